Background: an optimization exercise with open tools, aiming at small area. Do not read the settings as production practice. Only simulation tests tie the RTL to the original design; equivalence was not proved. Order is by start time. A run may have started before the one above it ended, and the first run may already hold edits. The series may have gaps, and a smaller design here may also do less where the tests do not look. The clock port is modelled as an ideal driver; clocking choices that lean on that would not hold on a real chip. Power and IR drop assume default switching activity.

<file path="flow/config.mk">
export PLATFORM = sky130hd
export DESIGN_NAME = L2C010
export DESIGN_NICKNAME = L2C010
export VERILOG_FILES = /design/flow/design.v
export SDC_FILE = /design/flow/constraint.sdc
export NUM_CORES = 4
export LEC_CHECK = 0
export CAP_MARGIN = 20
export CORE_MARGIN = 2
export CORE_UTILIZATION = 40
export SLEW_MARGIN = 20
</file>
<file path="flow/constraint.sdc">
create_clock -name core_clock -period 5.0 [get_ports {clock}]
set_input_delay 1.0000 -clock core_clock [delete_from_list [all_inputs] [get_ports {clock}]]
set_output_delay 1.0000 -clock core_clock [all_outputs]
set_load 0.01 [all_outputs]
</file>
<file path="flow/design.v">
module L2C010(
	input [9:0]sw,
	input [3:0]key,
	input clock,
	input rst,
	output [9:0]ledr,
	output [7:0]ledg,
	output reg[6:0]hex3, hex2, hex1, hex0);
	reg[24:0] delay;
	reg[24:0] delay2;
	reg[24:0] delay3;
	reg[24:0] delay4;
	reg signed [5:0]keyCount;
	reg tact;
	reg toggle;
	reg start;
	reg [3:0]last;
	reg first;
	reg fistScroll;
	reg increment;
	reg[1:0] count;
	reg[1:0] count2;
	reg[1:0] count3;
	reg[1:0] count4;			
	reg[24:0] counter_24M;
	reg clk_1Hz;	
	reg initialStart;
	parameter COUNT_24M = 12000;
	assign ledg[0] = tact;
	assign ledg[7:1] = 7'b0000000;
	integer numSel;
	integer LED_Select;
	reg firstTime;
	reg mylatch;
	reg [9:0]LED_reg;
	assign ledr[0] = LED_reg[0];
	assign ledr[1] = LED_reg[1];
	assign ledr[2] = LED_reg[2];
	assign ledr[3] = LED_reg[3];
	assign ledr[4] = LED_reg[4];
	assign ledr[5] = LED_reg[5];
	assign ledr[6] = LED_reg[6];
	assign ledr[7] = LED_reg[7];
	assign ledr[8] = LED_reg[8];
	assign ledr[9] = LED_reg[9];
	parameter COUNT_LEDBLIP = 1335;
	reg[24:0] counter_LEDBLIP;
always @(posedge clock) begin
	if (rst) begin
		counter_LEDBLIP <= 0;
		LED_Select <= 0;
		counter_24M <= 0;
		clk_1Hz <= 1'b0;
		tact <= 1'b0;
	end
	else begin
		if(sw[9:5] == 5'b10000 && start == 1'b1)begin
			if(counter_LEDBLIP == COUNT_LEDBLIP)begin
				counter_LEDBLIP <= 0;
				LED_Select <= LED_Select + 1;
			end
			else begin 
				counter_LEDBLIP <= counter_LEDBLIP + 1;
			end
			if(LED_Select == 18) begin
				LED_Select <= 0;
			end
		end
		else begin
			LED_Select <= 0;
		end 
		if(counter_24M == COUNT_24M) begin
			counter_24M <= 0;
			clk_1Hz <= !clk_1Hz;
		end
		else begin
			counter_24M <= counter_24M + 1;	
		end
		if(sw[8] && !sw[0])begin		
			tact <= !clk_1Hz;
		end 
		else begin
			tact <= 1'b0;
		end
	end
end
wire tick_1Hz = (counter_24M == COUNT_24M) && !clk_1Hz;
always @(posedge clock)begin
	if (rst) begin
		start <= 1'b1;
		numSel <= 0;
		count <= 2'b00;
		count2 <= 2'b00;
		count3 <= 2'b00;
		count4 <= 2'b00;
	end
	else if (tick_1Hz) begin
	if(sw[9:5] == 5'b10000) begin
		start <= 1'b1;
		if(numSel < 19 && !sw[0]) begin
			numSel <= numSel + 1;
		end
		else if(numSel == 19) begin
			numSel <= 0;
		end
	end
	else begin
		start <= 1'b0;
		numSel <= 0;
	end
	if(initialStart != 1'b1 || sw[0])begin
		count <= 2'b00;
		count2 <= 2'b00;
		count3 <= 2'b00;
		count4 <= 2'b00; 
	end
		else if(count == 2'b10)begin
			count <= 2'b00;
			if(count2 == 2'b10)begin
				count2 <= 2'b00;
					if(count3 == 2'b10) begin
						count3 <= 2'b00;
							if(count4 == 2'b10)begin
								count4 <= 2'b00;
							end
							else begin
								count4 <= count4 + 1;
							end
					end
					else begin
						count3 <= count3 + 1;
					end
			end
			else begin
				count2 <= count2 + 1;			
			end
		end
		else
			count <= count + 1;
	end
end
always @ (posedge clock) begin
	if (rst) begin
		keyCount = 6'b000000;
		firstTime = 1'b1;
		fistScroll = 1'b1;
		mylatch <= 1'b0;
		delay <= 0;
		delay2 <= 0;
		initialStart <= 1'b0;
		LED_reg[9:0] <= 0;
		hex3 = 7'b1111111; hex2 = 7'b1111111;
		hex1 = 7'b1111111; hex0 = 7'b1111111;
	end
	else begin
	if (sw[9:5] == 5'b00000)begin
		keyCount = 4'b0000;
		firstTime = 1'b1;
		fistScroll = 1'b1;
		LED_reg[9:0] <= 0;
		display(16, hex3[6:0]); display(0, hex2[6:0]); 
		display(1, hex1[6:0]);  display(0, hex0[6:0]); 				
	end
	else if(sw[9:5] == 5'b00001)begin
		keyCount = 4'b0000;
		firstTime = 1'b1;
		LED_reg[9:0] <= 0;
		case (sw[3:0])
			4'b0000: begin display(0, hex3[6:0]);display(0, hex2[6:0]);
						display(16, hex1[6:0]);display(0, hex0[6:0]);end
			4'b0001: begin display(0, hex3[6:0]);display(1, hex2[6:0]); 
		 				display(16, hex1[6:0]);display(1, hex0[6:0]);end
			4'b0010: begin display(0, hex3[6:0]);display(2, hex2[6:0]); 
		 				display(16, hex1[6:0]);display(2, hex0[6:0]);end
		  4'b0011: begin display(0, hex3[6:0]);display(3, hex2[6:0]); 
		 				display(16, hex1[6:0]);display(3, hex0[6:0]);end
		  4'b0100: begin display(0, hex3[6:0]);display(4, hex2[6:0]); 
		 				display(16, hex1[6:0]);display(4, hex0[6:0]);end
		  4'b0101: begin display(0, hex3[6:0]);display(5, hex2[6:0]); 
		 				display(16, hex1[6:0]);display(5, hex0[6:0]);end
		  4'b0110: begin display(0, hex3[6:0]);display(6, hex2[6:0]); 
		 				display(16, hex1[6:0]);display(6, hex0[6:0]);end
		  4'b0111: begin display(0, hex3[6:0]);display(7, hex2[6:0]); 
		 				display(16, hex1[6:0]);display(7, hex0[6:0]);end
		  4'b1000: begin display(0, hex3[6:0]);display(8, hex2[6:0]); 
		 				display(16, hex1[6:0]);display(8, hex0[6:0]);end
		  4'b1001: begin display(0, hex3[6:0]);display(9, hex2[6:0]); 
		 				display(16, hex1[6:0]);display(9, hex0[6:0]);end
		  4'b1010: begin display(1, hex3[6:0]);display(0, hex2[6:0]); 
		 				display(16, hex1[6:0]);display(10, hex0[6:0]);end
		  4'b1011: begin display(1, hex3[6:0]);display(1, hex2[6:0]); 
		 				display(16, hex1[6:0]);display(11, hex0[6:0]);end
		  4'b1100: begin display(1, hex3[6:0]);display(2, hex2[6:0]); 
		 				display(16, hex1[6:0]);display(12, hex0[6:0]);end
		  4'b1101: begin display(1, hex3[6:0]);display(3, hex2[6:0]); 
		 				display(16, hex1[6:0]);display(13, hex0[6:0]);end
		  4'b1110: begin display(1, hex3[6:0]);display(4, hex2[6:0]); 
		 				display(16, hex1[6:0]);display(14, hex0[6:0]);end
		  4'b1111: begin display(1, hex3[6:0]);display(5, hex2[6:0]); 
		 				display(16, hex1[6:0]);display(15, hex0[6:0]);end
			default:;  
		endcase
	end
	else if(sw[9:5] == 5'b00010)begin
     keyCount = 4'b0000;
     firstTime = 1'b1;
     fistScroll = 1'b1;
     LED_reg[9:0] <= 0;
     if(sw[0] == 1'b0)begin
				display(sw[4:3], hex3[6:0]);
				display(sw[2:1], hex2[6:0]);
				display(16, hex1[6:0]);
				display(sw[4:3] + sw[2:1], hex0[6:0]);
     end
     else if(sw[0] == 1'b1)begin
				display(sw[4:3], hex3[6:0]);
				display(sw[2:1], hex2[6:0]);
				display(16, hex1[6:0]);
				display(sw[4:3] * sw[2:1], hex0[6:0]);
     end    
	end
	if(sw[9:5] == 5'b00100) begin
		fistScroll = 1'b1;
		LED_reg[9:0] <= 0;
		display(16, hex0[6:0]);
		display(16, hex1[6:0]);
		display(16, hex3[6:0]);
	if(firstTime == 1'b1 || sw[0]) begin
		keyCount = 4'b0000;
		firstTime = 1'b0;
		display(keyCount, hex2[6:0]);	
	end
	if(!key[2] && (mylatch == 1'b0)) begin
		if(delay2 >= 20) begin
			mylatch <= 1'b1;
			if(!sw[1]) begin
				keyCount = keyCount + 1;
			end
			else  begin
				keyCount = keyCount - 1;
			end
			display(keyCount, hex2[6:0]);
			delay2 <= 0;
		end
		else begin
			delay2 <= delay2 +1;
		end
	end
	else if(key[2] && (mylatch == 1'b1)) begin
		display(keyCount, hex2[6:0]);
		if(delay >= 20)begin 
			mylatch <= 1'b0;
			delay <= 0;
		end
		else begin
			delay <= delay + 1;
		end
	end
	if(keyCount > 15)begin
		keyCount = 0;
		display(keyCount, hex2[6:0]);
	end
	if(keyCount < 0)begin
		keyCount = 15;
		display(keyCount, hex2[6:0]);
	end
end
	if(sw[9:5] == 5'b01000)begin
		keyCount = 4'b0000;
		firstTime = 1'b1;
		fistScroll = 1'b1;
		LED_reg[9:0] <= 0;
			if(initialStart != 1'b1)begin
				initialStart <= 1'b1;
			end
		display(count4, hex3[6:0]);
		display(count3, hex2[6:0]);
		display(count2, hex1[6:0]);
		display(count, hex0[6:0]);
	end
		else if(!sw[8] || sw[0])begin
			initialStart <= 1'b0;
		end
	if(sw[9:5] == 5'b10000)begin
		if(!sw[0]) begin
			case (numSel)					
			0:  begin display(16, hex3[6:0]);display(16, hex2[6:0]);
								display(16, hex1[6:0]);display(16, hex0[6:0]);end
			1:  begin display(16, hex3[6:0]);display(16, hex2[6:0]);
								display(16, hex1[6:0]);display(17, hex0[6:0]);end
			2:  begin display(16, hex3[6:0]);display(16, hex2[6:0]); 
								display(17, hex1[6:0]);display(18, hex0[6:0]);end
			3:  begin display(16, hex3[6:0]);display(17, hex2[6:0]); 
								display(18, hex1[6:0]);display(19, hex0[6:0]);end
			4:  begin display(17, hex3[6:0]);display(18, hex2[6:0]); 
								display(19, hex1[6:0]);display(19, hex0[6:0]);end
			5:  begin display(18, hex3[6:0]);display(19, hex2[6:0]); 
								display(19, hex1[6:0]);display(20, hex0[6:0]);end
			6:  begin display(19, hex3[6:0]);display(19, hex2[6:0]); 
								display(20, hex1[6:0]);display(16, hex0[6:0]);end
			7:  begin display(19, hex3[6:0]);display(20, hex2[6:0]); 
								display(16, hex1[6:0]);display(16, hex0[6:0]);end
			8:  begin display(20, hex3[6:0]);display(16, hex2[6:0]);
								display(16, hex1[6:0]);display(21, hex0[6:0]);end
			9:  begin display(16, hex3[6:0]);display(16, hex2[6:0]);
								display(21, hex1[6:0]);display(1, hex0[6:0]);	end
			10:  begin display(16, hex3[6:0]);display(21, hex2[6:0]); 
								display(1, hex1[6:0]);display(13, hex0[6:0]);	end
			11:  begin display(21, hex3[6:0]);display(1, hex2[6:0]);
								display(13, hex1[6:0]);display(16, hex0[6:0]);end	
			12:  begin display(1, hex3[6:0]);display(13, hex2[6:0]); 
								display(16, hex1[6:0]);display(0, hex0[6:0]);end
			13:  begin display(13, hex3[6:0]);display(16, hex2[6:0]); 
								display(0, hex1[6:0]);display(1, hex0[6:0]);end	
			14:  begin display(16, hex3[6:0]);display(0, hex2[6:0]); 
								display(1, hex1[6:0]);display(0, hex0[6:0]);end
			15:  begin display(0, hex3[6:0]);display(1, hex2[6:0]);
								display(0, hex1[6:0]);display(16, hex0[6:0]);end
			16:  begin display(1, hex3[6:0]);display(0, hex2[6:0]); 
								display(16, hex1[6:0]);display(16, hex0[6:0]);end
			17:  begin display(0, hex3[6:0]);display(16, hex2[6:0]); 
								display(16, hex1[6:0]);display(16, hex0[6:0]);end
			18:  begin display(16, hex3[6:0]);display(16, hex2[6:0]); 
								display(16, hex1[6:0]);display(16, hex0[6:0]);end
					 default: 			                               ; 
		endcase
		case (LED_Select)					
			0:  begin LED_reg[0] <= 1'b1; LED_reg[9:1] <= 1'b0;end
			1:  begin LED_reg[1] <= 1'b1;	LED_reg[9:2] <= 1'b0; LED_reg[0] <= 1'b0;end
			2:  begin LED_reg[2] <= 1'b1;	LED_reg[9:3] <= 1'b0; LED_reg[1:0] <= 1'b0;end
			3:  begin LED_reg[3] <= 1'b1;	LED_reg[9:4] <= 1'b0; LED_reg[2:0] <= 1'b0;end
			4:  begin LED_reg[4] <= 1'b1;	LED_reg[9:5] <= 1'b0; LED_reg[3:0] <= 1'b0;end
			5:  begin LED_reg[5] <= 1'b1;	LED_reg[9:6] <= 1'b0; LED_reg[4:0] <= 1'b0;end
			6:  begin LED_reg[6] <= 1'b1;	LED_reg[9:7] <= 1'b0; LED_reg[5:0] <= 1'b0;end
			7:  begin LED_reg[7] <= 1'b1;	LED_reg[9:8] <= 1'b0; LED_reg[6:0] <= 1'b0;end
			8:  begin LED_reg[8] <= 1'b1;	LED_reg[9:9] <= 1'b0; LED_reg[7:0] <= 1'b0;end
			9:  begin LED_reg[9] <= 1'b1;	LED_reg[8:0] <= 1'b0;end
			10: begin LED_reg[8] <= 1'b1;	LED_reg[9:9] <= 1'b0; LED_reg[7:0] <= 1'b0;end
			11: begin LED_reg[7] <= 1'b1;	LED_reg[9:8] <= 1'b0; LED_reg[6:0] <= 1'b0;end
			12: begin LED_reg[6] <= 1'b1;	LED_reg[9:7] <= 1'b0; LED_reg[5:0] <= 1'b0;end
			13: begin LED_reg[5] <= 1'b1;	LED_reg[9:6] <= 1'b0; LED_reg[4:0] <= 1'b0;end	
			14: begin LED_reg[4] <= 1'b1;	LED_reg[9:5] <= 1'b0; LED_reg[3:0] <= 1'b0;end
			15: begin LED_reg[3] <= 1'b1;	LED_reg[9:4] <= 1'b0; LED_reg[2:0] <= 1'b0;end
			16: begin LED_reg[2] <= 1'b1;	LED_reg[9:3] <= 1'b0; LED_reg[1:0] <= 1'b0;end
			17: begin LED_reg[1] <= 1'b1;	LED_reg[9:2] <= 1'b0; LED_reg[0] <= 1'b0;end
					default:  ;	
		endcase
		end
		else if(sw[0]) begin
		end
		else if (sw[9:5] != 5'b10000) begin 
			LED_reg[9:0] <= 0;
		end
	end
	end
end
	task display;
		input integer num;
		output reg[6:0]HEX;
		case (num)
			0:  begin HEX[6:0] = 7'b1000000; end
			1:  begin HEX[6:0] = 7'b1111001; end
			2:  begin HEX[6:0] = 7'b0100100; end
			3:  begin HEX[6:0] = 7'b0110000; end
			4:  begin HEX[6:0] = 7'b0011001; end
			5:  begin HEX[6:0] = 7'b0010010; end
			6:  begin HEX[6:0] = 7'b0000010; end
			7:  begin HEX[6:0] = 7'b1111000; end
			8:  begin HEX[6:0] = 7'b0000000; end
			9:  begin HEX[6:0] = 7'b0010000; end
			10: begin HEX[6:0] = 7'b0001000; end
			11: begin HEX[6:0] = 7'b0000011; end
			12: begin HEX[6:0] = 7'b1000110; end
			13: begin HEX[6:0] = 7'b0100001; end
			14: begin HEX[6:0] = 7'b0000110; end
			15: begin HEX[6:0] = 7'b0001110; end
			16: begin HEX[6:0] = 7'b1111111; end
			17: begin HEX[6:0] = 7'b0001001; end 
			18: begin HEX[6:0] = 7'b0000110; end 
			19: begin HEX[6:0] = 7'b1000111; end 
			20: begin HEX[6:0] = 7'b1000000; end 
			21: begin HEX[6:0] = 7'b1000110; end 
			default: begin HEX[6:0] = 7'b1111111; end
		endcase
	endtask 
endmodule 
</file>
<file path="flow/run.sh">
#!/bin/bash
# synth_recipe.tcl (not shown) runs the flow's synth.tcl, then flattens the netlist and writes it again
# the make line also repeats each setting of config.mk as NAME=value (left out here)
make -C /OpenROAD-flow-scripts/flow DESIGN_CONFIG=/design/flow/config.mk WORK_HOME=/design/flow/orfs CLKGATE_MAP_FILE= SYNTH_SCRIPT=/design/flow/synth_recipe.tcl finish
</file>
==> results of run 1 <==
[cells by family (layout without fill, tap and decap cells)]
family,Yosys count,count (layout),share of synthesized area [%]
compound gates,420,420,19.92
xor+xnor,108,108,6.876
simple gates,825,825,30.15
mux,21,21,1.655
buf+inv,161,195,4.675
other cells,1,7,0.02726
fa+ha+maj,47,47,4.384
flops,222,222,32.31
[layout make-up]
type | count | area, um^2
fill | 3371 | 18030
multi-input combinational | 1428 | 8691
sequential | 222 | 4444
timing repair buffer | 92 | 813.3
clock buffer | 35 | 764.5
tap | 448 | 560.5
inverter | 55 | 206.4
clock inverter | 13 | 188.9
[path summary, 6_finish.rpt]
kind | end | slack, ns | depth (start not counted)
setup reg to reg | hex0[6] | 1.27 | 9
setup / recovery | hex2[5] | 0.72 | 13
hold / removal | start | 0.47 | 1
hold reg to reg | start | 0.47 | 1
[critical path, stage by stage]
cell and delay (ns):
clkdlybuf4s50_1 0.42, buf_4 0.21, a2111o_1 0.54, nand3_1 0.15, inv_1 0.19, fa_1 0.47, xor2_1 0.20, and3_1 0.25
or2_2 0.39, a31oi_1 0.23, a221oi_1 0.13, or3_1 0.42, a21oi_1 0.15
[through the flow]
| step | setup slack [ns] | instances |
|---|---|---|
| after CTS | 0.7772 | 2293 |
| after detailed placement | 0.2146 | 2245 |
| after global placement | 0.2413 | 2245 |
| after global routing | 0.4311 | 2293 |
| after floorplan | 0.5930 | 1811 |
| final | 0.7245 | 2293 |
[layer usage]
layer / global-route usage [%] / vias up / routed length [um]
li1: - / 6580 / -
met1: 30.18 / 6325 / 18510
met2: 33.02 / 409 / 17190
met3: 3.781 / 62 / 2558
met4: 5.784 / 0 / 1101
met5: 0 / - / 0
[synthesized netlist by cell type, types with 6 or more instances]
cell type and number:
nor2_1 263, dfxtp_1 222, nand2_1 144, a21oi_1 120, clkbuf_1 88, o21ai_0 78, nand3_1 75, inv_1 55
xnor2_1 55, nor3_1 54, xor2_1 53, nor4_1 50, and3_1 45, ha_1 45, nand4_1 42, a31oi_1 30
or3_1 30, a211oi_1 21, and2_1 18, o211ai_1 17, mux2i_1 16, nor3b_1 16, nor2b_1 15, a21o_1 13
nand2b_1 13, and4_1 11, nand3b_1 11, a211o_1 10, o22ai_1 10, a2111oi_0 9, a221oi_1 9, or2_2 9
buf_1 8, buf_4 8, o21ai_1 8, nor4b_1 7, o21a_1 7, o21bai_1 7, o31ai_1 7, a221o_1 6
[power groups by stage]
stage / Combinational, W / Clock [W] / Sequential [W]
global placement: 0.000298 / 0 / 0.00184
finish: 0.000305 / 0.00206 / 0.00180
detailed placement: 0.000301 / 0 / 0.00184
global route: 0.000334 / 0.00218 / 0.00180
floorplan: 0.000190 / 0 / 0.00184
CTS: 0.000303 / 0.00211 / 0.00180
==> summary.txt, run 1 <==
Global routing
  • First-pass GRT wire length: around 64000 um
  • Largest net degree at the start of global routing: 41
  • Initial antenna violation count: 0
  • GRT overflow: 0
  • Vias in the first global route: between 10k and 15k
  • GRT Total Usage: 21.24%

Setup path
  • Startpoint Class: input pin
  • Critical R2R Launch: numSel[0]
  • Crit path DAT: roughly 4.7 ns
  • Worst setup EP type: flop
  • Critical Path RT: about 5.5 ns
  • Worst setup path start: sw[5]
  • WS Path Type: input pin to flop
  • Crit Path Max Fanout: 14

Clocking
  • Worst-Skew Late Latency: ~0.54 ns
  • Worst-case clock buffer depth: 3
  • CTS tree: built
  • Cells resized by post-CTS repair: 0
  • CTS H-tree lvls: 1
  • Clk slew on worst S/H paths: 0.06 ns
  • TritonCTS buffer count: 26
  • Buffer count from post-CTS setup fixing: 0
  • CTS Sinks: 222
  • Clk root buf: clkbuf_16
  • Number of hold buffers added after cts: 0

Floorplanning
  • Die X: 189.4 um
  • Io pins: between 60 and 70
  • Die H: ~190 um
  • Die Area: 35890 um^2
  • Starting Density: 40.82%
  • Site row count: 67
  • Core area: 33700 um^2

Timing
  • Hold Slack: 0.4666 ns
  • Final hold violations: 0
  • Final Skew: 0.01945 ns
  • Setup TNS: 0 ns
  • Pins Over Slew Limit: 0
  • RSZ-0062 raised after global routing: false
  • Final setup fails: 0
  • Period Utilization, post-route: 85.51%
  • Slew headroom: 32.73%
  • FMAX: between 200 and 250 MHz
  • Worst slew pin tran: around 1.0 ns
  • Fin crit period: 4.276 ns

Routing
  • Routed vias/inst: approximately 5.8
  • Routed vias: 13.38k
  • Post-DRT Antenna Nets: 0
  • DRT iter0 DRCs: between 1k and 1.5k
  • DRC: 0
  • DRT Wirelength: about 40000 um
  • First-pass DRT Iterations: 5
  • Average wire per standard cell: 17.17 um

Power
  • Leakage Power: between 5 and 6 nW
  • Maximum VDD drop: 0.0003207 V
  • Sw Share: a little under a quarter
  • Cell Pwr Density: approximately 270 nW/um^2
  • Tot Pwr: ~0.0042 W
  • Seq pwr share: a little over two fifths
  • Cell Int Power: about 0.0032 W
  • Clock network power share: slightly below 50%
  • Sw Pwr: around 0.00098 W
  • Logic pwr share: approximately 7.3%

Yosys
  • Dominant cells by area after synthesis: dfxtp_1 (32%), nor2_1 (7.2%), a21oi_1 (4.4%)
  • Async SR Flop Fraction: 0%
  • Sequential share of the synthesized area: 32.31%
  • Synth Warn #: 1
  • Synth top area share: between 30% and 40%
  • Synth area leader: dfxtp_1
  • Mapped cell area: ~14000 um^2
  • Number of synthesized flops with an enable pin: 0
  • Syn Inst Count: between 1.5k and 2k
  • Synth cell types: 83
  • Yosys reg bits: between 200 and 250
  • Syn_area_per_cell: between 7 and 8 um^2
  • Post-synth top flop: dfxtp_1

Hold path
  • HP Class: flop to flop
  • Start point of the worst hold path: start

Final layout
  • Biggest regs: LED_Select x32, numSel x32
  • Area growth syn-to-layout: 13.91%
  • Fin area: around 16000 um^2
  • Fin util: 46.50%
  • Commonest non-fill, non-tap cell in the layout: nor2_1
  • Most frequent cells in the layout: nor2_1 (263), dfxtp_1 (222), nand2_1 (144)
  • Final nets: ~1.9k
  • Layout cells sized above 1: under 10%
  • Antenna diodes: 0

Placed design
  • Area post-placement: 14720 um^2
  • IO buf count: a little over 50
  • DPL Wire Length: 28630 um
  • RePlAce Congestion: around 0.94

Run status
  • Status: timing/DRC/antenna clean

Job
  • Max cap viols: 0
==> run 2, diff against run 1 <==
==> flow/design.v (replaced) <==
module L2C010(
	input [9:0] sw,
	input [3:0] key,
	input clock,
	input rst,
	output [9:0] ledr,
	output [7:0] ledg,
	output [6:0] hex3, hex2, hex1, hex0);
	localparam [4:0] S_BL = 5'd16, S_H = 5'd17, S_E = 5'd14, S_L = 5'd19,
	                 S_O = 5'd0, S_C = 5'd12, S_D = 5'd13;
	wire [4:0] mode = sw[9:5];
	wire m0  = mode == 5'b00000;
	wire m1  = mode == 5'b00001;
	wire m2  = mode == 5'b00010;
	wire m4  = mode == 5'b00100;
	wire m8  = mode == 5'b01000;
	wire m16 = mode == 5'b10000;
	reg [13:0] c24;
	reg clk1;
	reg tact;
	wire wrap24 = c24[0] & ~c24[1] & ~c24[3] & c24[4] & c24[6] & ~c24[7] & ~c24[8] & ~c24[9] & ~c24[10] & ~c24[11] & ~c24[12];
	wire fb24 = c24[2] ^ c24[9] ^ c24[10] ^ c24[13];
	wire tick = wrap24 & ~clk1;
	reg [10:0] blip;
	reg [4:0] sel;
	reg start;
	wire bwrap = blip[0] & blip[1] & blip[3] & ~blip[4] & ~blip[5] & ~blip[6] & ~blip[7] & blip[8] & blip[9];  
	wire fbb = blip[9] ^ blip[10];
	always @(posedge clock) begin
		if (rst) begin
			c24 <= 0; clk1 <= 0; tact <= 0; blip <= 0; sel <= 0;
		end else begin
			if (wrap24) begin
				c24 <= 0; clk1 <= ~clk1;
			end else
				c24 <= ~{c24[12:0], fb24};
			tact <= sw[8] & ~sw[0] & ~clk1;
			if (m16 & start) begin
				if (bwrap) blip <= 0; else blip <= ~{blip[9:0], fbb};
				if (sel == 5'd18) sel <= 0;
				else if (bwrap) sel <= sel + 1'b1;
			end else
				sel <= 0;
		end
	end
	reg [4:0] numSel;
	reg [1:0] cnt0, cnt1, cnt2, cnt3;
	reg initialStart;
	always @(posedge clock) begin
		if (rst) begin
			start <= 1; numSel <= 0; cnt0 <= 0; cnt1 <= 0; cnt2 <= 0; cnt3 <= 0;
		end else if (tick) begin
			if (m16) begin
				start <= 1;
				if (numSel == 5'd19) numSel <= 0;
				else if (~sw[0]) numSel <= numSel + 1'b1;
			end else begin
				start <= 0; numSel <= 0;
			end
			if (~initialStart | sw[0]) begin
				cnt0 <= 0; cnt1 <= 0; cnt2 <= 0; cnt3 <= 0;
			end else if (cnt0 == 2'd2) begin
				cnt0 <= 0;
				if (cnt1 == 2'd2) begin
					cnt1 <= 0;
					if (cnt2 == 2'd2) begin
						cnt2 <= 0;
						cnt3 <= (cnt3 == 2'd2) ? 2'd0 : cnt3 + 1'b1;
					end else cnt2 <= cnt2 + 1'b1;
				end else cnt1 <= cnt1 + 1'b1;
			end else cnt0 <= cnt0 + 1'b1;
		end
	end
	wire [31:0] f3_b0 = 32'h000130d0;
	wire [31:0] f3_b1 = 32'h000000e0;
	wire [31:0] f3_b2 = 32'h00002820;
	wire [31:0] f3_b3 = 32'h00002820;
	wire [31:0] f3_b4 = 32'hfffc46df;
	wire [4:0] f3 = {f3_b4[numSel], f3_b3[numSel], f3_b2[numSel], f3_b1[numSel], f3_b0[numSel]};
	wire [31:0] f2_b0 = 32'h00009868;
	wire [31:0] f2_b1 = 32'h00000070;
	wire [31:0] f2_b2 = 32'h00001410;
	wire [31:0] f2_b3 = 32'h00001410;
	wire [31:0] f2_b4 = 32'hfffe236f;
	wire [4:0] f2 = {f2_b4[numSel], f2_b3[numSel], f2_b2[numSel], f2_b1[numSel], f2_b0[numSel]};
	wire [31:0] f1_b0 = 32'h00004c34;
	wire [31:0] f1_b1 = 32'h00000038;
	wire [31:0] f1_b2 = 32'h00000a08;
	wire [31:0] f1_b3 = 32'h00000a08;
	wire [31:0] f1_b4 = 32'hffff11b7;
	wire [4:0] f1 = {f1_b4[numSel], f1_b3[numSel], f1_b2[numSel], f1_b1[numSel], f1_b0[numSel]};
	wire [31:0] f0_b0 = 32'h0000261a;
	wire [31:0] f0_b1 = 32'h0000001c;
	wire [31:0] f0_b2 = 32'h00000504;
	wire [31:0] f0_b3 = 32'h00000504;
	wire [31:0] f0_b4 = 32'hffff88db;
	wire [4:0] f0 = {f0_b4[numSel], f0_b3[numSel], f0_b2[numSel], f0_b1[numSel], f0_b0[numSel]};
	reg [4:0] h3, h2, h1, h0;
	reg [3:0] led;       
	reg [3:0] kc;
	reg firstTime, mylatch;
	reg [4:0] deb;
	wire debDone = deb[4] & deb[2];  
	wire [3:0] ones = sw[3:0] > 4'd9 ? sw[3:0] - 4'd10 : sw[3:0];
	wire [3:0] res2 = sw[0] ? sw[4:3] * sw[2:1] : sw[4:3] + sw[2:1];
	wire [3:0] ledPos = sel > 5'd9 ? 5'd18 - sel : sel;
	reg [3:0] kcA, kcB;
	reg dispK;
	always @(*) begin
		kcA = (firstTime | sw[0]) ? 4'd0 : kc;
		dispK = firstTime | sw[0];
		kcB = kcA;
		if (~key[2] & ~mylatch) begin
			if (debDone) begin
				kcB = sw[1] ? kcA - 1'b1 : kcA + 1'b1;
				dispK = 1;
			end
		end else if (key[2] & mylatch)
			dispK = 1;
	end
	always @(posedge clock) begin
		if (rst) begin
			h3 <= S_BL; h2 <= S_BL; h1 <= S_BL; h0 <= S_BL;
			led <= 4'd15; kc <= 0; firstTime <= 1; mylatch <= 0; deb <= 0;
			initialStart <= 0;
		end else begin
			if (m0 | m1 | m2 | m8) begin
				kc <= 0; firstTime <= 1;
			end
			if (m0 | m1 | m2 | m4 | m8) led <= 4'd15;
			if (m0) begin
				h3 <= S_BL; h2 <= 5'd0; h1 <= 5'd1; h0 <= 5'd0;
			end
			if (m1) begin
				h3 <= {4'd0, sw[3:0] > 4'd9}; h2 <= {1'b0, ones}; h1 <= S_BL; h0 <= {1'b0, sw[3:0]};
			end
			if (m2) begin
				h3 <= {3'd0, sw[4:3]}; h2 <= {3'd0, sw[2:1]}; h1 <= S_BL; h0 <= {1'b0, res2};
			end
			if (m8) begin
				h3 <= {3'd0, cnt3}; h2 <= {3'd0, cnt2}; h1 <= {3'd0, cnt1}; h0 <= {3'd0, cnt0};
			end
			if (m8) initialStart <= 1;
			else if (~sw[8] | sw[0]) initialStart <= 0;
			if (m4) begin
				h3 <= S_BL; h1 <= S_BL; h0 <= S_BL;
				firstTime <= 0;
				kc <= kcB;
				if (dispK) h2 <= {1'b0, kcB};
				if (~key[2] & ~mylatch) begin
					if (debDone) begin mylatch <= 1; deb <= 0; end
					else deb <= deb + 1'b1;
				end else if (key[2] & mylatch) begin
					if (debDone) begin mylatch <= 0; deb <= 0; end
					else deb <= deb + 1'b1;
				end
			end
			if (m16 & ~sw[0]) begin
				if (numSel != 5'd19) begin
					h3 <= f3; h2 <= f2; h1 <= f1; h0 <= f0;
				end
				if (sel != 5'd18) led <= ledPos;
			end
		end
	end
	localparam [31:0] SEG0 = 32'hffff2812;
	localparam [31:0] SEG1 = 32'hfffdd860;
	localparam [31:0] SEG2 = 32'hfffdd004;
	localparam [31:0] SEG3 = 32'hfff78492;
	localparam [31:0] SEG4 = 32'hfff502ba;
	localparam [31:0] SEG5 = 32'hfff5208e;
	localparam [31:0] SEG6 = 32'hfffd1083;
	assign hex3 = {SEG6[h3], SEG5[h3], SEG4[h3], SEG3[h3], SEG2[h3], SEG1[h3], SEG0[h3]};
	assign hex2 = {SEG6[h2], SEG5[h2], SEG4[h2], SEG3[h2], SEG2[h2], SEG1[h2], SEG0[h2]};
	assign hex1 = {SEG6[h1], SEG5[h1], SEG4[h1], SEG3[h1], SEG2[h1], SEG1[h1], SEG0[h1]};
	assign hex0 = {SEG6[h0], SEG5[h0], SEG4[h0], SEG3[h0], SEG2[h0], SEG1[h0], SEG0[h0]};
	genvar gi;
	generate for (gi = 0; gi < 10; gi = gi + 1) begin : g_led
		assign ledr[gi] = led == gi;
	end endgenerate
	assign ledg = {7'b0, tact};
endmodule
--- a/flow/config.mk
+++ b/flow/config.mk
@@ -6,4 +6,5 @@
 export NUM_CORES = 4
 export LEC_CHECK = 0
+export ABC_AREA = 1
 export CAP_MARGIN = 20
 export CORE_MARGIN = 2
==> summary.txt, run 2 <==
Timing
  • Setup TNS: 0 ns
  • Slew headroom: ~45%
  • Final Skew: ~0.007 ns
  • Final setup fails: 0
  • Final hold violations: 0
  • Worst slew pin tran: between 0.8 and 0.9 ns
  • Period Utilization, post-route: 64.98%
  • Fin crit period: ~3.2 ns
  • Pins Over Slew Limit: 0
  • RSZ-0062 raised after global routing: false
  • FMAX: around 300 MHz

Job
  • Max cap viols: 0

Final layout
  • Area growth syn-to-layout: 15.51%
  • Commonest non-fill, non-tap cell in the layout: nand2_1
  • Max reg flops: 14
  • Most frequent cells in the layout: nand2_1 (153), inv_1 (113), a21oi_1 (85)
  • Multi-input gate area: between 3000 and 4000 um^2
  • Layout cells sized above 1: approximately 7.1%
  • Filler cell count in the final layout: around 1.5k
  • Biggest regs: c24 x14, blip x11
  • Final nets: 963
  • Post-route non-filler standard cell count: around 1.1k
  • Storage cell area: ~1600 um^2
  • Top reg by flops: c24
  • Antenna diodes: 0

Yosys
  • Dominant cells by area after synthesis: dfxtp_1 (28%), ha_1 (11%), nand2_1 (9.6%)
  • Async SR Flop Fraction: 0%
  • Count leader, synth: nand2_1
  • Syn Inst Count: roughly 860
  • Syn_area_per_cell: 6.932 um^2
  • Mapped cell area: ~6000 um^2
  • Sequential share of the synthesized area: 27.51%
  • Synth cell count leaders: nand2_1 (153), inv_1 (113), a21oi_1 (85)
  • Synth top area share: about 28%
  • Synth area leader: dfxtp_1
  • Number of synthesized flops with an enable pin: 0
  • Synth Warn #: 1
  • Synth cell types: 52
  • Yosys reg bits: 82
  • Post-synth top flop: dfxtp_1

Power
  • Maximum VDD drop: roughly 0.00014 V
  • Seq pwr share: 41.6%
  • Clock network power share: 46.8%
  • Tot Pwr: around 0.0017 W
  • Cell Int Power: 0.001271 W
  • Leakage Power: a little under 3 nW
  • Logic pwr share: between 10% and 20%
  • Sw Pwr: around 0.00038 W
  • Sw Share: a little under a quarter
  • Cell Pwr Density: 240.1 nW/um^2

Routing
  • DRT iter0 DRCs: between 300 and 400
  • DRC: 0
  • Routed vias: 5554
  • Routed vias/inst: just over 5
  • Average wire per standard cell: around 13 um
  • First-pass DRT Iterations: 5
  • DRT Wirelength: around 14000 um
  • Post-DRT Antenna Nets: 0

Clocking
  • TritonCTS buffer count: 9
  • Worst-case clock buffer depth: 2
  • CTS H-tree lvls: 3
  • CTS tree: built
  • Clk slew on worst S/H paths: around 0.060 ns
  • Clk root buf: clkbuf_16
  • Buffer count from post-CTS setup fixing: 0
  • Number of hold buffers added after cts: 0
  • Cells resized by post-CTS repair: 0
  • Worst-Skew Late Latency: 0.33 ns
  • CTS Sinks: 82

Setup path
  • Crit path DAT: 2.25 ns
  • Critical Path RT: ~4.0 ns
  • CP cell instances: inv_1, ha_1, o211ai_1, a21oi_1, a31oi_1, clkdlybuf4s50_1
  • CP max stage delay: approximately 0.56 ns
  • Startpoint Class: flop
  • Largest delay share family, worst path: buffers and inverters
  • Crit Path Max Fanout: 7
  • Worst setup EP type: primary output
  • WS Path Type: flop to primary output
  • Critical-path top delay cell: clkdlybuf4s50_1
  • CP Buf/Inv Count: 2

Floorplanning
  • Starting Density: between 40 and 50%
  • Io pins: 62
  • Die H: approximately 130 um
  • Site row count: between 40 and 50
  • Core area: approximately 15000 um^2
  • Die X: ~130 um
  • Die Area: roughly 16000 um^2

Global routing
  • Largest net degree at the start of global routing: 40
  • First-pass GRT wire length: around 24000 um
  • Initial antenna violation count: 0
  • Vias in the first global route: 5079
  • GRT Total Usage: between 15 and 20%
  • GRT overflow: 0

Placed design
  • IO buf count: 51
  • RePlAce Congestion: about 0.87
  • DPL Wire Length: 10580 um
  • Placed Cells: roughly 1.1k

Hold path
  • HP Class: flop to flop

Run status
  • Status: timing/DRC/antenna clean
run 2: changes by cell type in the layout (fill, tap and decap cells not counted), moves of 30 or more:
| cell | delta |
|---|---|
| dfxtp_1 | -140 |
| a21oi_1 | -35 |
| or3_1 | -30 |
| and3_1 | -45 |
| nand4_1 | -33 |
| inv_1 | +58 |
| buf_4 | -40 |
| nor3_1 | -37 |
| xnor2_1 | -52 |
| nor4_1 | -49 |
| xor2_1 | -47 |
| nor2_1 | -198 |
run 2: final cells by class:
type	count	area share [%]
clock inverter	4	1.416
tap	184	3.339
multi-input combinational	626	53.39
timing repair buffer	52	7.514
clock buffer	12	3.721
sequential	82	23.81
inverter	123	6.806
run 2: worst paths after layout:
kind / endpoint / slack (ns) / cells after the start / from
max reg2reg: h0[4] / 2.75 / 6 / numSel[2]
min: c24[6] / 0.39 / 1 / c24[5]
min reg2reg: c24[6] / 0.39 / 1 / c24[5]
max: hex3[3] / 1.75 / 6 / h3[0]
run 2: power by group through the flow:
stage	sequential, W	clock, W	combinational (W)
final	0.000688	0.000775	0.000193
after global routing	0.000691	0.000816	0.000217
after CTS	0.000688	0.000792	0.000194
after detailed placement	0.000703	0	0.000194
after global placement	0.000703	0	0.000193
after floorplan	0.000694	0	0.000126
run 2: metal layers:
metal	routed length, um	up-vias	global-route usage [%]
met5	0	-	0
li1	-	2922	-
met2	6386	124	29.48
met4	186	0	4.008
met1	6651	2487	24.46
met3	555	21	2.761
run 2: cell families after synthesis:
logic type,synth area share [%]
compound gates,21.34
xor+xnor,1.321
fa+ha+maj,11.36
buf+inv,11.19
flops,27.51
other cells,0.06283
simple gates,27.21
run 2: metrics by stage:
step                      worst slack (ns)  hold slack, ns  area, um^2  utilization (%)
after floorplan                      2.587          0.3682        5991                -
after global placement               1.660          0.3798        6540            45.00
final                                1.751          0.3876        6894            47.43
after global routing                 1.609          0.4090        6894            47.43
after detailed placement             1.647          0.3810        6540            45.00
after CTS                            1.736          0.3887        6894            47.43
==> run 3, diff against run 2 <==
==> flow/flow/run.sh (new file) <==
#!/bin/bash
# Layout flow: the standard ORFS flow (standard.sh) with three changes:
#  - the final ABC mapping in synthesis uses an area-oriented script (area.abc),
#  - half/full adders are not extracted (ADDER_MAP_FILE empty), so ABC maps
#    that logic too,
#  - ports are buffered with the smallest buffer cell.
# Everything before the ABC mapping (register inference, naming, flattening,
# renaming) is the standard synthesis; the registers are checked against a
# standard synthesis run, and on any difference the standard flow is used.
set -uo pipefail
W=$(pwd)
F=$W/flow

sed "/synth_preamble.tcl/a set abc_args [lreplace \$abc_args 1 1 $F/area.abc]" \
  "$FLOW_HOME/scripts/synth.tcl" > "$W/custom_synth_body.tcl"
sed "s#\$::env(SCRIPTS_DIR)/synth.tcl#$W/custom_synth_body.tcl#" \
  "$W/synth_recipe.tcl" > "$W/custom_synth.tcl"

regs() {
  grep -E '^\s*sky130_fd_sc_hd__[a-z0-9_]+ .*\$_[A-Z0-9_]*DFF' "$1" \
    | awk '{print $2, $1}' | sed -E 's/_[0-9]+$//' | sort
}

# reference: the standard synthesis
bash standard.sh WORK_HOME="$W/std" synth > "$W/std_synth.log" 2>&1
STD_NET="$W/std/results/$FLOW_PLATFORM/L2C010/base/1_2_yosys.v"

CUSTOM=(SYNTH_SCRIPT="$W/custom_synth.tcl" ADDER_MAP_FILE=
        "BUFFER_PORTS_ARGS=-buffer_cell sky130_fd_sc_hd__buf_1")
bash standard.sh "${CUSTOM[@]}" synth > "$W/custom_synth.log" 2>&1
NET="$W/orfs/results/$FLOW_PLATFORM/L2C010/base/1_2_yosys.v"

regs "$STD_NET" > "$W/regs_std.txt"
regs "$NET" > "$W/regs_custom.txt"
if [[ -s "$W/regs_std.txt" ]] && cmp -s "$W/regs_std.txt" "$W/regs_custom.txt"; then
  echo "registers match the standard synthesis; custom flow" > "$W/flow_choice.log"
  bash standard.sh "${CUSTOM[@]}" finish > "$W/custom_finish.log" 2>&1
else
  echo "registers differ from the standard synthesis; standard flow" > "$W/flow_choice.log"
  rm -rf "$W/orfs"
  bash standard.sh finish > "$W/standard_finish.log" 2>&1
fi
==> flow/flow/area.abc (new file) <==
strash
&get -n
&deepsyn -I 1 -J 200 -T 600
&put
strash
dch -f
map -a
topo
==> flow/standard.sh (new file) <==
#!/bin/bash
# synth_recipe.tcl (not shown) runs the flow's synth.tcl, then flattens the netlist and writes it again
# the make line also repeats each setting of config.mk as NAME=value (left out here)
make -C /OpenROAD-flow-scripts/flow DESIGN_CONFIG=/design/flow/config.mk WORK_HOME=/design/flow/orfs CLKGATE_MAP_FILE= SYNTH_SCRIPT=/design/flow/synth_recipe.tcl "${@:-finish}"
removed: flow/run.sh
==> summary.txt, run 3 <==
Setup path
  • WS Path Type: input pin to flop
  • Startpoint Class: input pin
  • Crit Path Max Fanout: 6
  • Worst setup path endpoint: h1[2]
  • Worst setup EP type: flop
  • Critical R2R Launch: numSel[0]
  • Crit path DAT: approximately 3.9 ns
  • Worst setup path start: sw[8]
  • FF-to-FF setup slack: 2.17 ns
  • R2R depth: 11
  • Reg-to-reg endpoint: h2[2]
  • Critical Path RT: ~5.3 ns

Global routing
  • GRT Total Usage: between 20 and 25%
  • Largest net degree at the start of global routing: 19
  • GRT overflow: 0
  • Initial antenna violation count: 0
  • First-pass GRT wire length: approximately 20000 um
  • Vias in the first global route: approximately 4.2k

Yosys
  • Syn Inst Count: 680
  • Async SR Flop Fraction: 0%
  • Syn_area_per_cell: 6.563 um^2
  • Count leader, synth: clkinv_1
  • Simple-Gate Fraction of Synth Area: 27.14%
  • Mapped cell area: around 4500 um^2
  • Number of synthesized flops with an enable pin: 0
  • Post-synthesis mux area share: 0%
  • Post-Synth Adder-Cell Area: 0%
  • Dominant cells by area after synthesis: dfxtp_1 (37%), clkinv_1 (11%), nor2_1 (10%)
  • Synth Warn #: 1
  • Synth cell types: 36
  • Synth area leader: dfxtp_1
  • Sequential share of the synthesized area: 36.78%
  • Synth Area in XOR/XNOR: less than 1%
  • Post-synth top flop: dfxtp_1
  • Compound-Gate Fraction of Synth Area: about 23%
  • Synth top area share: between 30% and 40%
  • Yosys reg bits: just over 80
  • Synth cell count leaders: clkinv_1 (130), nor2_1 (121), dfxtp_1 (82)
  • Largest family of logic cells by synthesized area: simple AND/OR/NAND/NOR gates

Power
  • Maximum VDD drop: between 0.00015 and 0.0002 V
  • Cell Pwr Density: 258.5 nW/um^2
  • Leakage Power: 1.658 nW

Floorplanning
  • Die Area: around 12000 um^2
  • Die X: approximately 110 um
  • Starting Density: between 40 and 50%
  • Die H: 109.6 um
  • Io pins: between 60 and 70
  • Site row count: 38
  • Core area: approximately 11000 um^2

Timing
  • Fin crit period: about 3.6 ns
  • Final setup fails: 0
  • Slew headroom: roughly 55%
  • Worst slew pin tran: 0.6705 ns
  • Final Skew: about 0.011 ns
  • Final hold violations: 0
  • RSZ-0062 raised after global routing: false
  • Setup TNS: 0 ns
  • FMAX: 278.9 MHz
  • Period Utilization, post-route: 71.71%
  • Pins Over Slew Limit: 0

Clocking
  • CTS Sinks: 82
  • CTS tree: built
  • Worst-Skew Late Latency: 0.36 ns
  • Number of hold buffers added after cts: 0
  • Clk root buf: clkbuf_8
  • Cells resized by post-CTS repair: 0
  • CTS H-tree lvls: 3
  • Clk slew on worst S/H paths: about 0.08 ns
  • Worst-case clock buffer depth: 2
  • Buffer count from post-CTS setup fixing: 0
  • TritonCTS buffer count: 9

Job
  • Max cap viols: 0

Final layout
  • Filler cell count in the final layout: ~1.2k
  • Storage cell area: roughly 1600 um^2
  • Multi-input gate area: between 2000 and 2500 um^2
  • Final nets: between 700 and 800
  • Layout cells sized above 1: approximately 3.1%
  • Top reg by flops: c24
  • Post-route non-filler standard cell count: approximately 890
  • Max reg flops: 14
  • Area growth syn-to-layout: 11.89%
  • Biggest regs: c24 x14, blip x11
  • Antenna diodes: 0
  • Commonest non-fill, non-tap cell in the layout: clkinv_1
  • Most frequent cells in the layout: clkinv_1 (130), nor2_1 (121), dfxtp_1 (82)

Routing
  • DRT iter0 DRCs: 362
  • DRT Wirelength: roughly 12000 um
  • Routed vias/inst: 5.312
  • Routed vias: between 4k and 5k
  • Post-DRT Antenna Nets: 0
  • First-pass DRT Iterations: 5
  • Average wire per standard cell: roughly 13 um
  • DRC: 0

Run status
  • Status: timing/DRC/antenna clean

Placed design
  • RePlAce Congestion: ~0.94
  • Placed Cells: between 800 and 900
  • IO buf count: a little over 50
  • DPL Wire Length: 9245 um

Hold path
  • HP Class: flop to flop
-- run 3: changes by cell type in the layout (fill, tap and decap cells not counted), moves of 39 or more --
cell	previous run	this run
clkinv_1	1	130
inv_1	113	0
nand2_1	153	76
nor2_1	65	121
buf_1	0	51
clkdlybuf4s50_1	51	0
ha_1	51	0
a21oi_1	85	46
-- run 3: through the flow --
stage               hold WS (ns)  setup slack, ns  util, %  cell area [um^2]  power (W)
global placement          0.3738            1.166    44.34              4807  0.0008491
CTS                       0.3934            1.497    46.06              4994   0.001304
finish                    0.3907            1.414    46.06              4994   0.001291
detailed placement        0.3802            1.121    44.34              4807  0.0008519
floorplan                 0.3682            1.936        -              4486  0.0008046
global route              0.4014            1.072    46.06              4994   0.001353
-- run 3: worst min path at each step --
stage                     startpoint      to  slack (ns)  cells after the start
after floorplan               c24[5]  c24[6]        0.37                      1
after global placement        c24[5]  c24[6]        0.37                      1
after detailed placement      c24[5]  c24[6]        0.38                      1
after CTS                     c24[5]  c24[6]        0.39                      1
after global routing          c24[5]  c24[6]        0.40                      1
final                         c24[5]  c24[6]        0.39                      1
-- run 3: report_power, final --
part | internal, W | switching (W)
Combinational | 0.0000489 | 0.000102
Sequential | 0.000671 | 0.0000160
Clock | 0.000209 | 0.000243
-- run 3: logic make-up after synthesis --
group                  after synthesis
AND/OR/NAND/NOR                    285
AO/OA/AOI/OAI                      169
flip-flops                          82
buffers and inverters              138
XOR/XNOR                             5
other                                1
-- run 3: per-layer routing --
| metal | up-vias | track usage, % | share of wire [%] | wire length [um] |
|---|---|---|---|---|
| li1 | 2444 | - | - | - |
| met1 | 2103 | 26.74 | 47 | 5542 |
| met2 | 150 | 34.26 | 46 | 5448 |
| met3 | 15 | 3.497 | 5.8 | 682 |
| met4 | 0 | 6.329 | 1.3 | 151 |
| met5 | - | 0 | 0 | 0 |
-- run 3: layout make-up --
type / instances / area share, %
multi-input combinational: 466 / 45.98
sequential: 82 / 32.87
inverter: 130 / 9.772
timing repair buffer: 53 / 4.134
tap: 140 / 3.508
clock buffer: 11 / 3.032
clock inverter: 5 / 0.7016
-- run 3: critical path, cell delays in order --
cell and delay [ns]:
buf_1 0.13, nor2_1 0.15, nand2_1 0.07, nor2_1 0.11, clkinv_1 0.12, nor2_1 0.19, clkinv_1 0.26, nor2_1 0.38
clkinv_1 0.25, nor2_1 0.19, clkinv_1 0.17, nor2_1 0.16, o21ai_0 0.10, a211oi_1 0.33, nand4_1 0.16, o21ai_0 0.11
==> run 4, diff against run 3 <==
==> flow/design.v (replaced) <==
module L2C010(
	input [9:0] sw,
	input [3:0] key,
	input clock,
	input rst,
	output [9:0] ledr,
	output [7:0] ledg,
	output [6:0] hex3, hex2, hex1, hex0);
	wire [4:0] mode = sw[9:5];
	wire m0  = mode == 5'b00000;
	wire m1  = mode == 5'b00001;
	wire m2  = mode == 5'b00010;
	wire m4  = mode == 5'b00100;
	wire m8  = mode == 5'b01000;
	wire m16 = mode == 5'b10000;
	reg [13:0] c24;
	reg clk1;
	reg tact;
	wire wrap24 = c24[0] & ~c24[1] & ~c24[3] & c24[4] & c24[6] & ~c24[7] & ~c24[8] & ~c24[9] & ~c24[10] & ~c24[11] & ~c24[12];
	wire fb24 = c24[2] ^ c24[9] ^ c24[10] ^ c24[13];
	wire tick = wrap24 & ~clk1;
	reg [10:0] blip;
	reg [4:0] sel;
	reg start;
	wire bwrap = blip[0] & blip[1] & blip[3] & ~blip[4] & ~blip[5] & ~blip[6] & ~blip[7] & blip[8] & blip[9];
	wire fbb = blip[9] ^ blip[10];
	always @(posedge clock) begin
		if (rst) begin
			c24 <= 0; clk1 <= 0; tact <= 0; blip <= 0; sel <= 0;
		end else begin
			if (wrap24) begin
				c24 <= 0; clk1 <= ~clk1;
			end else
				c24 <= ~{c24[12:0], fb24};
			tact <= sw[8] & ~sw[0] & ~clk1;
			if (m16 & start) begin
				if (bwrap) blip <= 0; else blip <= ~{blip[9:0], fbb};
				if (sel[4] & sel[1]) sel <= 0;     
				else if (bwrap) sel <= sel + 1'b1;
			end else
				sel <= 0;
		end
	end
	reg [4:0] numSel;
	reg [1:0] cnt0, cnt1, cnt2, cnt3;
	reg initialStart;
	always @(posedge clock) begin
		if (rst) begin
			start <= 1; numSel <= 0; cnt0 <= 0; cnt1 <= 0; cnt2 <= 0; cnt3 <= 0;
		end else if (tick) begin
			if (m16) begin
				start <= 1;
				if (numSel[4] & numSel[1] & numSel[0]) numSel <= 0;     
				else if (~sw[0]) numSel <= numSel + 1'b1;
			end else begin
				start <= 0; numSel <= 0;
			end
			if (~initialStart | sw[0]) begin
				cnt0 <= 0; cnt1 <= 0; cnt2 <= 0; cnt3 <= 0;
			end else if (cnt0[1]) begin     
				cnt0 <= 0;
				if (cnt1[1]) begin
					cnt1 <= 0;
					if (cnt2[1]) begin
						cnt2 <= 0;
						cnt3 <= {cnt3[0], ~cnt3[1] & ~cnt3[0]};
					end else cnt2 <= {cnt2[0], ~cnt2[0]};
				end else cnt1 <= {cnt1[0], ~cnt1[0]};
			end else cnt0 <= {cnt0[0], ~cnt0[0]};
		end
	end
	wire [31:0] f3_t0 = 32'h7615761f;
	wire [31:0] f3_t1 = 32'h20202020;
	wire [31:0] f3_t2 = 32'h44e44eef;
	wire [31:0] f3_t3 = 32'h20d020d0;
	wire [3:0] f3 = {f3_t3[numSel], f3_t2[numSel], f3_t1[numSel], f3_t0[numSel]};
	wire [31:0] f2_t0 = 32'haa06bb07;
	wire [31:0] f2_t1 = 32'h00180018;
	wire [31:0] f2_t2 = 32'h14101410;
	wire [31:0] f2_t3 = 32'h14181418;
	wire [31:0] f2_t4 = 32'h226e236f;
	wire [4:0] f2 = {f2_t4[numSel], f2_t3[numSel], f2_t2[numSel], f2_t1[numSel], f2_t0[numSel]};
	wire [31:0] f1_t0 = 32'h55875587;
	wire [31:0] f1_t1 = 32'h0808080c;
	wire [31:0] f1_t2 = 32'hffff13bb;
	wire [31:0] f1_t3 = 32'h08300834;
	wire [3:0] f1 = {f1_t3[numSel], f1_t2[numSel], f1_t1[numSel], f1_t0[numSel]};
	wire [31:0] f0_t0 = 32'hffffaec1;
	wire [31:0] f0_t1 = 32'h00000006;
	wire [31:0] f0_t2 = 32'h05000504;
	wire [31:0] f0_t3 = 32'h00000506;
	wire [31:0] f0_t4 = 32'hffff88db;
	wire [4:0] f0 = {f0_t4[numSel], f0_t3[numSel], f0_t2[numSel], f0_t1[numSel], f0_t0[numSel]};
	reg [3:0] h3, h1;
	reg [4:0] h2, h0;
	reg [3:0] led;       
	reg [3:0] kc;
	reg firstTime, mylatch;
	reg [4:0] deb;       
	wire debDone = deb[4] & deb[2];  
	wire [3:0] ones = sw[3:0] > 4'd9 ? sw[3:0] - 4'd10 : sw[3:0];
	wire [3:0] res2 = sw[0] ? sw[4:3] * sw[2:1] : sw[4:3] + sw[2:1];
	wire [3:0] ledPos;
	wire [31:0] ledPos_t0 = 32'haaaaaaaa;
	wire [31:0] ledPos_t1 = 32'hdddd98cc;
	wire [31:0] ledPos_t2 = 32'h78f078f0;
	wire [31:0] ledPos_t3 = 32'h7000700;
	assign ledPos = {ledPos_t3[sel], ledPos_t2[sel], ledPos_t1[sel], ledPos_t0[sel]};
	reg [3:0] kcA, kcB;
	reg dispK;
	always @(*) begin
		kcA = (firstTime | sw[0]) ? 4'd0 : kc;
		dispK = firstTime | sw[0];
		kcB = kcA;
		if (~key[2] & ~mylatch) begin
			if (debDone) begin
				kcB = sw[1] ? kcA - 1'b1 : kcA + 1'b1;
				dispK = 1;
			end
		end else if (key[2] & mylatch)
			dispK = 1;
	end
	always @(posedge clock) begin
		if (rst) begin
			h3 <= 4'd5; h2 <= 5'd17; h1 <= 4'd5; h0 <= 5'd17;
			led <= 4'd15; kc <= 0; firstTime <= 1; mylatch <= 0; deb <= 0;
			initialStart <= 0;
		end else begin
			if (m0 | m1 | m2 | m8) begin
				kc <= 0; firstTime <= 1;
			end
			if (m0 | m1 | m2 | m4 | m8) led <= 4'd15;
			if (m0) begin
				h3 <= 4'd5; h2 <= 5'd0; h1 <= 4'd1; h0 <= 5'd0;
			end
			if (m1) begin
				h3 <= {3'd0, sw[3:0] > 4'd9}; h2 <= {1'b0, ones}; h1 <= 4'd5; h0 <= {1'b0, sw[3:0]};
			end
			if (m2) begin
				h3 <= {2'd0, sw[4:3]}; h2 <= {3'd0, sw[2:1]}; h1 <= 4'd5; h0 <= {1'b0, res2};
			end
			if (m8) begin
				h3 <= {2'd0, cnt3}; h2 <= {3'd0, cnt2}; h1 <= {2'd0, cnt1}; h0 <= {3'd0, cnt0};
			end
			if (m8) initialStart <= 1;
			else if (~sw[8] | sw[0]) initialStart <= 0;
			if (m4) begin
				h3 <= 4'd5; h1 <= 4'd5; h0 <= 5'd17;
				firstTime <= 0;
				kc <= kcB;
				if (dispK) h2 <= {1'b0, kcB};
				if (~key[2] & ~mylatch) begin
					if (debDone) begin mylatch <= 1; deb <= 0; end
					else deb <= deb + 1'b1;
				end else if (key[2] & mylatch) begin
					if (debDone) begin mylatch <= 0; deb <= 0; end
					else deb <= deb + 1'b1;
				end
			end
			if (m16 & ~sw[0]) begin
				if (~(numSel[4] & numSel[1] & numSel[0])) begin
					h3 <= f3; h2 <= f2; h1 <= f1; h0 <= f0;
				end
				if (~(sel[4] & sel[1])) led <= ledPos;
			end
		end
	end
	localparam [15:0] HEX3_S0 = 16'hff22;
	localparam [15:0] HEX3_S1 = 16'hf0f0;
	localparam [15:0] HEX3_S2 = 16'hf4f4;
	localparam [15:0] HEX3_S3 = 16'h2222;
	localparam [15:0] HEX3_S4 = 16'haa;
	localparam [15:0] HEX3_S5 = 16'hcae;
	localparam [15:0] HEX3_S6 = 16'h1133;
	assign hex3 = {HEX3_S6[h3], HEX3_S5[h3], HEX3_S4[h3], HEX3_S3[h3], HEX3_S2[h3], HEX3_S1[h3], HEX3_S0[h3]};
	localparam [31:0] HEX2_S0 = 32'hffff2812;
	localparam [31:0] HEX2_S1 = 32'hfb73d860;
	localparam [31:0] HEX2_S2 = 32'hf337d004;
	localparam [31:0] HEX2_S3 = 32'h84928492;
	localparam [31:0] HEX2_S4 = 32'h2ba02ba;
	localparam [31:0] HEX2_S5 = 32'h208e208e;
	localparam [31:0] HEX2_S6 = 32'h10831083;
	assign hex2 = {HEX2_S6[h2], HEX2_S5[h2], HEX2_S4[h2], HEX2_S3[h2], HEX2_S2[h2], HEX2_S1[h2], HEX2_S0[h2]};
	localparam [15:0] HEX1_S0 = 16'hffaa;
	localparam [15:0] HEX1_S1 = 16'hf0f0;
	localparam [15:0] HEX1_S2 = 16'hf0fc;
	localparam [15:0] HEX1_S3 = 16'haaaa;
	localparam [15:0] HEX1_S4 = 16'h2222;
	localparam [15:0] HEX1_S5 = 16'h2626;
	localparam [15:0] HEX1_S6 = 16'h3333;
	assign hex1 = {HEX1_S6[h1], HEX1_S5[h1], HEX1_S4[h1], HEX1_S3[h1], HEX1_S2[h1], HEX1_S1[h1], HEX1_S0[h1]};
	localparam [31:0] HEX0_S0 = 32'hffff2812;
	localparam [31:0] HEX0_S1 = 32'hfb73d860;
	localparam [31:0] HEX0_S2 = 32'hf337d004;
	localparam [31:0] HEX0_S3 = 32'h84928492;
	localparam [31:0] HEX0_S4 = 32'h2ba02ba;
	localparam [31:0] HEX0_S5 = 32'h208e208e;
	localparam [31:0] HEX0_S6 = 32'h10831083;
	assign hex0 = {HEX0_S6[h0], HEX0_S5[h0], HEX0_S4[h0], HEX0_S3[h0], HEX0_S2[h0], HEX0_S1[h0], HEX0_S0[h0]};
	wire [15:0] ledr_t0 = 16'h1;
	wire [15:0] ledr_t1 = 16'h2;
	wire [15:0] ledr_t2 = 16'h404;
	wire [15:0] ledr_t3 = 16'h808;
	wire [15:0] ledr_t4 = 16'h1010;
	wire [15:0] ledr_t5 = 16'h2020;
	wire [15:0] ledr_t6 = 16'h4040;
	wire [15:0] ledr_t7 = 16'h80;
	wire [15:0] ledr_t8 = 16'h5500;
	wire [15:0] ledr_t9 = 16'h2200;
	assign ledr = {ledr_t9[led], ledr_t8[led], ledr_t7[led], ledr_t6[led], ledr_t5[led], ledr_t4[led], ledr_t3[led], ledr_t2[led], ledr_t1[led], ledr_t0[led]};
	assign ledg = {7'b0, tact};
endmodule
==> flow/flow/area.abc (replaced) <==
strash
&get -n
&deepsyn -I 1 -J 30 -T 600
&put
strash
dch -f
amap
topo
--- a/flow/config.mk
+++ b/flow/config.mk
@@ -6,5 +6,4 @@
 export NUM_CORES = 4
 export LEC_CHECK = 0
-export ABC_AREA = 1
 export CAP_MARGIN = 20
 export CORE_MARGIN = 2
==> summary.txt, run 4 <==
Setup path
  • Crit path DAT: about 4 ns
  • Reg-to-reg endpoint: cnt3[0]
  • WS Path Type: input pin to flop
  • Startpoint Class: input pin
  • FF-to-FF setup slack: about 2.4 ns
  • Worst setup path start: sw[6]
  • Worst setup EP type: flop
  • Crit Path Max Fanout: 9
  • R2R depth: 14
  • Critical R2R Launch: c24[7]
  • Critical Path RT: ~5.3 ns

Yosys
  • Async SR Flop Fraction: 0%
  • Synth top area share: 40.00%
  • Yosys reg bits: 80
  • Synth area leader: dfxtp_1
  • Number of synthesized flops with an enable pin: 0
  • Synth cell types: 48
  • Dominant cells by area after synthesis: dfxtp_1 (40%), nor2_1 (12%), clkinv_1 (8.3%)
  • Mapped cell area: approximately 4000 um^2
  • Sequential share of the synthesized area: between 40% and 50%
  • Synth cell count leaders: nor2_1 (124), clkinv_1 (88), dfxtp_1 (80)
  • Synth Warn #: 1
  • Syn Inst Count: approximately 570
  • Count leader, synth: nor2_1
  • Syn_area_per_cell: 7.074 um^2
  • Post-synth top flop: dfxtp_1

Clocking
  • Number of hold buffers added after cts: 0
  • CTS tree: built
  • Buffer count from post-CTS setup fixing: 0
  • Clk slew on worst S/H paths: approximately 0.080 ns
  • CTS Sinks: 80
  • CTS H-tree lvls: 3
  • Worst-case clock buffer depth: 2
  • Worst-Skew Late Latency: between 0.3 and 0.4 ns
  • Clk root buf: clkbuf_8
  • TritonCTS buffer count: 9
  • Cells resized by post-CTS repair: 0

Hold path
  • Start point of the worst hold path: c24[5]
  • Hold Crit Depth: 1
  • WHS Endpoint: c24[6]
  • HP Class: flop to flop

Timing
  • Final hold violations: 0
  • Fin crit period: between 3 and 4 ns
  • Pins Over Slew Limit: 0
  • Final Skew: around 0.013 ns
  • Final setup fails: 0
  • RSZ-0062 raised after global routing: false
  • Slew headroom: around 50%
  • FMAX: 277.9 MHz
  • Period Utilization, post-route: 71.96%
  • Worst slew pin tran: between 0.7 and 0.8 ns
  • Setup TNS: 0 ns

Routing
  • DRT iter0 DRCs: slightly below 300
  • Routed vias/inst: ~5.4
  • Average wire per standard cell: between 10 and 15 um
  • Uppermost routed layer: met4
  • Met3 WL: between 600 and 700 um
  • Met2 wire length: between 4000 and 5000 um
  • WL met1: 4783 um
  • DRT Wirelength: around 10000 um
  • Post-DRT Antenna Nets: 0
  • DRC: 0
  • Routed vias: slightly above 4k
  • First-pass DRT Iterations: 6

Power
  • Logic pwr share: roughly 8.6%
  • Cell Pwr Density: just under 300 nW/um^2
  • Leakage Power: 1.503 nW
  • Cell Int Power: 0.0009747 W
  • Sw Pwr: roughly 0.00033 W
  • Seq pwr share: between 50% and 60%
  • Clock network power share: around 41%
  • Maximum VDD drop: 0.0001891 V
  • Sw Share: between 20% and 30%

Run status
  • Status: timing/DRC/antenna clean

Final layout
  • Fin area: 4537 um^2
  • Max reg flops: 14
  • Most frequent cells in the layout: nor2_1 (124), clkinv_1 (88), dfxtp_1 (80)
  • Biggest regs: c24 x14, blip x11
  • Antenna diodes: 0
  • Filler cell count in the final layout: around 1.0k
  • Final nets: ~640
  • Area growth syn-to-layout: 13.31%
  • Top reg by flops: c24
  • Fin util: a little under half
  • Commonest non-fill, non-tap cell in the layout: nor2_1
  • Layout cells sized above 1: under 10%

Floorplanning
  • Starting Density: 41.15%
  • Die X: roughly 100 um
  • Die H: between 100 and 150 um
  • Die Area: around 11000 um^2
  • Core area: about 9700 um^2
  • Io pins: just over 60
  • Site row count: 36

Placed design
  • RePlAce Congestion: around 0.96
  • DPL Wire Length: 7910 um
  • Area post-placement: 4317 um^2
  • IO buf count: 51

Global routing
  • First-pass GRT wire length: approximately 17000 um
  • GRT Total Usage: between 10% and 20%
  • Initial antenna violation count: 0
  • Vias in the first global route: 3626
  • GRT overflow: 0
  • Largest net degree at the start of global routing: 17

Job
  • Max cap viols: 0
-- run 4: critical path, cell delays in order --
cell,delay [ns]
buf_1,0.11
or3_1,0.42
nor3_1,0.58
clkinv_1,0.42
nand2_1,0.26
clkinv_1,0.29
nand3_1,0.29
or2_0,0.27
a31o_1,0.13
o21a_1,0.11
-- run 4: power groups by stage --
stage | registers (W) | logic [W] | clock network (W)
2_1_floorplan | 0.000678 | 0.0000811 | 0
3_3_place_gp | 0.000680 | 0.000110 | 0
3_5_place_dp | 0.000681 | 0.000112 | 0
4_1_cts | 0.000666 | 0.000113 | 0.000542
5_1_grt | 0.000668 | 0.000127 | 0.000568
6_report | 0.000666 | 0.000113 | 0.000530
-- run 4: how the worst max path moves through the flow --
stage | depth (start not counted) | slack, ns | to
after floorplan | 9 | 1.99 | led[3]
after global placement | 10 | 1.22 | led[3]
after detailed placement | 10 | 1.12 | led[3]
after CTS | 10 | 1.49 | led[3]
after global routing | 10 | 1.29 | led[3]
final | 10 | 1.40 | led[3]
-- run 4: logic make-up after synthesis --
family	after synthesis	synth area share, %
buf+inv	99	10.31
flops	80	40.00
other cells	1	0.09366
compound gates	146	23.81
simple gates	240	25.78
-- run 4: per-layer routing --
metal	vias to the layer above	global-route usage (%)
li1	2089	-
met1	1861	25.47
met2	130	30.22
met3	16	3.070
met4	0	7.819
met5	-	0
-- run 4: layout make-up --
class / instances / area (um^2) / area share (%)
clock inverters: 6 / 92.59 / 2.041
clock buffers: 10 / 127.6 / 2.813
repair buffers: 53 / 206.4 / 4.550
inverters: 88 / 330.3 / 7.281
well taps: 133 / 166.4 / 3.668
multi-input cells: 393 / 2012 / 44.35
flip-flops and latches: 80 / 1602 / 35.30
-- run 4: per-stage QoR --
stage / total power (W) / hold WS [ns] / setup WS (ns) / cells
final: 0.001308 / 0.4002 / 1.402 / 763
after global placement: 0.0007905 / 0.3720 / 1.218 / 747
after global routing: 0.001363 / 0.4236 / 1.286 / 763
after detailed placement: 0.0007930 / 0.3745 / 1.120 / 747
after CTS: 0.001320 / 0.3996 / 1.489 / 763
after floorplan: 0.0007587 / 0.3682 / 1.986 / 572
==> run 5, diff against run 4 <==
--- a/flow/flow/run.sh
+++ b/flow/flow/run.sh
@@ -28,4 +28,10 @@
 CUSTOM=(SYNTH_SCRIPT="$W/custom_synth.tcl" ADDER_MAP_FILE=
         "BUFFER_PORTS_ARGS=-buffer_cell sky130_fd_sc_hd__buf_1")
+# further ORFS make variables, one assignment per line
+if [[ -f "$F/make_args.txt" ]]; then
+  while IFS= read -r line; do
+    [[ -n "$line" && "$line" != \#* ]] && CUSTOM+=("$line")
+  done < "$F/make_args.txt"
+fi
 bash standard.sh "${CUSTOM[@]}" synth > "$W/custom_synth.log" 2>&1
 NET="$W/orfs/results/$FLOW_PLATFORM/L2C010/base/1_2_yosys.v"
==> flow/flow/make_args.txt (new file) <==
CTS_ARGS=-sink_clustering_enable -repair_clock_nets -dont_use_dummy_load -sink_clustering_size 90 -sink_clustering_max_diameter 400 -buf_list sky130_fd_sc_hd__clkbuf_16
==> summary.txt, run 5 <==
Final layout
  • Commonest non-fill, non-tap cell in the layout: nor2_1
  • Top reg by flops: c24
  • Fin util: between 40% and 50%
  • Antenna diodes: 0
  • Final nets: ~640
  • Area growth syn-to-layout: 13.44%
  • Biggest regs: c24 x14, blip x11
  • Layout cells sized above 1: between 1.5 and 2%
  • Filler cell count in the final layout: about 1k
  • Most frequent cells in the layout: nor2_1 (124), clkinv_1 (88), dfxtp_1 (80)
  • Max reg flops: 14
  • Fin area: 4542 um^2

Placed design
  • Area post-placement: around 4300 um^2
  • IO buf count: 51
  • DPL Wire Length: just under 8000 um
  • RePlAce Congestion: approximately 0.96

Yosys
  • Async SR Flop Fraction: 0%
  • Syn_area_per_cell: roughly 7.1 um^2
  • Yosys reg bits: 80
  • Synth area leader: dfxtp_1
  • Mapped cell area: 4004 um^2
  • Number of synthesized flops with an enable pin: 0
  • Dominant cells by area after synthesis: dfxtp_1 (40%), nor2_1 (12%), clkinv_1 (8.3%)
  • Synth cell count leaders: nor2_1 (124), clkinv_1 (88), dfxtp_1 (80)
  • Synth top area share: 40.00%
  • Synth cell types: 48
  • Syn Inst Count: 566
  • Count leader, synth: nor2_1
  • Sequential share of the synthesized area: approximately 40%
  • Synth Warn #: 1
  • Post-synth top flop: dfxtp_1

Clocking
  • Worst-case clock buffer depth: 2
  • Worst-Skew Late Latency: around 0.33 ns
  • TritonCTS buffer count: 9
  • CTS H-tree lvls: 3
  • Number of hold buffers added after cts: 0
  • CTS tree: built
  • Clk slew on worst S/H paths: 0.06 ns
  • Clk root buf: clkbuf_16
  • Buffer count from post-CTS setup fixing: 0
  • CTS Sinks: 80
  • Cells resized by post-CTS repair: 0

Hold path
  • Hold Crit Depth: 1
  • HP Class: flop to flop
  • WHS Endpoint: c24[6]
  • Start point of the worst hold path: c24[5]

Routing
  • Routed vias: about 4.1k
  • Average wire per standard cell: around 13 um
  • Post-DRT Antenna Nets: 0
  • DRT iter0 DRCs: between 200 and 300
  • DRC: 0
  • DRT Wirelength: just over 10000 um
  • First-pass DRT Iterations: 5
  • Routed vias/inst: 5.409

Setup path
  • FF-to-FF setup slack: about 2.4 ns
  • Crit path top cell by count: clkinv_1
  • Critical Path Stages: 10
  • CP cell instances: buf_1, or3_1, nor3_1, clkinv_1, nand2_1, clkinv_1, nand3_1, or2_0, a31o_1, o21a_1
  • R2R depth: 14
  • Largest delay share family, worst path: simple AND/OR/NAND/NOR gates
  • Startpoint Class: input pin
  • Worst setup EP type: flop
  • WS Path Type: input pin to flop
  • Crit path DAT: roughly 3.9 ns
  • Critical R2R Launch: c24[7]
  • CP max stage delay: 0.57 ns
  • CP Buf/Inv Count: 3
  • Reg-to-reg endpoint: cnt3[0]
  • Critical Path RT: ~5.3 ns
  • Critical-path top delay cell: nor3_1
  • Crit Path Max Fanout: 9

Timing
  • Period Utilization, post-route: between 70% and 80%
  • Worst slew pin tran: 0.7340 ns
  • Setup TNS: 0 ns
  • Final setup fails: 0
  • Pins Over Slew Limit: 0
  • Fin crit period: between 3 and 4 ns
  • Final hold violations: 0
  • Final Skew: roughly 0.015 ns
  • Slew headroom: between 50 and 60%
  • RSZ-0062 raised after global routing: false
  • FMAX: 275.6 MHz

Power
  • Maximum VDD drop: about 0.00019 V
  • Leakage Power: ~1.5 nW
  • Cell Int Power: 0.001008 W
  • Clock network power share: between 40% and 50%
  • Logic pwr share: 8.6%
  • Seq pwr share: about half
  • Cell Pwr Density: between 200 and 300 nW/um^2
  • Sw Share: between 20% and 30%
  • Sw Pwr: roughly 0.0003 W

Floorplanning
  • Die X: about 100 um
  • Starting Density: 41.15%
  • Core area: 9729 um^2
  • Io pins: slightly above 60
  • Die Area: ~11000 um^2
  • Site row count: 36
  • Die H: ~100 um

Global routing
  • GRT overflow: 0
  • First-pass GRT wire length: ~17000 um
  • Vias in the first global route: ~3.6k
  • GRT Total Usage: 18.91%
  • Initial antenna violation count: 0
  • Largest net degree at the start of global routing: 17

Job
  • Max cap viols: 0

Run status
  • Status: timing/DRC/antenna clean
run 5: cell counts after synthesis:
No cell type changed its count.
run 5: kinds of logic (layout without fill, tap and decap cells):
kind of cell,after synthesis,after routing,synth area share (%)
compound gates,146,146,23.81
other cells,1,7,0.09366
simple gates,240,240,25.78
flops,80,80,40.00
buf+inv,99,150,10.31
run 5: area by class of cell:
| class | count | area [um^2] | share of cell area, % |
|---|---|---|---|
| inverter | 88 | 330.3 | 7.273 |
| sequential | 80 | 1602 | 35.26 |
| tap | 133 | 166.4 | 3.664 |
| multi-input combinational | 393 | 2012 | 44.30 |
| clock buffer | 9 | 225.2 | 4.959 |
| timing repair buffer | 53 | 206.4 | 4.545 |
run 5: how the worst max path moves through the flow:
stage	startpoint	to	slack (ns)
after global routing	sw[6]	led[3]	1.26
final	sw[6]	led[3]	1.37
after detailed placement	sw[6]	led[3]	1.12
after CTS	sw[6]	led[3]	1.47
after global placement	sw[6]	led[3]	1.22
after floorplan	sw[6]	led[3]	1.99
run 5: power groups by stage:
stage	logic (W)	clock network, W	registers [W]
4_1_cts	0.000113	0.000554	0.000667
2_1_floorplan	0.0000811	0	0.000678
3_5_place_dp	0.000112	0	0.000681
5_1_grt	0.000127	0.000577	0.000669
6_report	0.000113	0.000537	0.000667
3_3_place_gp	0.000110	0	0.000680
run 5: stage by stage:
step | hold WS, ns | instances | power (W) | setup slack, ns
floorplan | 0.3682 | 572 | 0.0007587 | 1.986
global placement | 0.3720 | 747 | 0.0007905 | 1.218
detailed placement | 0.3745 | 747 | 0.0007930 | 1.120
CTS | 0.3957 | 756 | 0.001334 | 1.466
global route | 0.4192 | 756 | 0.001373 | 1.258
finish | 0.3970 | 756 | 0.001317 | 1.372
run 5: per-layer routing:
| layer | global-route usage (%) | wire (um) | vias up |
|---|---|---|---|
| met5 | 0 | 0 | - |
| met4 | 8.784 | 218 | 0 |
| met3 | 2.882 | 540 | 18 |
| met2 | 30.26 | 4579 | 128 |
| met1 | 25.08 | 4820 | 1852 |
| li1 | - | - | 2091 |
==> run 6, diff against run 5 <==
==> flow/flow/make_args.txt (replaced) <==
CTS_ARGS=-sink_clustering_enable -repair_clock_nets -dont_use_dummy_load -buf_list {sky130_fd_sc_hd__clkbuf_4 sky130_fd_sc_hd__clkbuf_8}
==> summary.txt, run 6 <==
Floorplanning
  • Die X: roughly 100 um
  • Die Area: approximately 11000 um^2
  • Core area: slightly below 10000 um^2
  • Io pins: between 60 and 70
  • Starting Density: about two fifths
  • Site row count: 36
  • Die H: 104.0 um

Timing
  • Final setup fails: 0
  • Period Utilization, post-route: 71.80%
  • Slew headroom: about half
  • Pins Over Slew Limit: 0
  • Setup TNS: 0 ns
  • Final hold violations: 0
  • Worst slew pin tran: around 0.74 ns
  • Final WS setup: approximately 1.4 ns
  • FMAX: approximately 280 MHz
  • Fin crit period: 3.590 ns
  • Final Skew: 0.02173 ns
  • RSZ-0062 raised after global routing: false

Power
  • Clock network power share: about 32%
  • Cell Int Power: about 0.00085 W
  • Sw Pwr: between 0.0002 and 0.0003 W
  • Logic pwr share: around 10%
  • Maximum VDD drop: 0.0001599 V
  • Cell Pwr Density: 257.9 nW/um^2
  • Seq pwr share: 58.2%
  • Sw Share: between 20% and 30%
  • Leakage Power: between 1 and 1.5 nW

Yosys
  • Synth area leader: dfxtp_1
  • Synth top area share: between 40% and 50%
  • Dominant cells by area after synthesis: dfxtp_1 (40%), nor2_1 (12%), clkinv_1 (8.3%)
  • Synth cell types: between 40 and 50
  • Number of synthesized flops with an enable pin: 0
  • Syn Inst Count: 566
  • Sequential share of the synthesized area: roughly 40%
  • Yosys reg bits: 80
  • Syn_area_per_cell: 7.074 um^2
  • Synth cell count leaders: nor2_1 (124), clkinv_1 (88), dfxtp_1 (80)
  • Synth Warn #: 1
  • Post-synth top flop: dfxtp_1
  • Async SR Flop Fraction: 0%
  • Mapped cell area: between 4000 and 5000 um^2
  • Count leader, synth: nor2_1

Routing
  • Routed vias/inst: ~5.4
  • DRT Wirelength: approximately 10000 um
  • DRT iter0 DRCs: 330
  • DRC: 0
  • Average wire per standard cell: approximately 13 um
  • First-pass DRT Iterations: 4
  • Routed vias: 4068
  • Post-DRT Antenna Nets: 0

Clocking
  • Buffer count from post-CTS setup fixing: 0
  • Clk slew on worst S/H paths: 0.08 ns
  • Clk root buf: clkbuf_8
  • CTS tree: built
  • CTS H-tree lvls: 3
  • Worst-case clock buffer depth: 2
  • Cells resized by post-CTS repair: 0
  • CTS Sinks: 80
  • TritonCTS buffer count: 9
  • Worst-Skew Late Latency: roughly 0.35 ns
  • Number of hold buffers added after cts: 0

Final layout
  • Area growth syn-to-layout: 10.91%
  • Most frequent cells in the layout: nor2_1 (124), clkinv_1 (88), dfxtp_1 (80)
  • Antenna diodes: 0
  • Biggest regs: c24 x14, blip x11
  • Final nets: around 640
  • Max reg flops: 14
  • Commonest non-fill, non-tap cell in the layout: nor2_1
  • Filler cell count in the final layout: ~1.0k
  • Fin area: roughly 4400 um^2
  • Layout cells sized above 1: 1.766%
  • Top reg by flops: c24

Placed design
  • Pre-CTS setup slack: 1.120 ns
  • Area post-placement: around 4300 um^2
  • RePlAce Congestion: 0.9599
  • DPL Wire Length: between 7000 and 8000 um
  • IO buf count: 51

Setup path
  • FF-to-FF setup slack: 2.37 ns
  • Worst setup path endpoint: led[3]
  • Critical R2R Launch: c24[7]
  • R2R depth: 14
  • WS Path Type: input pin to flop
  • Worst setup path start: sw[6]
  • Crit Path Max Fanout: 9
  • Startpoint Class: input pin
  • Worst setup EP type: flop
  • Critical Path RT: roughly 5.3 ns
  • Reg-to-reg endpoint: cnt3[0]
  • Crit path DAT: ~3.9 ns

Global routing
  • Largest net degree at the start of global routing: 17
  • First-pass GRT wire length: ~17000 um
  • Initial antenna violation count: 0
  • GRT Total Usage: a little under a fifth
  • GRT overflow: 0
  • Vias in the first global route: 3629

Job
  • Max cap viols: 0

Run status
  • Status: timing/DRC/antenna clean

Hold path
  • HP Class: flop to flop
## run 6: changes by cell type in the layout (fill, tap and decap cells not counted)
cell       change
clkbuf_16      -9
clkbuf_8       +9
## run 6: cell type report
type                            count  area [um^2]  area share (%)
Multi-Input combinational cell    393         2012           45.31
Sequential cell                    80         1602           36.07
Inverter                           88        330.3           7.439
Timing Repair Buffer               53        206.4           4.649
Tap cell                          133        166.4           3.748
Clock buffer                        9        123.9           2.790
## run 6: worst max-delay path, stage by stage
cell and delay [ns]:
buf_1 0.11, or3_1 0.42, nor3_1 0.58, clkinv_1 0.42, nand2_1 0.26, clkinv_1 0.29, nand3_1 0.29, or2_0 0.27
a31o_1 0.13, o21a_1 0.11
## run 6: cell families after synthesis
kind of cell | Yosys count | share of synthesized area [%]
flops | 80 | 40.00
simple gates | 240 | 25.78
other cells | 1 | 0.09366
compound gates | 146 | 23.81
buf+inv | 99 | 10.31
## run 6: worst min-delay path by stage
stage / end / start / cells after the start / slack (ns)
after global placement: c24[6] / c24[5] / 1 / 0.37
final: c24[6] / c24[5] / 1 / 0.40
after floorplan: c24[6] / c24[5] / 1 / 0.37
after detailed placement: c24[6] / c24[5] / 1 / 0.37
after global routing: c24[6] / c24[5] / 1 / 0.42
after CTS: c24[6] / c24[5] / 1 / 0.40
## run 6: layer usage
metal,GRT usage (%),wire (um),vias to the layer above
met5,0,0,-
met4,7.819,202,0
met2,30.26,4538,126
met1,25.27,4820,1839
li1,-,-,2086
met3,2.882,577,17
## run 6: power groups by stage
stage,clock network (W),logic (W),registers [W]
6_report,0.000366,0.000113,0.000666
3_5_place_dp,0,0.000112,0.000681
2_1_floorplan,0,0.0000811,0.000678
5_1_grt,0.000402,0.000127,0.000668
4_1_cts,0.000377,0.000113,0.000666
3_3_place_gp,0,0.000110,0.000680
## run 6: per-stage QoR
step / util [%] / hold WS (ns) / instances / power, W
after floorplan: - / 0.3682 / 572 / 0.0007587
after detailed placement: 44.37 / 0.3745 / 747 / 0.0007930
after global placement: 44.37 / 0.3720 / 747 / 0.0007905
after CTS: 45.64 / 0.3996 / 756 / 0.001156
after global routing: 45.64 / 0.4236 / 756 / 0.001197
final: 45.64 / 0.4002 / 756 / 0.001145
==> run 7, diff against run 6 <==
==> flow/flow/make_args.txt (replaced) <==
CTS_ARGS=-sink_clustering_enable -repair_clock_nets -dont_use_dummy_load
==> summary.txt, run 7 <==
Clocking
  • Cells resized by post-CTS repair: 0
  • Clk root buf: clkbuf_8
  • Worst-case clock buffer depth: 2
  • Clk slew on worst S/H paths: around 0.080 ns
  • CTS tree: built
  • Worst-Skew Late Latency: ~0.35 ns
  • CTS H-tree lvls: 3
  • Number of hold buffers added after cts: 0
  • Buffer count from post-CTS setup fixing: 0
  • TritonCTS buffer count: 9
  • CTS Sinks: 80

Global routing
  • Largest net degree at the start of global routing: 17
  • GRT overflow: 0
  • Vias in the first global route: ~3.6k
  • First-pass GRT wire length: between 15000 and 20000 um
  • Initial antenna violation count: 0
  • GRT Total Usage: approximately a fifth

Timing
  • Final Skew: around 0.022 ns
  • Fin crit period: about 3.6 ns
  • Hold Slack: between 0.4 and 0.5 ns
  • Final setup fails: 0
  • Final hold violations: 0
  • RSZ-0062 raised after global routing: false
  • Period Utilization, post-route: slightly above 70%
  • Worst slew pin tran: about 0.74 ns
  • Pins Over Slew Limit: 0
  • Setup TNS: 0 ns
  • FMAX: approximately 280 MHz
  • Slew headroom: roughly 51%

Power
  • Leakage Power: 1.464 nW
  • Maximum VDD drop: 0.0001599 V
  • Sw Pwr: between 0.0002 and 0.0003 W
  • Tot Pwr: about 0.0011 W
  • Sw Share: between 20% and 30%
  • Cell Pwr Density: 257.9 nW/um^2
  • Cell Int Power: ~0.00085 W
  • Logic pwr share: between 9 and 10%
  • Clock network power share: 32.0%
  • Seq pwr share: between 50% and 60%

Yosys
  • Synth Warn #: 1
  • Simple-Gate Fraction of Synth Area: around a quarter
  • Mapped cell area: 4004 um^2
  • Post-synth top flop: dfxtp_1
  • Largest family of logic cells by synthesized area: simple AND/OR/NAND/NOR gates
  • Post-Synth Adder-Cell Area: 0%
  • Synth area leader: dfxtp_1
  • Sequential share of the synthesized area: ~40%
  • Synth cell count leaders: nor2_1 (124), clkinv_1 (88), dfxtp_1 (80)
  • Post-synthesis mux area share: 0%
  • Count leader, synth: nor2_1
  • Dominant cells by area after synthesis: dfxtp_1 (40%), nor2_1 (12%), clkinv_1 (8.3%)
  • Syn_area_per_cell: roughly 7 um^2
  • Synth cell types: 48
  • Synth top area share: roughly 40%
  • Syn Inst Count: 566
  • Synth Area in XOR/XNOR: 0%
  • Async SR Flop Fraction: 0%
  • Number of synthesized flops with an enable pin: 0
  • Compound-Gate Fraction of Synth Area: a little under a quarter
  • Yosys reg bits: 80

Routing
  • Average wire per standard cell: around 13 um
  • DRC: 0
  • Routed vias/inst: ~5.4
  • WL met1: about 4800 um
  • Met2 wire length: about 4500 um
  • First-pass DRT Iterations: 4
  • DRT Wirelength: around 10000 um
  • Met3 WL: between 500 and 600 um
  • Post-DRT Antenna Nets: 0
  • DRT iter0 DRCs: 330
  • Uppermost routed layer: met4
  • Routed vias: 4068

Final layout
  • Max reg flops: 14
  • Layout cells sized above 1: under 10%
  • Biggest regs: c24 x14, blip x11
  • Final nets: 641
  • Commonest non-fill, non-tap cell in the layout: nor2_1
  • Most frequent cells in the layout: nor2_1 (124), clkinv_1 (88), dfxtp_1 (80)
  • Area growth syn-to-layout: 10.91%
  • Fin area: between 4000 and 5000 um^2
  • Antenna diodes: 0
  • Top reg by flops: c24

Floorplanning
  • Core area: around 10000 um^2
  • Die H: 104.0 um
  • Site row count: 36
  • Io pins: 62
  • Die Area: 10830 um^2
  • Starting Density: between 40% and 50%
  • Die X: ~100 um

Setup path
  • Critical Path RT: roughly 5.3 ns
  • Crit Path Max Fanout: 9
  • Worst setup EP type: flop
  • Startpoint Class: input pin
  • Crit path DAT: 3.89 ns
  • WS Path Type: input pin to flop

Job
  • Max cap viols: 0

Run status
  • Status: timing/DRC/antenna clean

Hold path
  • HP Class: flop to flop

Placed design
  • IO buf count: 51
  • RePlAce Congestion: ~0.96
  • DPL Wire Length: a little under 8000 um
  • Area post-placement: approximately 4300 um^2
==> run 7: cell counts after synthesis <==
No cell type changed its count.
==> run 7: worst paths after layout <==
check / startpoint / end / slack (ns) / cells after the start
worst max-delay path: sw[6] / led[3] / 1.41 / 10
worst min-delay path: c24[5] / c24[6] / 0.40 / 1
worst max register to register: c24[7] / cnt3[0] / 2.37 / 14
worst min register to register: c24[5] / c24[6] / 0.40 / 1
==> run 7: layout make-up <==
type / count / area, um^2
inverters: 88 / 330.3
well taps: 133 / 166.4
clock buffers: 9 / 123.9
multi-input cells: 393 / 2012
flip-flops and latches: 80 / 1602
repair buffers: 53 / 206.4
fillers: 1045 / 5289
==> run 7: power by group through the flow <==
stage	Sequential [W]	Combinational [W]	Clock [W]
6_report	0.000666	0.000113	0.000366
5_1_grt	0.000668	0.000127	0.000402
4_1_cts	0.000666	0.000113	0.000377
3_5_place_dp	0.000681	0.000112	0
3_3_place_gp	0.000680	0.000110	0
2_1_floorplan	0.000678	0.0000811	0
==> run 7: metrics by stage <==
| stage | utilization [%] | setup slack, ns | cells |
|---|---|---|---|
| 2_1_floorplan | - | 1.986 | 572 |
| 3_3_place_gp | 44.37 | 1.218 | 747 |
| 3_5_place_dp | 44.37 | 1.120 | 747 |
| 4_1_cts | 45.64 | 1.486 | 756 |
| 5_1_grt | 45.64 | 1.280 | 756 |
| 6_report | 45.64 | 1.410 | 756 |
==> run 7: routing by layer <==
| metal | up-vias | GRT usage [%] |
|---|---|---|
| met5 | - | 0 |
| met4 | 0 | 7.819 |
| met3 | 17 | 2.882 |
| met2 | 126 | 30.26 |
| met1 | 1839 | 25.27 |
| li1 | 2086 | - |
==> run 7: kinds of logic after synthesis <==
logic type,count (synthesis)
other,1
AND/OR/NAND/NOR,240
AO/OA/AOI/OAI,146
buffers and inverters,99
flip-flops,80
==> run 7: worst max-delay path, stage by stage <==
cell      delay [ns]
buf_1           0.11
or3_1           0.42
nor3_1          0.58
clkinv_1        0.42
nand2_1         0.26
clkinv_1        0.29
nand3_1         0.29
or2_0           0.27
a31o_1          0.13
o21a_1          0.11
==> run 8, diff against run 7 <==
--- a/flow/design.v
+++ b/flow/design.v
@@ -22,4 +22,6 @@
 	reg [10:0] blip;
 	reg [4:0] sel;
+	wire [4:0] selSucc;
+	wire selLast;
 	reg start;
 	wire bwrap = blip[0] & blip[1] & blip[3] & ~blip[4] & ~blip[5] & ~blip[6] & ~blip[7] & blip[8] & blip[9];
@@ -36,6 +38,6 @@
 			if (m16 & start) begin
 				if (bwrap) blip <= 0; else blip <= ~{blip[9:0], fbb};
-				if (sel[4] & sel[1]) sel <= 0;     
-				else if (bwrap) sel <= sel + 1'b1;
+				if (selLast) sel <= 0;
+				else if (bwrap) sel <= selSucc;
 			end else
 				sel <= 0;
@@ -43,4 +45,14 @@
 	end
 	reg [4:0] numSel;
+	wire [4:0] nsSucc;
+	wire nsLast;
+	wire [31:0] nsSucc_t0 = 32'h55555555;
+	wire [31:0] nsSucc_t1 = 32'h66666666;
+	wire [31:0] nsSucc_t2 = 32'h78787878;
+	wire [31:0] nsSucc_t3 = 32'h7f807f80;
+	wire [31:0] nsSucc_t4 = 32'hffff8000;
+	assign nsSucc = {nsSucc_t4[numSel], nsSucc_t3[numSel], nsSucc_t2[numSel], nsSucc_t1[numSel], nsSucc_t0[numSel]};
+	wire [31:0] nsLast_t0 = 32'h88880000;
+	assign nsLast = {nsLast_t0[numSel]};
 	reg [1:0] cnt0, cnt1, cnt2, cnt3;
 	reg initialStart;
@@ -51,6 +63,6 @@
 			if (m16) begin
 				start <= 1;
-				if (numSel[4] & numSel[1] & numSel[0]) numSel <= 0;     
-				else if (~sw[0]) numSel <= numSel + 1'b1;
+				if (nsLast) numSel <= 0;
+				else if (~sw[0]) numSel <= nsSucc;
 			end else begin
 				start <= 0; numSel <= 0;
@@ -98,5 +110,14 @@
 	reg firstTime, mylatch;
 	reg [4:0] deb;       
-	wire debDone = deb[4] & deb[2];  
+	wire [4:0] debSucc;
+	wire debLast;
+	wire [31:0] debSucc_t0 = 32'h55555555;
+	wire [31:0] debSucc_t1 = 32'h66666666;
+	wire [31:0] debSucc_t2 = 32'h78787878;
+	wire [31:0] debSucc_t3 = 32'h7f807f80;
+	wire [31:0] debSucc_t4 = 32'hffff8000;
+	assign debSucc = {debSucc_t4[deb], debSucc_t3[deb], debSucc_t2[deb], debSucc_t1[deb], debSucc_t0[deb]};
+	wire [31:0] debLast_t0 = 32'hf0f00000;
+	assign debLast = {debLast_t0[deb]};
 	wire [3:0] ones = sw[3:0] > 4'd9 ? sw[3:0] - 4'd10 : sw[3:0];
 	wire [3:0] res2 = sw[0] ? sw[4:3] * sw[2:1] : sw[4:3] + sw[2:1];
@@ -107,4 +128,12 @@
 	wire [31:0] ledPos_t3 = 32'h7000700;
 	assign ledPos = {ledPos_t3[sel], ledPos_t2[sel], ledPos_t1[sel], ledPos_t0[sel]};
+	wire [31:0] selSucc_t0 = 32'h55555555;
+	wire [31:0] selSucc_t1 = 32'h66666666;
+	wire [31:0] selSucc_t2 = 32'h78787878;
+	wire [31:0] selSucc_t3 = 32'h7f807f80;
+	wire [31:0] selSucc_t4 = 32'hffff8000;
+	assign selSucc = {selSucc_t4[sel], selSucc_t3[sel], selSucc_t2[sel], selSucc_t1[sel], selSucc_t0[sel]};
+	wire [31:0] selLast_t0 = 32'hcccc0000;
+	assign selLast = {selLast_t0[sel]};
 	reg [3:0] kcA, kcB;
 	reg dispK;
@@ -114,5 +143,5 @@
 		kcB = kcA;
 		if (~key[2] & ~mylatch) begin
-			if (debDone) begin
+			if (debLast) begin
 				kcB = sw[1] ? kcA - 1'b1 : kcA + 1'b1;
 				dispK = 1;
@@ -151,16 +180,16 @@
 				if (dispK) h2 <= {1'b0, kcB};
 				if (~key[2] & ~mylatch) begin
-					if (debDone) begin mylatch <= 1; deb <= 0; end
-					else deb <= deb + 1'b1;
+					if (debLast) begin mylatch <= 1; deb <= 0; end
+					else deb <= debSucc;
 				end else if (key[2] & mylatch) begin
-					if (debDone) begin mylatch <= 0; deb <= 0; end
-					else deb <= deb + 1'b1;
+					if (debLast) begin mylatch <= 0; deb <= 0; end
+					else deb <= debSucc;
 				end
 			end
 			if (m16 & ~sw[0]) begin
-				if (~(numSel[4] & numSel[1] & numSel[0])) begin
+				if (~nsLast) begin
 					h3 <= f3; h2 <= f2; h1 <= f1; h0 <= f0;
 				end
-				if (~(sel[4] & sel[1])) led <= ledPos;
+				if (~selLast) led <= ledPos;
 			end
 		end
==> flow/flow/run.sh (replaced) <==
#!/bin/bash
# Layout flow: the standard ORFS flow (standard.sh) with these changes:
#  - synthesis: the final ABC mapping uses area-oriented scripts; several
#    candidate scripts (flow/abc_*.abc) are tried and the one giving the
#    smallest synthesized area is kept,
#  - half/full adders are not extracted (ADDER_MAP_FILE empty), so ABC maps
#    that logic too,
#  - ports are buffered with the smallest buffer cell,
#  - further ORFS make variables from flow/make_args.txt (one per line).
# Everything before the ABC mapping (register inference, naming, flattening,
# renaming) is the standard synthesis; the registers are checked against a
# standard synthesis run, and on any difference the standard flow is used.
# Each tool's output goes to a log file in this folder (and ORFS's own logs).
set -uo pipefail
W=$(pwd)
F=$W/flow
PLAT_DIR=results/$FLOW_PLATFORM/L2C010/base

EXTRA=()
if [[ -f "$F/make_args.txt" ]]; then
  while IFS= read -r line; do
    [[ -n "$line" && "$line" != \#* ]] && EXTRA+=("$line")
  done < "$F/make_args.txt"
fi

mk_synth_script() {  # $1 abc script, $2 name
  sed "/synth_preamble.tcl/a set abc_args [lreplace \$abc_args 1 1 $1]" \
    "$FLOW_HOME/scripts/synth.tcl" > "$W/synth_body_$2.tcl"
  sed "s#\$::env(SCRIPTS_DIR)/synth.tcl#$W/synth_body_$2.tcl#" \
    "$W/synth_recipe.tcl" > "$W/synth_$2.tcl"
}

regs() {
  grep -E '^\s*sky130_fd_sc_hd__[a-z0-9_]+ .*\$_[A-Z0-9_]*DFF' "$1" \
    | awk '{print $2, $1}' | sed -E 's/_[0-9]+$//' | sort
}

area_of() {
  grep -i "chip area" "$1/reports/$FLOW_PLATFORM/L2C010/base/synth_stat.txt" 2>/dev/null \
    | tail -n 1 | awk '{print $NF}'
}

# reference: the standard synthesis
bash standard.sh WORK_HOME="$W/std" synth > "$W/std_synth.log" 2>&1

# candidate syntheses, up to NUM_CORES at a time
names=()
for a in "$F"/abc_*.abc; do
  n=$(basename "$a" .abc)
  names+=("$n")
  mk_synth_script "$a" "$n"
done
running=0
for n in "${names[@]}"; do
  bash standard.sh WORK_HOME="$W/cand_$n" SYNTH_SCRIPT="$W/synth_$n.tcl" ADDER_MAP_FILE= \
    > "$W/cand_${n}_synth.log" 2>&1 synth &
  running=$((running + 1))
  if (( running >= ${NUM_CORES:-4} )); then wait -n; running=$((running - 1)); fi
done
wait

best=""; best_area=""
regs "$W/std/$PLAT_DIR/1_2_yosys.v" > "$W/regs_std.txt"
: > "$W/candidates.log"
for n in "${names[@]}"; do
  a=$(area_of "$W/cand_$n")
  regs "$W/cand_$n/$PLAT_DIR/1_2_yosys.v" > "$W/regs_$n.txt"
  same=no
  if [[ -s "$W/regs_std.txt" ]] && cmp -s "$W/regs_std.txt" "$W/regs_$n.txt"; then same=yes; fi
  echo "$n area=${a:-none} registers_match=$same" >> "$W/candidates.log"
  if [[ $same == yes && -n "$a" ]]; then
    if [[ -z "$best" ]] || awk -v x="$a" -v y="$best_area" 'BEGIN{exit !(x < y)}'; then
      best=$n; best_area=$a
    fi
  fi
done

if [[ -n "$best" ]]; then
  echo "custom flow with $best (synthesized area $best_area)" > "$W/flow_choice.log"
  CUSTOM=(SYNTH_SCRIPT="$W/synth_$best.tcl" ADDER_MAP_FILE=
          "BUFFER_PORTS_ARGS=-buffer_cell sky130_fd_sc_hd__buf_1" "${EXTRA[@]}")
  bash standard.sh "${CUSTOM[@]}" synth > "$W/custom_synth.log" 2>&1
  regs "$W/orfs/$PLAT_DIR/1_2_yosys.v" > "$W/regs_custom.txt"
  if cmp -s "$W/regs_std.txt" "$W/regs_custom.txt"; then
    bash standard.sh "${CUSTOM[@]}" finish > "$W/custom_finish.log" 2>&1
    exit 0
  fi
  echo "final synthesis registers differ; standard flow" >> "$W/flow_choice.log"
else
  echo "no candidate matches the standard registers; standard flow" > "$W/flow_choice.log"
fi
rm -rf "$W/orfs"
bash standard.sh finish > "$W/standard_finish.log" 2>&1
==> flow/flow/abc_amap_s0.abc (new file) <==
strash
&get -n
&deepsyn -S 0 -I 1 -J 50 -T 600
&put
strash
dch -f
amap
topo
==> flow/flow/abc_amap_s1.abc (new file) <==
strash
&get -n
&deepsyn -S 1 -I 1 -J 50 -T 600
&put
strash
dch -f
amap
topo
==> flow/flow/abc_amap_s2.abc (new file) <==
strash
&get -n
&deepsyn -S 2 -I 1 -J 50 -T 600
&put
strash
dch -f
amap
topo
==> flow/flow/abc_amap_s3.abc (new file) <==
strash
&get -n
&deepsyn -S 3 -I 1 -J 50 -T 600
&put
strash
dch -f
amap
topo
==> flow/flow/abc_nf_s0.abc (new file) <==
strash
&get -n
&deepsyn -S 0 -I 1 -J 50 -T 600
&put
strash
&get -n
&dch -f
&nf -R 1000
&put
topo
==> flow/flow/abc_nf_s1.abc (new file) <==
strash
&get -n
&deepsyn -S 1 -I 1 -J 50 -T 600
&put
strash
&get -n
&dch -f
&nf -R 1000
&put
topo
==> flow/flow/abc_nf_s2.abc (new file) <==
strash
&get -n
&deepsyn -S 2 -I 1 -J 50 -T 600
&put
strash
&get -n
&dch -f
&nf -R 1000
&put
topo
==> flow/flow/abc_nf_s3.abc (new file) <==
strash
&get -n
&deepsyn -S 3 -I 1 -J 50 -T 600
&put
strash
&get -n
&dch -f
&nf -R 1000
&put
topo
removed: flow/flow/area.abc
==> summary.txt, run 8 <==
Yosys
  • Post-synth top flop: dfxtp_1
  • Syn Inst Count: 510
  • Syn_area_per_cell: 7.652 um^2
  • Yosys reg bits: 80
  • Synth top area share: between 40% and 50%
  • Async SR Flop Fraction: 0%
  • Mapped cell area: 3902 um^2
  • Synth cell count leaders: dfxtp_1 (80), nand2_1 (76), nor2_1 (74)
  • Dominant cells by area after synthesis: dfxtp_1 (41%), nand2_1 (7.3%), nor2_1 (7.1%)
  • Sequential share of the synthesized area: 41.04%
  • Synth area leader: dfxtp_1
  • Count leader, synth: dfxtp_1
  • Synth Warn #: 1
  • Number of synthesized flops with an enable pin: 0
  • Synth cell types: 50

Clocking
  • Cells resized by post-CTS repair: 0
  • Clk slew on worst S/H paths: approximately 0.070 ns
  • CTS H-tree lvls: 3
  • Clk root buf: clkbuf_8
  • Buffer count from post-CTS setup fixing: 0
  • Number of hold buffers added after cts: 0
  • CTS Sinks: 80
  • TritonCTS buffer count: 9
  • Worst-Skew Late Latency: around 0.35 ns
  • CTS tree: built
  • Worst-case clock buffer depth: 2

Hold path
  • Start point of the worst hold path: c24[5]
  • HP Class: flop to flop

Floorplanning
  • Site row count: 36
  • Core area: ~9600 um^2
  • Die H: between 100 and 150 um
  • Die X: about 100 um
  • Starting Density: about two fifths
  • Io pins: 62
  • Die Area: approximately 11000 um^2

Final layout
  • Antenna diodes: 0
  • Filler cell count in the final layout: a little over 1k
  • Commonest non-fill, non-tap cell in the layout: dfxtp_1
  • Multi-input gate area: roughly 2200 um^2
  • Max reg flops: 14
  • Biggest regs: c24 x14, blip x11
  • Storage cell area: 1602 um^2
  • Area growth syn-to-layout: 11.00%
  • Final nets: 584
  • Most frequent cells in the layout: dfxtp_1 (80), nand2_1 (76), nor2_1 (74)
  • Fin util: 44.94%
  • Top reg by flops: c24
  • Fin area: between 4000 and 5000 um^2
  • Layout cells sized above 1: under 10%

Placed design
  • RePlAce Congestion: ~0.86
  • IO buf count: between 50 and 60
  • DPL Wire Length: a little over 7000 um
  • Area post-placement: 4208 um^2

Timing
  • RSZ-0062 raised after global routing: false
  • Pins Over Slew Limit: 0
  • FMAX: between 300 and 400 MHz
  • Fin crit period: about 3.3 ns
  • Final setup fails: 0
  • Final Skew: roughly 0.021 ns
  • Setup TNS: 0 ns
  • Final hold violations: 0
  • Period Utilization, post-route: 66.16%
  • Slew headroom: around two fifths
  • Worst slew pin tran: around 0.9 ns

Run status
  • Status: timing/DRC/antenna clean

Setup path
  • Worst setup EP type: flop
  • Worst setup path start: sw[8]
  • Crit path DAT: 3.52 ns
  • Startpoint Class: input pin
  • WS Path Type: input pin to flop
  • Critical R2R Launch: firstTime
  • Critical Path RT: between 5 and 6 ns
  • Crit Path Max Fanout: 8

Global routing
  • GRT overflow: 0
  • Vias in the first global route: between 3k and 4k
  • GRT Total Usage: 19.13%
  • Largest net degree at the start of global routing: 18
  • First-pass GRT wire length: between 15000 and 20000 um
  • Initial antenna violation count: 0

Routing
  • Average wire per standard cell: approximately 14 um
  • Routed vias/inst: roughly 5.6
  • First-pass DRT Iterations: 5
  • DRT iter0 DRCs: between 200 and 300
  • Post-DRT Antenna Nets: 0
  • DRC: 0
  • Routed vias: 3893
  • DRT Wirelength: approximately 10000 um

Power
  • Leakage Power: about 1.6 nW
  • Tot Pwr: about 0.0012 W
  • Maximum VDD drop: 0.0001655 V
  • Cell Pwr Density: between 200 and 300 nW/um^2

Job
  • Max cap viols: 0
==> run 8: cell types whose count changed after synthesis, moves of 6 or more <==
cell      delta
nor2b_1      +7
nor2_1      -50
clkinv_1    -75
nand2_1     +28
nor3_1       -9
a21oi_1     +10
or3_1        -6
o22ai_1     -20
nand3_1     +22
xnor2_1      +6
a21o_1       +7
and3_1       +7
==> run 8: layout make-up <==
| type | count | share of cell area [%] |
|---|---|---|
| Clock buffer | 9 | 2.860 |
| Inverter | 13 | 1.127 |
| Multi-Input combinational cell | 412 | 50.61 |
| Sequential cell | 80 | 36.97 |
| Tap cell | 133 | 3.842 |
| Timing Repair Buffer | 52 | 4.593 |
==> run 8: kinds of logic after synthesis <==
group | Yosys count | synth area share [%]
buffers and inverters | 24 | 3.367
AO/OA/AOI/OAI | 130 | 21.26
AND/OR/NAND/NOR | 266 | 32.16
multiplexers | 1 | 0.2885
XOR/XNOR | 8 | 1.796
other | 1 | 0.09609
flip-flops | 80 | 41.04
==> run 8: path summary, 6_finish.rpt <==
check	end	slack (ns)	cells past startpoint
worst max-delay path	h2[1]	1.69	11
worst min-delay path	c24[6]	0.39	1
worst max register to register	h2[3]	2.72	10
worst min register to register	c24[6]	0.39	1
==> run 8: worst max-delay path, stage by stage <==
cell      delay [ns]
buf_1           0.19
nor3_1          0.18
nand2_1         0.07
nor2_1          0.38
nand2_1         0.31
nor2_1          0.48
nand2_1         0.19
nor3_1          0.21
o21bai_1        0.20
o21a_1          0.22
o22ai_1         0.08
==> run 8: metrics by stage <==
| step | hold WS [ns] | std cells | setup slack, ns |
|---|---|---|---|
| floorplan | 0.3682 | 516 | 2.238 |
| global placement | 0.3718 | 690 | 1.411 |
| detailed placement | 0.3888 | 690 | 1.407 |
| CTS | 0.3930 | 699 | 1.766 |
| global route | 0.4113 | 699 | 1.432 |
| finish | 0.3874 | 699 | 1.692 |
==> run 8: power by group <==
group / leakage, nW / total (W) / internal (W) / switching, W
registers: 0.652 / 0.000680 / 0.000658 / 0.0000220
logic: 0.863 / 0.000128 / 0.0000448 / 0.0000831
clock network: 0.0647 / 0.000362 / 0.000161 / 0.000201
total: 1.58 / 0.00117 / 0.000864 / 0.000307
==> run 8: per-layer routing <==
metal	track usage (%)	share of wire [%]	up-vias
met5	0	0	-
met4	7.591	1.4	0
met3	3.051	5.8	19
met2	31.42	47	139
met1	25.27	46	1775
li1	-	-	1960
==> run 9, diff against run 8 <==
--- a/flow/flow/run.sh
+++ b/flow/flow/run.sh
@@ -20,5 +20,5 @@
 if [[ -f "$F/make_args.txt" ]]; then
   while IFS= read -r line; do
-    [[ -n "$line" && "$line" != \#* ]] && EXTRA+=("$line")
+    [[ -n "$line" && "$line" != \#* ]] && EXTRA+=("${line//@F@/$F}")
   done < "$F/make_args.txt"
 fi
==> flow/flow/make_args.txt (replaced) <==
CTS_ARGS=-sink_clustering_enable -repair_clock_nets -dont_use_dummy_load -buf_list sky130_fd_sc_hd__clkbuf_4
POST_CTS_TCL=@F@/post_cts.tcl
==> flow/flow/post_cts.tcl (new file) <==
set block [ord::get_db_block]
set changed 0
foreach inst [$block getInsts] {
  if {[[$inst getMaster] getName] ne "sky130_fd_sc_hd__clkbuf_4"} { continue }
  set net [[$inst findITerm X] getNet]
  if {$net eq "NULL"} { continue }
  set fanout [expr {[llength [$net getITerms]] - 1}]
  if {$fanout >= 12} {
    puts "post_cts: [$inst getName] drives $fanout pins, upsized to clkbuf_8"
    replace_cell [$inst getName] sky130_fd_sc_hd__clkbuf_8
    incr changed
  }
}
if {$changed > 0} {
  detailed_placement
  check_placement -verbose
}
removed: flow/flow/abc_amap_s0.abc
removed: flow/flow/abc_amap_s1.abc
removed: flow/flow/abc_amap_s2.abc
removed: flow/flow/abc_amap_s3.abc
removed: flow/flow/abc_nf_s1.abc
removed: flow/flow/abc_nf_s2.abc
removed: flow/flow/abc_nf_s3.abc
==> summary.txt, run 9 <==
Run status
  • Status: timing/DRC/antenna clean

Power
  • Sw Pwr: around 0.00030 W
  • Maximum VDD drop: 0.0001389 V
  • Sw Share: a little over a quarter
  • Leakage Power: between 1.5 and 2 nW
  • Tot Pwr: 0.001091 W
  • Cell Pwr Density: 254.7 nW/um^2
  • Clock network power share: between 20 and 30%
  • Cell Int Power: just under 0.0008 W
  • Seq pwr share: slightly above 60%
  • Logic pwr share: around an eighth

Yosys
  • Dominant cells by area after synthesis: dfxtp_1 (41%), nand2_1 (7.3%), nor2_1 (7.1%)
  • Synth cell count leaders: dfxtp_1 (80), nand2_1 (76), nor2_1 (74)
  • Yosys reg bits: 80
  • Synth top area share: 41.04%
  • Synth cell types: 50
  • Synth Warn #: 1
  • Synth area leader: dfxtp_1
  • Number of synthesized flops with an enable pin: 0
  • Async SR Flop Fraction: 0%
  • Count leader, synth: dfxtp_1
  • Syn_area_per_cell: approximately 7.7 um^2
  • Post-synth top flop: dfxtp_1
  • Syn Inst Count: 510
  • Mapped cell area: just under 4000 um^2
  • Sequential share of the synthesized area: between 40% and 50%

Timing
  • Slew headroom: between 30% and 40%
  • Pins Over Slew Limit: 0
  • Fin crit period: ~3.2 ns
  • RSZ-0062 raised after global routing: false
  • Period Utilization, post-route: 64.26%
  • Final setup fails: 0
  • FMAX: approximately 310 MHz
  • Setup TNS: 0 ns
  • Final WS setup: 1.787 ns
  • Final Skew: ~0.025 ns
  • Worst slew pin tran: roughly 0.9 ns
  • Hold Slack: 0.3931 ns
  • Final hold violations: 0

Final layout
  • Fin area: 4282 um^2
  • Most frequent cells in the layout: dfxtp_1 (80), nand2_1 (76), nor2_1 (74)
  • Filler cell count in the final layout: roughly 1.0k
  • Layout cells sized above 1: roughly 1.8%
  • Storage cell area: between 1500 and 2000 um^2
  • Top reg by flops: c24
  • Area growth syn-to-layout: 9.715%
  • Final nets: 584
  • Max reg flops: 14
  • Biggest regs: c24 x14, blip x11
  • Commonest non-fill, non-tap cell in the layout: dfxtp_1
  • Multi-input gate area: around 2200 um^2
  • Antenna diodes: 0

Routing
  • DRC: 0
  • Post-DRT Antenna Nets: 0
  • DRT Wirelength: between 9000 and 10000 um
  • Average wire per standard cell: ~14 um
  • DRT iter0 DRCs: ~260
  • First-pass DRT Iterations: 4
  • Routed vias: 3873
  • Routed vias/inst: between 5 and 6

Setup path
  • Crit path DAT: 3.49 ns
  • Critical Path RT: ~5.3 ns
  • Crit Path Max Fanout: 8
  • FF-to-FF setup slack: between 2 and 3 ns
  • WS Path Type: input pin to flop
  • Worst setup EP type: flop
  • Startpoint Class: input pin

Global routing
  • Largest net degree at the start of global routing: 18
  • Initial antenna violation count: 0
  • GRT overflow: 0
  • First-pass GRT wire length: ~16000 um
  • Vias in the first global route: between 3k and 4k
  • GRT Total Usage: a little under a fifth

Placed design
  • DPL Wire Length: between 7000 and 8000 um
  • Area post-placement: ~4200 um^2
  • Pre-CTS setup slack: 1.407 ns
  • IO buf count: 51
  • RePlAce Congestion: around 0.86

Floorplanning
  • Die H: around 100 um
  • Starting Density: between 40 and 50%
  • Site row count: 36
  • Die Area: about 11000 um^2
  • Core area: slightly below 10000 um^2
  • Io pins: 62
  • Die X: between 100 and 150 um

Job
  • Max cap viols: 0

Clocking
  • Clk slew on worst S/H paths: between 0.1 and 0.15 ns
  • Worst-Skew Late Latency: 0.41 ns
  • CTS tree: built
  • CTS Sinks: 80

Hold path
  • HP Class: flop to flop
run 9: cell counts after synthesis:
Identical to the previous run, type by type.
run 9: power groups by stage:
stage | clock [W] | sequential (W) | combinational (W)
after floorplan | 0 | 0.000688 | 0.0000900
after global placement | 0 | 0.000694 | 0.000125
after detailed placement | 0 | 0.000694 | 0.000127
after global routing | 0.000319 | 0.000684 | 0.000146
final | 0.000283 | 0.000680 | 0.000128
run 9: stage by stage:
| step | instances | util, % |
|---|---|---|
| 2_1_floorplan | 516 | - |
| 3_3_place_gp | 690 | 43.65 |
| 3_5_place_dp | 690 | 43.65 |
| 5_1_grt | 699 | 44.42 |
| 6_report | 699 | 44.42 |
run 9: per-layer routing:
layer | up-vias | global-route usage (%) | routed length (um)
met5 | - | 0 | 0
met4 | 0 | 5.466 | 95
met3 | 9 | 3.864 | 426
met2 | 108 | 31.42 | 4620
met1 | 1797 | 25.02 | 4656
li1 | 1959 | - | -
run 9: cell type report:
type / count / share of cell area [%]
Multi-Input combinational cell: 412 / 51.20
Sequential cell: 80 / 37.41
Timing Repair Buffer: 52 / 4.646
Tap cell: 133 / 3.887
Clock buffer: 9 / 1.724
Inverter: 13 / 1.140
run 9: cells by family after synthesis:
group | synth area share [%]
XOR/XNOR | 1.796
other | 0.09609
multiplexers | 0.2885
AND/OR/NAND/NOR | 32.16
flip-flops | 41.04
AO/OA/AOI/OAI | 21.26
buffers and inverters | 3.367
run 9: final timing paths:
| path | startpoint | to | cells past startpoint |
|---|---|---|---|
| worst max-delay path | sw[8] | h2[1] | 11 |
| worst min-delay path | c24[5] | c24[6] | 1 |
| worst max register to register | firstTime | h2[3] | 10 |
| worst min register to register | c24[5] | c24[6] | 1 |
run 9: critical path, stage by stage:
cell,delay (ns)
buf_1,0.19
nor3_1,0.18
nand2_1,0.07
nor2_1,0.39
nand2_1,0.31
nor2_1,0.46
nand2_1,0.18
nor3_1,0.20
o21bai_1,0.20
o21a_1,0.22
o22ai_1,0.08
==> run 10, diff against run 9 <==
==> flow/flow/abc_nf_s1.abc (new file) <==
strash
&get -n
&deepsyn -S 1 -I 1 -J 50 -T 600
&put
strash
&get -n
&dch -f
&nf -R 1000
&put
topo
==> flow/flow/abc_nf_s2.abc (new file) <==
strash
&get -n
&deepsyn -S 2 -I 1 -J 50 -T 600
&put
strash
&get -n
&dch -f
&nf -R 1000
&put
topo
==> flow/flow/abc_nf_s3.abc (new file) <==
strash
&get -n
&deepsyn -S 3 -I 1 -J 50 -T 600
&put
strash
&get -n
&dch -f
&nf -R 1000
&put
topo
==> flow/flow/abc_nfj300_s0.abc (new file) <==
strash
&get -n
&deepsyn -S 0 -I 1 -J 300 -T 1200
&put
strash
&get -n
&dch -f
&nf -R 1000
&put
topo
==> flow/flow/abc_nfj300_s1.abc (new file) <==
strash
&get -n
&deepsyn -S 1 -I 1 -J 300 -T 1200
&put
strash
&get -n
&dch -f
&nf -R 1000
&put
topo
==> flow/flow/abc_nfj300_s2.abc (new file) <==
strash
&get -n
&deepsyn -S 2 -I 1 -J 300 -T 1200
&put
strash
&get -n
&dch -f
&nf -R 1000
&put
topo
==> flow/flow/abc_nfj300_s3.abc (new file) <==
strash
&get -n
&deepsyn -S 3 -I 1 -J 300 -T 1200
&put
strash
&get -n
&dch -f
&nf -R 1000
&put
topo
==> summary.txt, run 10 <==
Setup path
  • Startpoint Class: input pin
  • CP Buf/Inv Count: 3
  • Crit path top cell by count: nand2_1
  • Crit Path Max Fanout: 9
  • CP cell instances: buf_1, or2_0, nor4b_1, buf_4, nand2_1, nor2_1, nand2_1, nand2_1, nor3_1, buf_4, nand3_1, nor2_1, a2111oi_0
  • Worst setup EP type: flop
  • R2R depth: 8
  • Reg-to-reg endpoint: h0[3]
  • Crit path DAT: 3.86 ns
  • Critical-path top delay cell: nor2_1
  • CP max stage delay: 0.39 ns
  • WS Path Type: input pin to flop
  • FF-to-FF setup slack: ~2.8 ns
  • Critical R2R Launch: numSel[2]
  • Critical Path RT: around 5.3 ns
  • Largest delay share family, worst path: simple AND/OR/NAND/NOR gates

Floorplanning
  • Die X: just over 100 um
  • Core area: 9328 um^2
  • Site row count: 35
  • Die Area: around 10000 um^2
  • Die H: 102.3 um
  • Starting Density: 41.44%
  • Io pins: 62

Final layout
  • Storage cell area: roughly 1600 um^2
  • Area growth syn-to-layout: 10.42%
  • Filler cell count in the final layout: slightly below 1k
  • Commonest non-fill, non-tap cell in the layout: dfxtp_1
  • Multi-input gate area: 2147 um^2
  • Biggest regs: c24 x14, blip x11
  • Max reg flops: 14
  • Final nets: roughly 580
  • Top reg by flops: c24
  • Antenna diodes: 0
  • Most frequent cells in the layout: dfxtp_1 (80), nor2_1 (75), nand2_1 (72)
  • Layout cells sized above 1: approximately 2.3%

Power
  • Leakage Power: ~1.6 nW
  • Logic pwr share: between 10% and 20%
  • Maximum VDD drop: around 0.00012 V
  • Clock network power share: a little over a quarter
  • Cell Pwr Density: ~260 nW/um^2
  • Cell Int Power: about 0.00081 W
  • Sw Pwr: 0.0002980 W
  • Sw Share: a little over a quarter
  • Seq pwr share: 61.2%

Placed design
  • RePlAce Congestion: slightly above 0.9
  • DPL Wire Length: 6969 um
  • IO buf count: between 50 and 60

Timing
  • FMAX: roughly 280 MHz
  • RSZ-0062 raised after global routing: false
  • Slew headroom: just under 50%
  • Worst slew pin tran: 0.7504 ns
  • Period Utilization, post-route: approximately 70%
  • Setup TNS: 0 ns
  • Hold Slack: between 0.3 and 0.4 ns
  • Fin crit period: approximately 3.6 ns
  • Final setup fails: 0
  • Final Skew: 0.02773 ns
  • Pins Over Slew Limit: 0
  • Final hold violations: 0

Yosys
  • Dominant cells by area after synthesis: dfxtp_1 (41%), nor2_1 (7.3%), nand2_1 (7.0%)
  • Syn Inst Count: between 500 and 600
  • Synth Warn #: 1
  • Number of synthesized flops with an enable pin: 0
  • Async SR Flop Fraction: 0%
  • Synth top area share: just over 40%
  • Mapped cell area: around 3900 um^2
  • Sequential share of the synthesized area: roughly two fifths
  • Count leader, synth: dfxtp_1
  • Post-synth top flop: dfxtp_1
  • Synth cell count leaders: dfxtp_1 (80), nor2_1 (75), nand2_1 (72)
  • Synth area leader: dfxtp_1
  • Syn_area_per_cell: around 7.7 um^2
  • Synth cell types: between 40 and 50
  • Yosys reg bits: 80

Global routing
  • Vias in the first global route: between 3k and 4k
  • Initial antenna violation count: 0
  • GRT Total Usage: a little under a fifth
  • GRT overflow: 0
  • First-pass GRT wire length: 15440 um
  • Largest net degree at the start of global routing: 23

Hold path
  • Start point of the worst hold path: c24[1]
  • Hold Crit Depth: 1
  • HP Class: flop to flop
  • WHS Endpoint: c24[2]

Clocking
  • CTS Sinks: 80
  • Clk slew on worst S/H paths: 0.11 ns
  • CTS tree: built
  • Worst-Skew Late Latency: about 0.42 ns

Routing
  • DRC: 0
  • First-pass DRT Iterations: 5
  • Routed vias: about 3.8k
  • Average wire per standard cell: 13.48 um
  • DRT Wirelength: just over 9000 um
  • Routed vias/inst: approximately 5.5
  • DRT iter0 DRCs: between 300 and 400
  • Post-DRT Antenna Nets: 0

Run status
  • Status: timing/DRC/antenna clean

Job
  • Max cap viols: 0
run 10: through the flow:
step / util (%) / worst slack [ns] / instances / power (W) / cell area (um^2)
after floorplan: - / 1.518 / 510 / 0.0007778 / 3887
after global placement: 44.90 / 1.016 / 683 / 0.0008209 / 4188
after detailed placement: 44.90 / 1.040 / 683 / 0.0008225 / 4188
after global routing: 45.75 / 1.068 / 692 / 0.001165 / 4268
final: 45.75 / 1.444 / 692 / 0.001104 / 4268
run 10: power by group through the flow:
stage | registers [W] | clock network, W | logic [W]
2_1_floorplan | 0.000685 | 0 | 0.0000923
3_3_place_gp | 0.000691 | 0 | 0.000130
3_5_place_dp | 0.000691 | 0 | 0.000131
5_1_grt | 0.000680 | 0.000335 | 0.000150
6_report | 0.000676 | 0.000296 | 0.000132
run 10: final cells by class:
| type | count | area share, % |
|---|---|---|
| timing repair buffer | 55 | 5.189 |
| clock buffer | 9 | 1.876 |
| multi-input combinational | 404 | 50.31 |
| sequential | 80 | 37.53 |
| tap | 129 | 3.782 |
| inverter | 15 | 1.319 |
run 10: worst register-to-register path, delay by kind of cell, from the launching register on:
kind	cells	cell delay, ns
AND/OR/NAND/NOR	6	0.92
AO/OA/AOI/OAI	2	0.57
flip-flops	1	0.59
run 10: kinds of logic (layout without fill, tap and decap cells):
family	after synthesis	in the layout	share of synthesized area, %
buffers and inverters	26	79	3.593
and+or+nand+nor	257	257	31.56
muxes	2	2	0.5827
xor gates and xnor gates	13	13	2.946
AOI/OAI and AO/OA	125	125	19.78
other	1	7	0.09703
DFF	80	80	41.44
run 10: metal layers:
layer | track usage, % | vias up | routed length, um
met4 | 8.000 | 0 | 206
met5 | 0 | - | 0
met2 | 28.24 | 122 | 4133
met3 | 2.941 | 22 | 463
met1 | 26.28 | 1727 | 4525
li1 | - | 1911 | -
run 10: worst max path at each step:
stage	to	cells after the start	slack [ns]	from
finish	h1[2]	13	1.44	sw[6]
global route	h1[2]	13	1.07	sw[6]
detailed placement	h0[3]	12	1.04	sw[6]
global placement	h0[3]	12	1.02	sw[6]
floorplan	h0[3]	10	1.52	sw[6]
==> run 11, diff against run 10 <==
==> flow/flow/abc_j1000_s1.abc (new file) <==
strash
&get -n
&deepsyn -S 1 -I 1 -J 1000 -T 2400
&put
strash
&get -n
&dch -f
&nf -R 1000
&put
topo
==> flow/flow/abc_j1000_s5.abc (new file) <==
strash
&get -n
&deepsyn -S 5 -I 1 -J 1000 -T 2400
&put
strash
&get -n
&dch -f
&nf -R 1000
&put
topo
==> flow/flow/abc_j2000_s6.abc (new file) <==
strash
&get -n
&deepsyn -S 6 -I 1 -J 2000 -T 2400
&put
strash
&get -n
&dch -f
&nf -R 1000
&put
topo
==> flow/flow/abc_j300_s2.abc (new file) <==
strash
&get -n
&deepsyn -S 2 -I 1 -J 300 -T 1200
&put
strash
&get -n
&dch -f
&nf -R 1000
&put
topo
removed: flow/flow/abc_nf_s0.abc
removed: flow/flow/abc_nf_s1.abc
removed: flow/flow/abc_nf_s2.abc
removed: flow/flow/abc_nf_s3.abc
removed: flow/flow/abc_nfj300_s0.abc
removed: flow/flow/abc_nfj300_s1.abc
removed: flow/flow/abc_nfj300_s2.abc
removed: flow/flow/abc_nfj300_s3.abc
==> summary.txt, run 11 <==
Global routing
  • Met3 GRT Util: around 3.4%
  • Met1 usage: between 20% and 30%
  • Largest net degree at the start of global routing: 24
  • GRT overflow: 0
  • First-pass GRT wire length: about 15000 um
  • GRT Total Usage: a little under a fifth
  • Met2 Track Usage GR: 30.47%
  • Vias in the first global route: ~3.4k
  • GRT Max-Usage Layer: met2
  • Initial antenna violation count: 0

Yosys
  • Async SR Flop Fraction: 0%
  • Post-synthesis mux area share: 0.2926%
  • Post-synth top flop: dfxtp_1
  • Number of synthesized flops with an enable pin: 0
  • Synth area leader: dfxtp_1
  • Synth Area in XOR/XNOR: just under 3%
  • Count leader, synth: dfxtp_1
  • Mapped cell area: 3849 um^2
  • Dominant cells by area after synthesis: dfxtp_1 (42%), nor2_1 (7.3%), nand2_1 (7.1%)
  • Simple-Gate Fraction of Synth Area: slightly above 30%
  • Synth cell types: about 50
  • Synth Warn #: 1
  • Post-Synth Adder-Cell Area: 0%
  • Largest family of logic cells by synthesized area: simple AND/OR/NAND/NOR gates
  • Yosys reg bits: 80
  • Sequential share of the synthesized area: a little over two fifths
  • Syn_area_per_cell: 7.682 um^2
  • Syn Inst Count: between 500 and 600
  • Synth cell count leaders: dfxtp_1 (80), nor2_1 (75), nand2_1 (73)
  • Synth top area share: about two fifths
  • Compound-Gate Fraction of Synth Area: 21.10%

Clocking
  • CTS tree: built
  • Clk slew on worst S/H paths: 0.09 ns
  • CTS Sinks: 80
  • Worst-Skew Late Latency: between 0.4 and 0.5 ns

Floorplanning
  • Die Area: 10420 um^2
  • Site row count: 35
  • Die H: around 100 um
  • Core area: between 9000 and 10000 um^2
  • Starting Density: 41.46%
  • Die X: slightly above 100 um
  • Io pins: between 60 and 70

Placed design
  • DPL Wire Length: between 7000 and 8000 um
  • RePlAce Congestion: ~0.90
  • Area post-placement: ~4100 um^2
  • IO buf count: 51

Final layout
  • Biggest regs: c24 x14, blip x11
  • Top reg by flops: c24
  • Filler cell count in the final layout: between 1k and 1.5k
  • Final nets: roughly 580
  • Fin area: ~4200 um^2
  • Layout cells sized above 1: under 10%
  • Antenna diodes: 0
  • Most frequent cells in the layout: dfxtp_1 (80), nor2_1 (75), nand2_1 (73)
  • Max reg flops: 14
  • Storage cell area: about 1600 um^2
  • Area growth syn-to-layout: 9.883%
  • Multi-input gate area: roughly 2100 um^2
  • Commonest non-fill, non-tap cell in the layout: dfxtp_1

Timing
  • Slew headroom: about two fifths
  • FMAX: around 300 MHz
  • Final hold violations: 0
  • Fin crit period: 3.339 ns
  • Final Skew: 0.02323 ns
  • Setup TNS: 0 ns
  • Worst slew pin tran: 0.8919 ns
  • Final setup fails: 0
  • RSZ-0062 raised after global routing: false
  • Period Utilization, post-route: around 67%
  • Pins Over Slew Limit: 0

Routing
  • First-pass DRT Iterations: 5
  • DRC: 0
  • Post-DRT Antenna Nets: 0
  • DRT Wirelength: around 9500 um
  • DRT iter0 DRCs: about 190
  • Average wire per standard cell: approximately 14 um
  • Routed vias/inst: ~5.4
  • Routed vias: about 3.7k

Power
  • Maximum VDD drop: around 0.00013 V
  • Cell Pwr Density: approximately 260 nW/um^2
  • Leakage Power: about 1.5 nW

Run status
  • Status: timing/DRC/antenna clean

Setup path
  • Startpoint Class: input pin
  • Critical Path RT: 5.32 ns
  • Crit Path Max Fanout: 10
  • Worst setup EP type: flop
  • Crit path DAT: 3.66 ns
  • FF-to-FF setup slack: around 2.2 ns
  • WS Path Type: input pin to flop

Job
  • Max cap viols: 0

Hold path
  • HP Class: flop to flop
## run 11: cells by family (layout without fill, tap and decap cells)
family / count (synthesis) / count (layout)
mux: 1 / 1
flops: 80 / 80
compound gates: 132 / 132
simple gates: 249 / 249
buf+inv: 25 / 75
other cells: 1 / 7
xor+xnor: 13 / 13
## run 11: final cells by class
type,instances,area share [%]
timing repair buffer,52,4.704
tap,129,3.817
clock buffer,9,1.893
inverter,14,1.243
sequential,80,37.87
multi-input combinational,402,50.47
## run 11: stage by stage
stage	utilization [%]	total power, W	cells	setup WS (ns)	hold WS, ns
after floorplan	-	0.0007937	507	1.941	0.3682
after global placement	44.69	0.0008390	677	1.288	0.3752
after detailed placement	44.69	0.0008424	677	1.223	0.3737
after global routing	45.55	0.001183	686	1.383	0.3966
final	45.55	0.001121	686	1.661	0.3885
## run 11: path summary, 6_finish.rpt
check,startpoint,endpoint,depth (start not counted)
worst max-delay path,sw[6],h2[3],9
worst max register to register,numSel[0],h3[1],7
worst min register to register,c24[5],c24[6],1
worst min-delay path,c24[5],c24[6],1
## run 11: report_power, final
part	internal [W]	switching, W
Sequential	0.000658	0.0000205
Combinational	0.0000537	0.0000956
Clock	0.000101	0.000192
## run 11: critical path, stage by stage
cell and delay [ns]:
buf_1 0.22, nor4_1 0.53, nand2_1 0.22, o41ai_1 0.71
nand2_1 0.18, a21oi_1 0.24, nor2b_1 0.19, xnor2_1 0.10
o221a_1 0.26
## run 11: layer usage
| layer | up-vias | wire length, um |
|---|---|---|
| met5 | - | 0 |
| met4 | 0 | 128 |
| met3 | 11 | 473 |
| met2 | 98 | 4335 |
| met1 | 1701 | 4590 |
| li1 | 1880 | - |
==> run 12, diff against run 11 <==
--- a/flow/flow/run.sh
+++ b/flow/flow/run.sh
@@ -80,4 +80,6 @@
   CUSTOM=(SYNTH_SCRIPT="$W/synth_$best.tcl" ADDER_MAP_FILE=
           "BUFFER_PORTS_ARGS=-buffer_cell sky130_fd_sc_hd__buf_1" "${EXTRA[@]}")
+  # reuse the chosen candidate's synthesis (make finds it up to date)
+  cp -a "$W/cand_$best" "$W/orfs"
   bash standard.sh "${CUSTOM[@]}" synth > "$W/custom_synth.log" 2>&1
   regs "$W/orfs/$PLAT_DIR/1_2_yosys.v" > "$W/regs_custom.txt"
==> flow/flow/abc_nf_s0.abc (new file) <==
strash
&get -n
&deepsyn -S 0 -I 1 -J 50 -T 600
&put
strash
&get -n
&dch -f
&nf -R 1000
&put
topo
==> flow/flow/abc_nf_s1.abc (new file) <==
strash
&get -n
&deepsyn -S 1 -I 1 -J 50 -T 600
&put
strash
&get -n
&dch -f
&nf -R 1000
&put
topo
removed: flow/flow/abc_j1000_s1.abc
removed: flow/flow/abc_j1000_s5.abc
removed: flow/flow/abc_j2000_s6.abc
removed: flow/flow/abc_j300_s2.abc
==> summary.txt, run 12 <==
Global routing
  • GRT Total Usage: a little under a fifth
  • Initial antenna violation count: 0
  • Largest net degree at the start of global routing: 18
  • GRT overflow: 0
  • Vias in the first global route: 3430
  • First-pass GRT wire length: approximately 16000 um

Timing
  • RSZ-0062 raised after global routing: false
  • FMAX: a little over 300 MHz
  • Final setup fails: 0
  • Slew headroom: between 30 and 40%
  • Fin crit period: roughly 3.2 ns
  • Final WS setup: between 1.5 and 2 ns
  • Pins Over Slew Limit: 0
  • Period Utilization, post-route: about 64%
  • Final hold violations: 0
  • Final Skew: roughly 0.025 ns
  • Setup TNS: 0 ns
  • Worst slew pin tran: a little over 0.9 ns

Yosys
  • Count leader, synth: dfxtp_1
  • Synth cell types: 50
  • Async SR Flop Fraction: 0%
  • Synth top area share: around 41%
  • Syn_area_per_cell: 7.652 um^2
  • Sequential share of the synthesized area: just over 40%
  • Mapped cell area: around 3900 um^2
  • Synth Warn #: 1
  • Post-synth top flop: dfxtp_1
  • Number of synthesized flops with an enable pin: 0
  • Synth area leader: dfxtp_1
  • Synth cell count leaders: dfxtp_1 (80), nand2_1 (76), nor2_1 (74)
  • Dominant cells by area after synthesis: dfxtp_1 (41%), nand2_1 (7.3%), nor2_1 (7.1%)
  • Syn Inst Count: slightly above 500
  • Yosys reg bits: 80

Run status
  • Status: timing/DRC/antenna clean

Power
  • Sw Pwr: between 0.0002 and 0.0003 W
  • Cell Int Power: roughly 0.00080 W
  • Logic pwr share: between 10% and 20%
  • Sw Share: 27.08%
  • Leakage Power: approximately 1.6 nW
  • Seq pwr share: between 60% and 70%
  • Clock network power share: between 20 and 30%
  • Maximum VDD drop: 0.0001389 V
  • Cell Pwr Density: between 200 and 300 nW/um^2

Routing
  • DRT iter0 DRCs: about 260
  • Routed vias: ~3.9k
  • First-pass DRT Iterations: 4
  • Average wire per standard cell: roughly 14 um
  • DRC: 0
  • DRT Wirelength: around 9800 um
  • Routed vias/inst: ~5.5
  • Post-DRT Antenna Nets: 0

Final layout
  • Fin area: approximately 4300 um^2
  • Fin util: between 40% and 50%
  • Final nets: around 580
  • Antenna diodes: 0
  • Max reg flops: 14
  • Top reg by flops: c24
  • Commonest non-fill, non-tap cell in the layout: dfxtp_1
  • Most frequent cells in the layout: dfxtp_1 (80), nand2_1 (76), nor2_1 (74)
  • Biggest regs: c24 x14, blip x11
  • Layout cells sized above 1: under 10%
  • Area growth syn-to-layout: 9.715%

Floorplanning
  • Io pins: a little over 60
  • Die H: 102.8 um
  • Die X: between 100 and 150 um
  • Site row count: 36
  • Core area: 9639 um^2
  • Starting Density: roughly two fifths
  • Die Area: 10560 um^2

Placed design
  • Area post-placement: 4208 um^2
  • Pre-CTS setup slack: approximately 1.4 ns
  • IO buf count: slightly above 50
  • RePlAce Congestion: slightly below 0.9
  • DPL Wire Length: approximately 7300 um

Setup path
  • CP cell instances: buf_1, nor3_1, nand2_1, nor2_1, nand2_1, nor2_1, nand2_1, nor3_1, o21bai_1, o21a_1, o22ai_1
  • Crit path top cell by count: nand2_1
  • CP Buf/Inv Count: 1
  • Startpoint Class: input pin
  • Worst setup EP type: flop
  • Crit path DAT: 3.49 ns
  • Critical Path RT: 5.28 ns
  • Crit Path Max Fanout: 8
  • Largest delay share family, worst path: simple AND/OR/NAND/NOR gates
  • Critical-path top delay cell: nor2_1
  • CP max stage delay: about 0.46 ns
  • WS Path Type: input pin to flop

Job
  • Max cap viols: 0

Clocking
  • CTS Sinks: 80
  • CTS tree: built
  • Clk slew on worst S/H paths: roughly 0.11 ns
  • Worst-Skew Late Latency: about 0.41 ns

Hold path
  • HP Class: flop to flop
## run 12: changes by cell type after synthesis, moves of 4 or more
cell,previous run,this run
nor4_1,6,10
a22oi_1,6,2
a22o_1,0,4
nand3_1,16,32
nand2b_1,11,5
a21oi_1,41,32
a31oi_1,6,11
o211ai_1,6,2
nor2b_1,12,7
## run 12: cells by family after synthesis
group / synth area share [%]
and+or+nand+nor: 32.16
AOI/OAI and AO/OA: 21.26
DFF: 41.04
buffers and inverters: 3.367
xor gates and xnor gates: 1.796
muxes: 0.2885
other: 0.09609
## run 12: worst paths after layout
path | cells after the start | to | slack, ns | from
setup / recovery | 11 | h2[1] | 1.79 | sw[8]
hold / removal | 1 | c24[6] | 0.39 | c24[5]
setup reg to reg | 10 | h2[3] | 2.73 | firstTime
hold reg to reg | 1 | c24[6] | 0.39 | c24[5]
## run 12: per-stage QoR
stage / power, W / cells / hold slack (ns)
2_1_floorplan: 0.0007777 / 516 / 0.3682
6_report: 0.001091 / 699 / 0.3931
5_1_grt: 0.001149 / 699 / 0.4179
3_5_place_dp: 0.0008215 / 690 / 0.3888
3_3_place_gp: 0.0008187 / 690 / 0.3718
## run 12: layout make-up
type | instances | area [um^2]
clock buffers | 9 | 73.82
fillers | 1013 | 5358
inverters | 13 | 48.80
multi-input cells | 412 | 2192
flip-flops and latches | 80 | 1602
well taps | 133 | 166.4
repair buffers | 52 | 198.9
## run 12: worst register-to-register path, stage by stage, from the launching register on
cell     delay [ns]
dfxtp_1        0.34
nor2_1         0.31
nand2_1        0.16
or3b_1         0.21
a21oi_1        0.07
a21oi_1        0.19
nor2_1         0.09
o41ai_1        0.46
a22o_1         0.25
o21ai_0        0.08
nand2_1        0.07
## run 12: metal layers
metal  up-vias  GRT usage [%]  share of wire (%)
li1       1959              -                  -
met1      1797          25.02                 48
met2       108          31.42                 47
met3         9          3.864                4.3
met4         0          5.466               0.97
met5         -              0                  0
## run 12: power groups by stage
stage / Clock [W] / Combinational, W / Sequential, W
2_1_floorplan: 0 / 0.0000900 / 0.000688
3_3_place_gp: 0 / 0.000125 / 0.000694
3_5_place_dp: 0 / 0.000127 / 0.000694
5_1_grt: 0.000319 / 0.000146 / 0.000684
6_report: 0.000283 / 0.000128 / 0.000680

## what the ideal ports hide
Ports are ideal in the flow. The routed layouts listed here were re-timed in OpenROAD.
Step 1: set_driving_cell puts a clkbuf_16 on clock and a buf_2 on each other input, an assumption about the parent block.
Step 2 moves the port delays by t, midway between the first and last clock arrival at a register: inputs arrive t later, outputs are due t later. That takes back most of the time a late clock gives input paths.
Slacks: no drivers / after step 1 / after step 2; pairs: no drivers / after step 1.
| run | t, ns | setup slack, ns | latest minus earliest clock arrival (ns) | slew at the worst register clock pin (ns) |
|---|---|---|---|---|
| run 1 | 0.585 | 0.724 / 0.753 / 0.168 | 0.022 / 0.022 | 0.07 / 0.07 |
| run 2 | 0.368 | 1.751 / 1.715 / 1.639 | 0.010 / 0.010 | 0.06 / 0.06 |
| run 3 | 0.391 | 1.414 / 1.428 / 1.037 | 0.011 / 0.011 | 0.09 / 0.09 |
| run 4 | 0.384 | 1.402 / 1.417 / 1.034 | 0.013 / 0.013 | 0.09 / 0.09 |
| run 5 | 0.361 | 1.372 / 1.389 / 1.028 | 0.015 / 0.015 | 0.06 / 0.06 |
| run 6 | 0.377 | 1.410 / 1.426 / 1.049 | 0.022 / 0.022 | 0.08 / 0.08 |
| run 7 | 0.377 | 1.410 / 1.426 / 1.049 | 0.022 / 0.022 | 0.08 / 0.08 |
| run 8 | 0.370 | 1.692 / 1.695 / 1.325 | 0.022 / 0.022 | 0.08 / 0.08 |
| run 9 | 0.424 | 1.787 / 1.789 / 1.365 | 0.030 / 0.030 | 0.12 / 0.12 |
| run 10 | 0.435 | 1.444 / 1.447 / 1.012 | 0.028 / 0.028 | 0.11 / 0.11 |
| run 11 | 0.441 | 1.661 / 1.665 / 1.224 | 0.036 / 0.036 | 0.11 / 0.11 |
| run 12 | 0.424 | 1.787 / 1.789 / 1.365 | 0.030 / 0.030 | 0.12 / 0.12 |
After both steps every run listed still meets setup and hold. The setup slack of run 1, which loses most, moves by +0.029 ns with the drivers and by -0.556 ns with both steps.
